This is an optimization exercise on Yosys and OpenROAD, whose aim is small area, not a production implementation. In this exercise RTL edits were held to simulation tests only and were not proved equivalent to the original. Runs are listed by start time; runs that overlapped did not see each other's results, and the first one shown may already differ from the original design. The series may have gaps, and a smaller design here may also do less where the tests do not look. The flow treats the clock pin as an ideal source. Dropping or thinning the clock tree relies on that and would not hold on a real chip. Power and IR drop assume default switching activity.

**flow/constraint.sdc**
```tcl
create_clock -name core_clock -period 8.0 [get_ports {clk}]
set_input_delay 1.6000 -clock core_clock [delete_from_list [all_inputs] [get_ports {clk}]]
set_output_delay 1.6000 -clock core_clock [all_outputs]
set_load 0.01 [all_outputs]
```
**flow/run.sh**
```bash
#!/bin/bash
# synth_recipe.tcl (not shown) runs the flow's synth.tcl, then flattens the netlist and writes it again
# the make line also repeats each setting of config.mk as NAME=value (left out here)
make -C /OpenROAD-flow-scripts/flow DESIGN_CONFIG=/design/flow/config.mk WORK_HOME=/design/flow/orfs CLKGATE_MAP_FILE= SYNTH_SCRIPT=/design/flow/synth_recipe.tcl finish
```
**flow/config.mk**
```make
export PLATFORM = sky130hd
export DESIGN_NAME = design3
export DESIGN_NICKNAME = design3
export VERILOG_FILES = /design/flow/design.v
export SDC_FILE = /design/flow/constraint.sdc
export NUM_CORES = 4
export LEC_CHECK = 0
export CAP_MARGIN = 20
export CORE_MARGIN = 2
export CORE_UTILIZATION = 40
export SLEW_MARGIN = 20
```
**flow/design.v**
```verilog
module design3(clk, rst, fill, consume, error, height);
input clk, rst, fill, consume ;
output reg error;
output reg [7:0] height;
integer amount, only_activate;
always @(posedge clk)begin
if(rst)begin
  amount = 0;
  only_activate = 0;
  error = 1;
  height = 3'd000;
end
else begin
if(only_activate==0)begin
  if(amount<40)begin
  error=1;
  only_activate=1;
  amount = amount + 8;
  end
  else if(amount<=240 && amount>=40)begin
  error = 0;
  amount = amount + 8*fill - 4*consume; 
  only_activate = 0;
  end
  else if(amount>240)begin
  error = 1;
  amount = amount - 4; 
  only_activate = 1;
  end
  if(amount<=40) begin
  height = (amount/4)*3;
  end
  else if(amount<120 && amount>40) begin
  height = 30 + ((amount-40)/2);
  end
  else if(amount<248 && amount>=120)begin
  height = 30 + 40 + ((amount-120)/4);
   end
  end
else if(only_activate==1)begin
  if(amount<=40)begin
    if(amount>=40)begin
    error=0;
    end
  amount = amount + 8; 
  only_activate = 0;
  end
  else if(amount>=240)begin
    if(amount<=240)begin
    error=0;
    end
  amount = amount - 4; 
  only_activate = 0;
  end
  if(amount<=40) begin
  height = (amount/4)*3;
  end
  else if(amount<120 && amount>40) begin
  height = 30 + ((amount-40)/2);
  end
  else if(amount<248 && amount>=120)begin
  height = 30 + 40 + ((amount-120)/4);
   end
  end
 if(height<30||height>100)begin
  error=1;
  end
  else begin
  error=0;
  end
end
end
endmodule
```
==> results.yml, run 1 <==
finish:
  layout.cells.most_common_list: "147 x sky130_fd_sc_hd__ha_1, 117 x sky130_fd_sc_hd__nor2_1, 96 x sky130_fd_sc_hd__nand2_1"
  drive_above_1_share_pct: 7.77
  syn_to_final_growth_pct: 6.96
  layout.cells.most_common: "sky130_fd_sc_hd__ha_1"
  n_antenna_cell: 0
  final_nets: 1478
global_route:
  grt_antenna_before_repair: 0
  first_pass_grt_wire_length_mm: 59.8
  grt_util_all_layers_pct: 29.7
  globalRouteOverflowTotal: 0
  grt_start_max_net_pins: 43
  grt_pass1_vias: 10000
die:
  floorplan.initialDensity_pct: 41.0
  chipWidth_um: 160
  die-area_um2: 25500
  fp.coreArea_um2: 23600
  fp-row-count: 56
  die_y_um: 160
  num_io_pins: 13
worst_setup_path:
  critPathLaunchType: "primary input"
  crit_reg_reg_startpoint: "amount[24]$_SDFF_PP0_"
  critical_path.max_fanout: 7
  worst-endpoint-arrival_ns: 7.59
  worst_ep_required_time_ns: 8.19
  reg2reg_slack_ns: 0.81
  critical_path_class: "in -> reg"
  reg2reg_depth: 21
  r2r_end: "error$_SDFF_PP1_"
  worst_setup_path_end_kind: "register"
outcome:
  outcome: "timing/DRC/antenna clean"
clocking:
  hold_buffers: 0
  cts_tree: "yes"
  postCtsSetupBuffers: 0
  numCtsBuffers: 5
  cts.root.buffer_cell: "sky130_fd_sc_hd__clkbuf_16"
  cts.clk_slew.worst_paths_ns: 0.06
  postCtsResizedCells: 0
  cts.sink_count: 40
  max_clock_buf_depth: 2
  cts_htree_levels: 2
  worst_skew_pair.late_latency_ns: 0.31
drt:
  via_count: 10700
  detailedRoute.firstIterationViolations: 1463
  post-route-drc-count: 0
  met1_wl_mm: 17.2
  maxUsedRoutingLayer: "met4"
  met2_length_mm: 16.5
  final_routed_wirelength_mm: 39.0
  drtPass1Iterations: 6
  postRouteAntennaNets: 0
  met3_wirelength_mm: 4.01
  detail_route.wl_per_cell_um: 23.7
  routed_via_density: 6.50
synth:
  synth-edff-count: 0
  syn_inst: 1319
  ys_async_sr_fraction_pct: 0
  yosysWarningCount: 1
  synth_seq_cells: 40
  synthFlopType: "sky130_fd_sc_hd__dfxtp_1"
  yosys.cell_types.count: 105
  mappedNetlistArea_um2: 9690
  syn_nets: 1473
  syn_area_per_cell_um2: 7.35
  synth.yosys.seq_area_share_pct: 8.26
placed_design:
  place.port_buffers: 12
  pre_cts_ws_ns: 0.535
  place_hpwl_mm: 29.8
  place.gp.congestion: 0.969
timing:
  maxSlewViolCount: 0
  worst-slew-pin-transition_ns: 0.976
  setup-tns-final_ns: 0
  achievable-frequency_mhz: 135
  fin_worst_hold_slack_ns: 0.794
  min_period_over_period_pct: 92.4
  setup_viol: 0
  slew_headroom_pct: 34.9
  clock_skew_ns: 0.00969
  final-hold-violation-count: 0
  rsz0062_at_grt: "false"
  finalCriticalPeriod_ns: 7.40
  setup_slack_ns: 0.604
hold_path:
  hold_path.class: "reg -> reg"
  worst_hold_path.num_cells: 4
  hold_end: "height[2]$_SDFF_PP0_"
  hold_path_startpoint: "height[2]$_SDFF_PP0_"
flow_run:
  cap_viol_max_count: 0
worst max path at each step:
stage / depth (start not counted) / slack [ns] / end / start
finish: 22 / 0.60 / error$_SDFF_PP1_ / fill
global route: 22 / 0.34 / error$_SDFF_PP1_ / fill
CTS: 22 / 0.86 / error$_SDFF_PP1_ / fill
detailed placement: 22 / 0.54 / error$_SDFF_PP1_ / fill
global placement: 19 / 0.59 / error$_SDFF_PP1_ / fill
floorplan: 20 / 1.64 / error$_SDFF_PP1_ / fill
synthesized netlist by cell type (6+ instances only):
library cell,n,area (um2)
sky130_fd_sc_hd__buf_6,7,78.8
sky130_fd_sc_hd__o21ai_1,6,30.0
sky130_fd_sc_hd__o21ai_0,60,300
sky130_fd_sc_hd__a21o_1,18,135
sky130_fd_sc_hd__nor2b_1,14,87.6
sky130_fd_sc_hd__nand4_1,23,144
sky130_fd_sc_hd__or3_1,8,50.1
sky130_fd_sc_hd__nand3_1,52,260
sky130_fd_sc_hd__nor3b_1,7,52.6
sky130_fd_sc_hd__buf_2,9,45.0
sky130_fd_sc_hd__and3_1,19,119
sky130_fd_sc_hd__a21oi_1,92,460
sky130_fd_sc_hd__a21boi_0,11,82.6
sky130_fd_sc_hd__o211ai_1,17,128
sky130_fd_sc_hd__a31oi_1,17,106
sky130_fd_sc_hd__xor2_1,15,131
sky130_fd_sc_hd__inv_1,91,342
sky130_fd_sc_hd__a211oi_1,25,188
sky130_fd_sc_hd__ha_1,147,1840
sky130_fd_sc_hd__nor2_1,117,439
sky130_fd_sc_hd__a22oi_1,7,52.6
sky130_fd_sc_hd__o31ai_1,11,82.6
sky130_fd_sc_hd__dfxtp_1,40,801
sky130_fd_sc_hd__nor4_1,19,119
sky130_fd_sc_hd__a221oi_1,12,105
sky130_fd_sc_hd__o22ai_1,15,93.8
sky130_fd_sc_hd__o221ai_1,12,105
sky130_fd_sc_hd__clkbuf_1,28,105
sky130_fd_sc_hd__xnor2_1,70,613
sky130_fd_sc_hd__a2111oi_0,8,70.1
sky130_fd_sc_hd__or2_2,7,43.8
sky130_fd_sc_hd__nor3_1,49,245
sky130_fd_sc_hd__o21a_1,7,52.6
sky130_fd_sc_hd__nand2_1,96,360
sky130_fd_sc_hd__mux2i_1,14,140
sky130_fd_sc_hd__and2_1,14,87.6
flip-flops by register name, summed over array words and instances (netlist names):
name / cells
amount: 30
height: 8
only_activate: 1
error: 1
routing by layer:
metal	vias up	track usage, %
met4	0	10.3
met1	5030	41.7
met3	105	5.53
li1	4929	-
met2	618	45.3
met5	-	0
metrics by stage:
| step | util (%) | cells | instance area [um2] |
|---|---|---|---|
| after global placement | 43.3 | 1636 | 10200 |
| final | 43.9 | 1644 | 10400 |
| after CTS | 43.9 | 1644 | 10400 |
| after detailed placement | 43.3 | 1636 | 10200 |
| after floorplan | - | 1319 | 9690 |
| after global routing | 43.9 | 1644 | 10400 |
critical path, stage by stage:
cell	delay, ns
sky130_fd_sc_hd__clkdlybuf4s50_1	0.45
sky130_fd_sc_hd__inv_1	0.04
sky130_fd_sc_hd__ha_1	0.26
sky130_fd_sc_hd__inv_1	0.06
sky130_fd_sc_hd__ha_1	0.32
sky130_fd_sc_hd__ha_1	0.20
sky130_fd_sc_hd__or2_2	0.27
sky130_fd_sc_hd__a221oi_1	0.25
sky130_fd_sc_hd__buf_4	0.18
sky130_fd_sc_hd__o21ai_0	0.23
sky130_fd_sc_hd__o21ai_0	0.27
sky130_fd_sc_hd__nand3_1	0.10
sky130_fd_sc_hd__a31oi_1	0.28
sky130_fd_sc_hd__a21boi_0	0.58
sky130_fd_sc_hd__nand4_1	0.25
sky130_fd_sc_hd__nor4_4	0.47
sky130_fd_sc_hd__nand4_2	0.36
sky130_fd_sc_hd__mux2i_1	0.26
sky130_fd_sc_hd__nor2b_1	0.07
sky130_fd_sc_hd__a2111oi_1	0.57
sky130_fd_sc_hd__o211ai_1	0.18
sky130_fd_sc_hd__a221o_1	0.33
kinds of logic after synthesis:
kind of cell / Yosys count / synth area share [%]
AOI/OAI and AO/OA: 407 / 29.6
and+or+nand+nor: 475 / 25.7
adders and majority gates: 150 / 19.6
DFF: 40 / 8.26
muxes: 20 / 2.30
xor gates and xnor gates: 88 / 8.38
buffers and inverters: 139 / 6.12
layout make-up:
| class | instances | area [um2] |
|---|---|---|
| Fill cell | 2447 | 13200 |
| Multi-Input combinational cell | 1140 | 8300 |
| Sequential cell | 40 | 801 |
| Tap cell | 319 | 399 |
| Timing Repair Buffer | 45 | 368 |
| Inverter | 92 | 345 |
| Clock buffer | 6 | 139 |
| Clock inverter | 2 | 10.0 |
Power of run 1 is left out: the tool's default activity adds up to more than one toggle a clock period on the data nets, which glitch-free logic cannot reach.
==> run 2: changes to the inputs <==
==> flow/design.v (replaced) <==
module design3(clk, rst, fill, consume, error, height);
input clk, rst, fill, consume;
output error;
output [7:0] height;
reg [6:0] s;
wire [6:0] ns;
wire new_n26, new_n27, new_n28, new_n29, new_n30, new_n31, new_n32, new_n33, new_n34, new_n35, new_n36, new_n37, new_n38, new_n39, new_n40, new_n41, new_n42, new_n43, new_n44, new_n45, new_n46, new_n47, new_n48, new_n49, new_n50, new_n51, new_n52, new_n53, new_n54, new_n55, new_n56, new_n57, new_n58, new_n59, new_n60, new_n61, new_n62, new_n63, new_n66, new_n67, new_n69, new_n70, new_n71, new_n72, new_n73, new_n74, new_n76, new_n77, new_n78, new_n79, new_n80, new_n81, new_n82, new_n83, new_n84, new_n85, new_n86, new_n87, new_n88, new_n90, new_n92, new_n93, new_n94, new_n95, new_n96, new_n98, new_n99, new_n100, new_n102, new_n103, new_n104, new_n106, new_n108, new_n110, new_n111, new_n112, new_n113, new_n115;
  g_clkinv u0 (.A(s[5]), .Y(new_n26));
  g_clkinv u1 (.A(s[2]), .Y(new_n27));
  g_clkinv u2 (.A(s[3]), .Y(new_n28));
  g_clkinv u3 (.A(s[4]), .Y(new_n29));
  g_nor2 u4 (.A(new_n28), .B(new_n29), .Y(new_n30));
  g_clkinv u5 (.A(new_n30), .Y(new_n31));
  g_nor2 u6 (.A(new_n27), .B(new_n31), .Y(new_n32));
  g_clkinv u7 (.A(new_n32), .Y(new_n33));
  g_nor2 u8 (.A(new_n26), .B(new_n33), .Y(new_n34));
  g_clkinv u9 (.A(new_n34), .Y(new_n35));
  g_nor2 u10 (.A(s[3]), .B(s[4]), .Y(new_n36));
  g_nor3 u11 (.A(s[1]), .B(s[2]), .C(s[4]), .Y(new_n37));
  g_nor2 u12 (.A(new_n36), .B(new_n37), .Y(new_n38));
  g_clkinv u13 (.A(s[0]), .Y(new_n39));
  g_a21oi u14 (.A1(new_n34), .A2(s[1]), .B1(new_n39), .Y(new_n40));
  g_clkinv u15 (.A(new_n40), .Y(new_n41));
  g_nand2 u16 (.A(new_n28), .B(s[5]), .Y(new_n42));
  g_nand2 u17 (.A(new_n26), .B(s[3]), .Y(new_n43));
  g_a21oi u18 (.A1(s[0]), .A2(s[1]), .B1(s[5]), .Y(new_n44));
  g_nand2 u19 (.A(new_n44), .B(new_n27), .Y(new_n45));
  g_clkinv u20 (.A(new_n45), .Y(new_n46));
  g_a21oi u21 (.A1(new_n42), .A2(new_n43), .B1(new_n46), .Y(new_n47));
  g_nor2 u22 (.A(s[4]), .B(new_n28), .Y(new_n48));
  g_clkinv u23 (.A(new_n48), .Y(new_n49));
  g_nor2 u24 (.A(s[3]), .B(new_n45), .Y(new_n50));
  g_nor2 u25 (.A(s[2]), .B(new_n44), .Y(new_n51));
  g_nand2 u26 (.A(new_n51), .B(new_n36), .Y(new_n52));
  g_o211ai u27 (.A1(new_n45), .A2(new_n36), .B1(new_n42), .C1(new_n52), .Y(new_n53));
  g_clkinv u28 (.A(new_n36), .Y(new_n54));
  g_a21oi u29 (.A1(s[1]), .A2(s[2]), .B1(new_n54), .Y(new_n55));
  g_clkinv u30 (.A(s[1]), .Y(new_n56));
  g_nor2 u31 (.A(s[3]), .B(new_n29), .Y(new_n57));
  g_nor2 u32 (.A(new_n48), .B(new_n57), .Y(new_n58));
  g_nor4 u33 (.A(new_n39), .B(new_n56), .C(s[5]), .D(new_n58), .Y(new_n59));
  g_o21ai u34 (.A1(new_n55), .A2(new_n59), .B1(s[2]), .Y(new_n60));
  g_clkinv u35 (.A(new_n60), .Y(new_n61));
  g_nor2 u36 (.A(new_n53), .B(new_n61), .Y(new_n62));
  g_a211oi u37 (.A1(new_n62), .A2(new_n28), .B1(new_n46), .C1(new_n57), .Y(new_n63));
  g_o22ai u38 (.A1(new_n26), .A2(new_n49), .B1(new_n50), .B2(new_n63), .Y(height[4]));
  g_o22ai u39 (.A1(new_n29), .A2(new_n47), .B1(new_n49), .B2(height[4]), .Y(height[5]));
  g_nor3 u40 (.A(s[5]), .B(new_n30), .C(height[5]), .Y(new_n66));
  g_clkinv u41 (.A(new_n66), .Y(new_n67));
  g_a22oi u42 (.A1(new_n38), .A2(new_n41), .B1(new_n67), .B2(new_n35), .Y(error));
  g_a211oi u43 (.A1(s[1]), .A2(new_n34), .B1(s[6]), .C1(error), .Y(new_n69));
  g_nor2 u44 (.A(s[6]), .B(error), .Y(new_n70));
  g_nand2 u45 (.A(new_n70), .B(consume), .Y(new_n71));
  g_o21ai u46 (.A1(new_n35), .A2(new_n69), .B1(new_n71), .Y(new_n72));
  g_clkinv u47 (.A(rst), .Y(new_n73));
  g_o21ai u48 (.A1(s[0]), .A2(new_n72), .B1(new_n73), .Y(new_n74));
  g_a21oi u49 (.A1(s[0]), .A2(new_n72), .B1(new_n74), .Y(ns[0]));
  g_clkinv u50 (.A(fill), .Y(new_n76));
  g_nand4 u51 (.A(new_n70), .B(new_n39), .C(new_n76), .D(consume), .Y(new_n77));
  g_nand2 u52 (.A(new_n70), .B(new_n76), .Y(new_n78));
  g_o221ai u53 (.A1(new_n66), .A2(new_n70), .B1(s[0]), .B2(new_n71), .C1(new_n78), .Y(new_n79));
  g_or2 u54 (.A(new_n34), .B(new_n79), .X(new_n80));
  g_o211ai u55 (.A1(s[0]), .A2(new_n35), .B1(new_n77), .C1(new_n80), .Y(new_n81));
  g_o21ai u56 (.A1(new_n34), .A2(new_n66), .B1(s[6]), .Y(new_n82));
  g_nand2 u57 (.A(new_n79), .B(new_n56), .Y(new_n83));
  g_a21oi u58 (.A1(new_n77), .A2(new_n82), .B1(new_n83), .Y(new_n84));
  g_clkinv u59 (.A(new_n84), .Y(new_n85));
  g_o21ai u60 (.A1(new_n56), .A2(new_n80), .B1(new_n85), .Y(new_n86));
  g_nand2 u61 (.A(new_n86), .B(new_n81), .Y(new_n87));
  g_clkinv u62 (.A(new_n83), .Y(new_n88));
  g_a221oi u63 (.A1(s[1]), .A2(new_n81), .B1(new_n87), .B2(new_n88), .C1(rst), .Y(ns[1]));
  g_a21oi u64 (.A1(new_n87), .A2(new_n27), .B1(rst), .Y(new_n90));
  g_o21a u65 (.A1(new_n27), .A2(new_n87), .B1(new_n90), .X(ns[2]));
  g_nand3 u66 (.A(new_n86), .B(s[1]), .C(s[2]), .Y(new_n92));
  g_o21ai u67 (.A1(s[2]), .A2(new_n85), .B1(new_n92), .Y(new_n93));
  g_nor2 u68 (.A(new_n28), .B(new_n93), .Y(new_n94));
  g_clkinv u69 (.A(new_n94), .Y(new_n95));
  g_nand2 u70 (.A(new_n93), .B(new_n28), .Y(new_n96));
  g_a21oi u71 (.A1(new_n95), .A2(new_n96), .B1(rst), .Y(ns[3]));
  g_nor2 u72 (.A(s[2]), .B(new_n85), .Y(new_n98));
  g_nor2 u73 (.A(new_n98), .B(new_n94), .Y(new_n99));
  g_o21ai u74 (.A1(new_n58), .A2(new_n99), .B1(new_n73), .Y(new_n100));
  g_a21oi u75 (.A1(new_n58), .A2(new_n99), .B1(new_n100), .Y(ns[4]));
  g_a21oi u76 (.A1(new_n98), .A2(new_n36), .B1(new_n26), .Y(new_n102));
  g_nor2 u77 (.A(new_n31), .B(new_n92), .Y(new_n103));
  g_nor2 u78 (.A(new_n102), .B(new_n103), .Y(new_n104));
  g_nor2 u79 (.A(rst), .B(new_n104), .Y(ns[5]));
  g_nand2 u80 (.A(new_n82), .B(new_n73), .Y(new_n106));
  g_nor2 u81 (.A(new_n106), .B(new_n69), .Y(ns[6]));
  g_a21oi u82 (.A1(new_n32), .A2(s[1]), .B1(s[5]), .Y(new_n108));
  g_a21oi u83 (.A1(new_n67), .A2(new_n108), .B1(new_n41), .Y(height[0]));
  g_nor3 u84 (.A(new_n39), .B(s[5]), .C(new_n32), .Y(new_n110));
  g_nor2 u85 (.A(s[0]), .B(s[5]), .Y(new_n111));
  g_nand2 u86 (.A(new_n38), .B(new_n111), .Y(new_n112));
  g_nand2 u87 (.A(height[0]), .B(new_n44), .Y(new_n113));
  g_o311ai u88 (.A1(new_n56), .A2(new_n34), .A3(new_n110), .B1(new_n112), .C1(new_n113), .Y(height[1]));
  g_a21oi u89 (.A1(s[1]), .A2(new_n54), .B1(new_n55), .Y(new_n115));
  g_a2111oi u90 (.A1(new_n115), .A2(new_n111), .B1(new_n51), .C1(new_n37), .D1(new_n59), .Y(height[2]));
  g_clkinv u91 (.A(new_n62), .Y(height[3]));
  g_a21oi u92 (.A1(new_n31), .A2(new_n26), .B1(new_n46), .Y(height[6]));
assign height[7] = 1'b0;
always @(posedge clk) s <= ns;
endmodule
module g_a2111oi(A1, A2, B1, C1, D1, Y);
  input A1, A2, B1, C1, D1;
  output Y;
  assign Y = (~(A1)&~(B1)&~(C1)&~(D1)) | (~(A2)&~(B1)&~(C1)&~(D1));
endmodule
module g_a211oi(A1, A2, B1, C1, Y);
  input A1, A2, B1, C1;
  output Y;
  assign Y = (~(A1)&~(B1)&~(C1)) | (~(A2)&~(B1)&~(C1));
endmodule
module g_a21oi(A1, A2, B1, Y);
  input A1, A2, B1;
  output Y;
  assign Y = (~(A1)&~(B1)) | (~(A2)&~(B1));
endmodule
module g_a221oi(A1, A2, B1, B2, C1, Y);
  input A1, A2, B1, B2, C1;
  output Y;
  assign Y = (~(A1)&~(B1)&~(C1)) | (~(A1)&~(B2)&~(C1)) | (~(A2)&~(B1)&~(C1)) | (~(A2)&~(B2)&~(C1));
endmodule
module g_a22oi(A1, A2, B1, B2, Y);
  input A1, A2, B1, B2;
  output Y;
  assign Y = (~(A1)&~(B1)) | (~(A1)&~(B2)) | (~(A2)&~(B1)) | (~(A2)&~(B2));
endmodule
module g_clkinv(A, Y);
  input A;
  output Y;
  assign Y = (~(A));
endmodule
module g_nand2(A, B, Y);
  input A, B;
  output Y;
  assign Y = (~(A)) | (~(B));
endmodule
module g_nand3(A, B, C, Y);
  input A, B, C;
  output Y;
  assign Y = (~(A)) | (~(B)) | (~(C));
endmodule
module g_nand4(A, B, C, D, Y);
  input A, B, C, D;
  output Y;
  assign Y = (~(A)) | (~(B)) | (~(C)) | (~(D));
endmodule
module g_nor2(A, B, Y);
  input A, B;
  output Y;
  assign Y = (~(A)&~(B));
endmodule
module g_nor3(A, B, C, Y);
  input A, B, C;
  output Y;
  assign Y = (~(A)&~(B)&~(C));
endmodule
module g_nor4(A, B, C, D, Y);
  input A, B, C, D;
  output Y;
  assign Y = (~(A)&~(B)&~(C)&~(D));
endmodule
module g_o211ai(A1, A2, B1, C1, Y);
  input A1, A2, B1, C1;
  output Y;
  assign Y = (~(A1)&~(A2)) | (~(B1)) | (~(C1));
endmodule
module g_o21a(A1, A2, B1, X);
  input A1, A2, B1;
  output X;
  assign X = ((A1)&(B1)) | ((A2)&(B1));
endmodule
module g_o21ai(A1, A2, B1, Y);
  input A1, A2, B1;
  output Y;
  assign Y = (~(A1)&~(A2)) | (~(B1));
endmodule
module g_o221ai(A1, A2, B1, B2, C1, Y);
  input A1, A2, B1, B2, C1;
  output Y;
  assign Y = (~(B1)&~(B2)) | (~(A1)&~(A2)) | (~(C1));
endmodule
module g_o22ai(A1, A2, B1, B2, Y);
  input A1, A2, B1, B2;
  output Y;
  assign Y = (~(B1)&~(B2)) | (~(A1)&~(A2));
endmodule
module g_o311ai(A1, A2, A3, B1, C1, Y);
  input A1, A2, A3, B1, C1;
  output Y;
  assign Y = (~(A1)&~(A2)&~(A3)) | (~(B1)) | (~(C1));
endmodule
module g_or2(A, B, X);
  input A, B;
  output X;
  assign X = ((A)) | ((B));
endmodule
--- a/flow/config.mk
+++ b/flow/config.mk
@@ -8,4 +8,8 @@
 export CAP_MARGIN = 20
 export CORE_MARGIN = 2
 export CORE_UTILIZATION = 40
+export CTS_BUF_LIST = sky130_fd_sc_hd__clkbuf_4
+export CTS_CLUSTER_SIZE = 30
 export SLEW_MARGIN = 20
+export SYNTH_HIERARCHICAL = 1
+export SYNTH_MINIMUM_KEEP_SIZE = 0
==> results.yml, run 2 <==
power_and_ir_drop:
  power.net_switching_uw: 162
  total_power_uw: 339
  part_of_the_power_in_the_clock_network_pct: 10.1
  p_seq_share_pct: 20.4
  combinational_share_of_power_pct: 69.5
  sw_frac_of_total_pct: 47.9
  worst_ir_drop_vdd_mv: 0.194
  static-leakage-power_uw: 0.000315
  power_report.internal_total_uw: 176
  power.density_cell_area_nw_per_um2: 395
worst_setup_path:
  worst_setup_path_end_kind: "output port"
  crit_family: "buffers and inverters"
  worst-endpoint-arrival_ns: 3.27
  crit_reg_reg_startpoint: "s[1]$_DFF_P_"
  critical_path_class: "reg -> out"
  reg2reg_depth: 24
  slowest_stage: "sky130_fd_sc_hd__clkdlybuf4s50_1"
  worst_ep_required_time_ns: 6.40
  r2r_end: "s[4]$_DFF_P_"
  reg2reg_slack_ns: 3.87
  critPathLaunchType: "register"
  critical-path-max-stage-delay_ns: 0.58
  cp_num_buf_inv: 4
  timing.critical_path.cells: "inv_1, nor2_1, nor2_1, nor4_2, o21ai_1, inv_1, nor2_1, a211oi_2, o22ai_1, o22ai_1, nor3_2, inv_1, a21oi_2, nand2_1, o311ai_1, clkdlybuf4s50_1"
  critical_path.max_fanout: 6
timing:
  final-hold-violation-count: 0
  worst-slew-pin-transition_ns: 0.501
  rsz0062_at_grt: "false"
  clock_skew_ns: 0.00267
  maxSlewViolCount: 0
  setup-tns-final_ns: 0
  finalCriticalPeriod_ns: 4.87
  min_period_over_period_pct: 60.9
  achievable-frequency_mhz: 205
  slew_headroom_pct: 66.5
  setup_viol: 0
flow_run:
  cap_viol_max_count: 0
finish:
  drive_above_1_share_pct: 25.9
  final_nets: 121
  largest_register_ffs: 7
  max_flop_register: "s"
  filler_cell_count: 191
  layout.cells.most_common_list: "21 x sky130_fd_sc_hd__inv_1, 20 x sky130_fd_sc_hd__nor2_1, 14 x sky130_fd_sc_hd__a21oi_2"
  n_antenna_cell: 0
  syn_to_final_growth_pct: 21.8
  layout.cells.most_common: "sky130_fd_sc_hd__inv_1"
synth:
  ys_async_sr_fraction_pct: 0
  syn_inst: 102
  synth_top_area_share_pct: 19.9
  post_synth_top_area_cell: "sky130_fd_sc_hd__dfxtp_1"
  yosys.cell_types.count: 22
  synth-edff-count: 0
  synth_seq_cells: 7
  synth.most_common_cell: "sky130_fd_sc_hd__inv_1"
  synth_common_cells: "21 x sky130_fd_sc_hd__inv_1, 20 x sky130_fd_sc_hd__nor2_1, 14 x sky130_fd_sc_hd__a21oi_2"
  yosysWarningCount: 7
  synth.yosys.seq_area_share_pct: 19.9
  syn_area_per_cell_um2: 6.91
  synthFlopType: "sky130_fd_sc_hd__dfxtp_1"
  synth_area_leaders: "sky130_fd_sc_hd__dfxtp_1 20%, sky130_fd_sc_hd__a21oi_2 17%, sky130_fd_sc_hd__inv_1 11%"
  mappedNetlistArea_um2: 704
  syn_nets: 106
drt:
  drtPass1Iterations: 3
  via_count: 696
  final_routed_wirelength_mm: 1.55
  post-route-drc-count: 0
  routed_via_density: 5.23
  detailedRoute.firstIterationViolations: 16
  postRouteAntennaNets: 0
  detail_route.wl_per_cell_um: 11.7
global_route:
  grt_pass1_vias: 631
  globalRouteOverflowTotal: 0
  first_pass_grt_wire_length_mm: 2.57
  grt_util_all_layers_pct: 17.4
  grt_antenna_before_repair: 0
  grt_start_max_net_pins: 11
clocking:
  cts_tree: "yes"
  postCtsResizedCells: 0
  cts.sink_count: 7
  cts.root.buffer_cell: "sky130_fd_sc_hd__clkbuf_4"
  numCtsBuffers: 3
  cts_htree_levels: 1
  max_clock_buf_depth: 2
  cts.clk_slew.worst_paths_ns: 0.05
  postCtsSetupBuffers: 0
  hold_buffers: 0
  worst_skew_pair.late_latency_ns: 0.24
outcome:
  outcome: "timing/DRC/antenna clean"
placed_design:
  place_hpwl_mm: 1.29
  place.gp.congestion: 0.808
  place.port_buffers: 11
die:
  chipWidth_um: 46.0
  die-area_um2: 2110
  floorplan.initialDensity_pct: 41.7
  fp.coreArea_um2: 1690
  num_io_pins: 13
  die_y_um: 46.0
  fp-row-count: 15
hold_path:
  worst_hold_path.num_cells: 2
  hold_end: "s[6]$_DFF_P_"
  hold_path.class: "reg -> reg"
  hold_path_startpoint: "s[6]$_DFF_P_"
-- run 2: cell types whose count changed after synthesis, moves of 22 or more --
cell                       previous run  this run
sky130_fd_sc_hd__a211oi_1            25         0
sky130_fd_sc_hd__a21oi_1             92         0
sky130_fd_sc_hd__clkbuf_1            28         0
sky130_fd_sc_hd__dfxtp_1             40         7
sky130_fd_sc_hd__ha_1               147         0
sky130_fd_sc_hd__inv_1               91        21
sky130_fd_sc_hd__nand2_1             96        12
sky130_fd_sc_hd__nand3_1             52         1
sky130_fd_sc_hd__nand4_1             23         1
sky130_fd_sc_hd__nor2_1             117        20
sky130_fd_sc_hd__nor3_1              49         0
sky130_fd_sc_hd__o21ai_0             60         0
sky130_fd_sc_hd__xnor2_1             70         0
-- run 2: routing by layer --
layer  wire (um)  global-route usage (%)
met3          25                    1.19
met2         715                    27.8
met5           0                       0
met4          18                    12.0
met1         791                    21.9
-- run 2: power groups by stage --
stage	sequential [uW]	clock [uW]	combinational [uW]
floorplan	65.1	0	166
global placement	69.7	0	234
detailed placement	69.9	0	236
CTS	69.1	36.4	236
global route	72.0	38.5	259
finish	69.3	34.2	235
-- run 2: final cells by class --
type                    count  area (um2)  share of cell area [%]
multi-input cells          73         478                    55.7
inverters                  21        78.8                    9.18
repair buffers             11         110                    12.8
flip-flops and latches      7         140                    16.3
well taps                  17        21.3                    2.48
clock buffers               4        30.0                    3.50
-- run 2: through the flow --
step | area (um2) | cells | hold WS (ns) | setup WS [ns] | util, %
2_1_floorplan | 704 | 102 | 0.491 | 3.99 | -
3_3_place_gp | 828 | 129 | 0.518 | 3.48 | 49.0
3_5_place_dp | 828 | 129 | 0.532 | 3.42 | 49.0
4_1_cts | 858 | 133 | 0.546 | 3.15 | 50.8
5_1_grt | 858 | 133 | 0.598 | 2.85 | 50.8
6_report | 858 | 133 | 0.545 | 3.13 | 50.8
-- run 2: worst min-delay path: stages (launching register included) --
cell and delay, ns:
sky130_fd_sc_hd__dfxtp_1 0.36, sky130_fd_sc_hd__a211oi_2 0.05, sky130_fd_sc_hd__nor2_1 0.10
-- run 2: modules after synthesis, one instance, submodules excluded, excerpt --
module   area [um2]  flip-flops and latches
g_nand2        3.75                       0
g_or2          6.26                       0
g_a21oi        8.76                       0
design3         151                       7
g_a22oi        12.5                       0
g_nor3         10.0                       0
-- run 2: logic make-up after synthesis --
kind of cell	count (synthesis)	synth area share [%]
AND/OR/NAND/NOR	39	25.6
AO/OA/AOI/OAI	33	41.7
buffers and inverters	22	12.3
flip-flops	7	19.9
other	1	0.532
-- run 2: worst max-delay path by stage --
stage	from	end	slack, ns	depth (start not counted)
global route	s[3]$_DFF_P_	height[1]	2.85	16
finish	s[3]$_DFF_P_	height[1]	3.13	16
detailed placement	s[3]$_DFF_P_	height[1]	3.42	16
CTS	s[3]$_DFF_P_	height[1]	3.15	16
global placement	s[3]$_DFF_P_	height[1]	3.48	16
floorplan	s[1]$_DFF_P_	height[1]	3.99	13
==> run 3: changes to the inputs <==
--- a/flow/config.mk
+++ b/flow/config.mk
@@ -6,10 +6,10 @@
 export NUM_CORES = 4
 export LEC_CHECK = 0
 export CAP_MARGIN = 20
-export CORE_MARGIN = 2
-export CORE_UTILIZATION = 40
+export CORE_AREA = 2.5 2.5 62.5 62.5
 export CTS_BUF_LIST = sky130_fd_sc_hd__clkbuf_4
 export CTS_CLUSTER_SIZE = 30
+export DIE_AREA = 0 0 65 65
 export SLEW_MARGIN = 20
 export SYNTH_HIERARCHICAL = 1
 export SYNTH_MINIMUM_KEEP_SIZE = 0
==> results.yml, run 3 <==
outcome:
  outcome: "timing/DRC/antenna clean"
finish:
  layout.cells.most_common_list: "21 x sky130_fd_sc_hd__inv_1, 20 x sky130_fd_sc_hd__nor2_1, 14 x sky130_fd_sc_hd__a21oi_2"
  max_flop_register: "s"
  n_antenna_cell: 0
  largest_register_ffs: 7
  syn_to_final_growth_pct: 27.0
  drive_above_1_share_pct: 25.9
  final_nets: 121
  layout.cells.most_common: "sky130_fd_sc_hd__inv_1"
synth:
  synth_area_leaders: "sky130_fd_sc_hd__dfxtp_1 20%, sky130_fd_sc_hd__a21oi_2 17%, sky130_fd_sc_hd__inv_1 11%"
  synth.yosys.seq_area_share_pct: 19.9
  syn_inst: 102
  synth_seq_cells: 7
  synth.most_common_cell: "sky130_fd_sc_hd__inv_1"
  syn_nets: 106
  synth_common_cells: "21 x sky130_fd_sc_hd__inv_1, 20 x sky130_fd_sc_hd__nor2_1, 14 x sky130_fd_sc_hd__a21oi_2"
  syn_area_per_cell_um2: 6.91
  post_synth_top_area_cell: "sky130_fd_sc_hd__dfxtp_1"
  yosys.cell_types.count: 22
  synth-edff-count: 0
  mappedNetlistArea_um2: 704
  synth_top_area_share_pct: 19.9
  yosysWarningCount: 7
  ys_async_sr_fraction_pct: 0
  synthFlopType: "sky130_fd_sc_hd__dfxtp_1"
worst_setup_path:
  worst_setup_path_end_kind: "output port"
  critPathLaunchType: "register"
  critical_path_class: "reg -> out"
  worst-endpoint-arrival_ns: 3.25
  critical_path.max_fanout: 6
  crit_reg_reg_startpoint: "s[1]$_DFF_P_"
  worst_ep_required_time_ns: 6.40
  worstSetupStartpoint: "s[3]$_DFF_P_"
power_and_ir_drop:
  total_power_uw: 338
  static-leakage-power_uw: 0.000315
  power.density_cell_area_nw_per_um2: 378
  worst_ir_drop_vdd_mv: 0.0923
global_route:
  grt_pass1_vias: 671
  first_pass_grt_wire_length_mm: 2.73
  grt_antenna_before_repair: 0
  grt_util_all_layers_pct: 8.20
  grt_start_max_net_pins: 11
  globalRouteOverflowTotal: 0
drt:
  routed_via_density: 4.32
  via_count: 700
  post-route-drc-count: 0
  drtPass1Iterations: 4
  final_routed_wirelength_mm: 1.56
  detailedRoute.firstIterationViolations: 10
  detail_route.wl_per_cell_um: 9.62
  postRouteAntennaNets: 0
clocking:
  max_clock_buf_depth: 2
  cts.sink_count: 7
  postCtsSetupBuffers: 0
  cts_tree: "yes"
  hold_buffers: 0
  postCtsResizedCells: 0
  cts_htree_levels: 1
  cts.clk_slew.worst_paths_ns: 0.05
  numCtsBuffers: 3
  cts.root.buffer_cell: "sky130_fd_sc_hd__clkbuf_4"
  worst_skew_pair.late_latency_ns: 0.24
die:
  chipWidth_um: 65
  die-area_um2: 4230
  floorplan.initialDensity_pct: 20.8
  fp-row-count: 21
  fp.coreArea_um2: 3390
  num_io_pins: 13
  die_y_um: 65
timing:
  final-hold-violation-count: 0
  slew_headroom_pct: 66.3
  maxSlewViolCount: 0
  rsz0062_at_grt: "false"
  worst-slew-pin-transition_ns: 0.505
  fin_worst_hold_slack_ns: 0.532
  finalCriticalPeriod_ns: 4.85
  min_period_over_period_pct: 60.6
  clock_skew_ns: 0.000227
  achievable-frequency_mhz: 206
  setup_viol: 0
  setup-tns-final_ns: 0
flow_run:
  cap_viol_max_count: 0
placed_design:
  place.port_buffers: 11
  place.gp.congestion: 0.862
  place_hpwl_mm: 1.33
hold_path:
  hold_path.class: "reg -> reg"
  hold_path_startpoint: "s[6]$_DFF_P_"
[run 3: cell counts after synthesis]
Identical to the previous run, type by type.
[run 3: through the flow]
stage	util, %	std cells	setup slack, ns	cell area [um2]
2_1_floorplan	-	102	3.99	704
3_3_place_gp	25.5	158	3.42	865
3_5_place_dp	25.5	158	3.40	865
4_1_cts	26.4	162	3.11	895
5_1_grt	26.4	162	2.83	895
6_report	26.4	162	3.15	895
[run 3: power breakdown]
| group | internal [uW] | total [uW] | leakage [uW] | switching, uW |
|---|---|---|---|---|
| Clock | 22.3 | 34.3 | 0.0000184 | 11.9 |
| Combinational | 108 | 235 | 0.000240 | 127 |
| Sequential | 46.5 | 69.3 | 0.0000575 | 22.8 |
[run 3: final cells by class]
class                           count  area [um2]
Clock buffer                        4        30.0
Sequential cell                     7         140
Fill cell                         374        2490
Multi-Input combinational cell     73         478
Tap cell                           46        57.6
Inverter                           21        78.8
Timing Repair Buffer               11         110
[run 3: worst max-delay path, stage by stage (launching register included)]
cell,delay (ns)
sky130_fd_sc_hd__dfxtp_1,0.34
sky130_fd_sc_hd__inv_1,0.17
sky130_fd_sc_hd__nor2_1,0.09
sky130_fd_sc_hd__nor2_1,0.26
sky130_fd_sc_hd__nor4_2,0.11
sky130_fd_sc_hd__o21ai_1,0.14
sky130_fd_sc_hd__inv_1,0.05
sky130_fd_sc_hd__nor2_1,0.16
sky130_fd_sc_hd__a211oi_2,0.09
sky130_fd_sc_hd__o22ai_1,0.22
sky130_fd_sc_hd__o22ai_1,0.16
sky130_fd_sc_hd__nor3_2,0.23
sky130_fd_sc_hd__inv_1,0.12
sky130_fd_sc_hd__a21oi_2,0.15
sky130_fd_sc_hd__nand2_1,0.06
sky130_fd_sc_hd__o311ai_1,0.08
sky130_fd_sc_hd__clkdlybuf4s50_1,0.58
[run 3: path summary, 6_finish.rpt]
kind | to | slack [ns] | depth (start not counted)
worst min register to register | s[6]$_DFF_P_ | 0.53 | 2
worst max register to register | s[4]$_DFF_P_ | 3.87 | 24
worst max-delay path | height[1] | 3.15 | 16
worst min-delay path | s[6]$_DFF_P_ | 0.53 | 2
[run 3: logic make-up (layout without fill, tap and decap cells)]
kind of cell | count (synthesis) | after routing | synth area share [%]
compound gates | 33 | 33 | 41.7
flops | 7 | 7 | 19.9
simple gates | 39 | 39 | 25.6
buf+inv | 22 | 36 | 12.3
other cells | 1 | 1 | 0.532
[run 3: modules after synthesis (local to each module, per instance), a selection]
module / flip-flops and latches / times used / cell area [um2]
g_a2111oi: 0 / 1 / 15.0
g_o311ai: 0 / 1 / 8.76
g_nand4: 0 / 1 / 6.26
g_o22ai: 0 / 2 / 6.26
g_o21ai: 0 / 7 / 5.00
g_nor2: 0 / 20 / 3.75
g_o21a: 0 / 1 / 7.51
g_nor4: 0 / 1 / 12.5
g_o211ai: 0 / 2 / 12.5
g_or2: 0 / 1 / 6.26
g_a22oi: 0 / 1 / 12.5
g_nand3: 0 / 1 / 5.00
g_a211oi: 0 / 2 / 12.5
[run 3: routing by layer]
layer	GRT usage, %	vias up	part of all wire, %
met3	1.22	2	3.7
met4	4.79	0	1.1
li1	-	371	-
met5	0	-	0
met2	14.0	11	49
met1	9.63	316	47
==> run 4: changes to the inputs <==
==> flow/flow/run.sh (new file) <==
#!/bin/bash
# Own layout flow: the standard synthesis and layout steps, with
#  - port buffers of the smallest buffer cell (every port still gets one),
#  - combinational cells swapped to their smallest drive strength after the resizer,
#  - a minimal clock tree (no dummy load cells).
# Each tool's output goes to a log file in the work folder.
set -uo pipefail
W=$PWD
export BUFFER_PORTS_ARGS="-buffer_cell sky130_fd_sc_hd__buf_1"
export POST_RESIZE_TCL=$W/flow/downsize.tcl
export CTS_ARGS="-sink_clustering_enable -repair_clock_nets -dont_use_dummy_load -sink_clustering_size 30 -buf_list sky130_fd_sc_hd__clkbuf_4 -root_buf sky130_fd_sc_hd__clkbuf_4"
bash standard.sh synth > $W/synth.log 2>&1 || { tail -50 $W/synth.log; exit 1; }
bash standard.sh > $W/layout.log 2>&1 || { tail -50 $W/layout.log; exit 1; }
==> flow/flow/downsize.tcl (new file) <==
# Swap each combinational cell to the smallest-area cell of the same family
# (same function and pins, e.g. a21oi_2 -> a21oi_1). Registers, clock cells,
# port buffers and tie cells are left as they are.
set lib_cells {}
foreach lc [get_lib_cells */*] { lappend lib_cells [get_name $lc] }
proc family { name } {
  if { [regexp {^(sky130_fd_sc_hd__[a-z0-9]+)_([0-9]+)$} $name -> base drive] } { return $base }
  return ""
}
array set best {}
foreach lc [get_lib_cells */*] {
  set n [get_name $lc]
  if { [regexp {lpflow|probe} $n] } { continue }
  set fam [family $n]
  if { $fam == "" } { continue }
  set a [get_property $lc area]
  if { ![info exists best($fam)] || $a < [lindex $best($fam) 1] } { set best($fam) [list $n $a] }
}
set count 0
foreach inst [[ord::get_db_block] getInsts] {
  set m [[$inst getMaster] getName]
  if { ![regexp {^sky130_fd_sc_hd__(a|o|nand|nor|inv|and|or|xor|xnor|mux|maj|clkinv)} $m] } { continue }
  if { [regexp {^sky130_fd_sc_hd__(dfx|dfr|clkbuf|buf|conb)} $m] } { continue }
  set fam [family $m]
  if { $fam == "" || ![info exists best($fam)] } { continue }
  set to [lindex $best($fam) 0]
  if { $to != $m } {
    replace_cell [$inst getName] $to
    incr count
  }
}
puts "downsize: swapped $count cells"
==> flow/standard.sh (new file) <==
#!/bin/bash
# synth_recipe.tcl (not shown) runs the flow's synth.tcl, then flattens the netlist and writes it again
# the make line also repeats each setting of config.mk as NAME=value (left out here)
make -C /OpenROAD-flow-scripts/flow DESIGN_CONFIG=/design/flow/config.mk WORK_HOME=/design/flow/orfs CLKGATE_MAP_FILE= SYNTH_SCRIPT=/design/flow/synth_recipe.tcl "${@:-finish}"
--- a/flow/config.mk
+++ b/flow/config.mk
@@ -7,8 +7,6 @@
 export LEC_CHECK = 0
 export CAP_MARGIN = 20
 export CORE_AREA = 2.5 2.5 62.5 62.5
-export CTS_BUF_LIST = sky130_fd_sc_hd__clkbuf_4
-export CTS_CLUSTER_SIZE = 30
 export DIE_AREA = 0 0 65 65
 export SLEW_MARGIN = 20
 export SYNTH_HIERARCHICAL = 1
removed: flow/run.sh
==> results.yml, run 4 <==
drt:
  drtPass1Iterations: 4
  routed_via_density: 4.24
  postRouteAntennaNets: 0
  detailedRoute.firstIterationViolations: 16
  via_count: 682
  final_routed_wirelength_mm: 1.49
  post-route-drc-count: 0
  detail_route.wl_per_cell_um: 9.22
worst_setup_path:
  worstSetupStartpoint: "s[3]$_DFF_P_"
  reg2reg_slack_ns: 4.00
  worst-endpoint-arrival_ns: 2.85
  reg2reg_depth: 24
  critPathCapture: "height[1]"
  critPathLaunchType: "register"
  critical_path_class: "reg -> out"
  worst_ep_required_time_ns: 6.40
  critical_path.max_fanout: 6
  r2r_end: "s[4]$_DFF_P_"
  worst_setup_path_end_kind: "output port"
  crit_reg_reg_startpoint: "s[3]$_DFF_P_"
placed_design:
  place.port_buffers: 11
  place.gp.congestion: 0.778
  place_hpwl_mm: 1.26
synth:
  synth_common_cells: "21 x sky130_fd_sc_hd__inv_1, 20 x sky130_fd_sc_hd__nor2_1, 14 x sky130_fd_sc_hd__a21oi_2"
  mappedNetlistArea_um2: 704
  synth-edff-count: 0
  synth.most_common_cell: "sky130_fd_sc_hd__inv_1"
  synth.yosys.seq_area_share_pct: 19.9
  synth-simple-area-share_pct: 25.6
  yosys.cell_types.count: 22
  post_synth_top_area_cell: "sky130_fd_sc_hd__dfxtp_1"
  yosys-mux-area-fraction_pct: 0
  yosysWarningCount: 7
  ys_async_sr_fraction_pct: 0
  synth_compound_gate_area_share_pct: 41.7
  syn_area_per_cell_um2: 6.91
  syn_inst: 102
  syn_nets: 106
  synth_adder_area_share_pct: 0
  synth_area_leaders: "sky130_fd_sc_hd__dfxtp_1 20%, sky130_fd_sc_hd__a21oi_2 17%, sky130_fd_sc_hd__inv_1 11%"
  synth_xor_area_share_pct: 0
  synthFlopType: "sky130_fd_sc_hd__dfxtp_1"
  synth_seq_cells: 7
  synth_top_area_share_pct: 19.9
  synth_top_family_by_area: "compound AO/OA/AOI/OAI gates"
die:
  die_y_um: 65
  fp-row-count: 21
  num_io_pins: 13
  die-area_um2: 4230
  floorplan.initialDensity_pct: 20.8
  chipWidth_um: 65
  fp.coreArea_um2: 3390
global_route:
  first_pass_grt_wire_length_mm: 2.62
  globalRouteOverflowTotal: 0
  grt_pass1_vias: 638
  grt_util_all_layers_pct: 7.56
  grt_antenna_before_repair: 0
  grt_start_max_net_pins: 11
timing:
  finalCriticalPeriod_ns: 4.45
  setup-tns-final_ns: 0
  fin_worst_hold_slack_ns: 0.532
  clock_skew_ns: 0.00963
  achievable-frequency_mhz: 225
  min_period_over_period_pct: 55.6
  setup_viol: 0
  maxSlewViolCount: 0
  final-hold-violation-count: 0
  rsz0062_at_grt: "false"
clocking:
  postCtsSetupBuffers: 0
  cts.sink_count: 7
  max_clock_buf_depth: 2
  hold_buffers: 0
  numCtsBuffers: 3
  worst_skew_pair.late_latency_ns: 0.24
  cts.root.buffer_cell: "sky130_fd_sc_hd__clkbuf_4"
  cts_htree_levels: 1
  cts_tree: "yes"
  cts.clk_slew.worst_paths_ns: 0.05
  postCtsResizedCells: 0
hold_path:
  worst_hold_path.num_cells: 2
  hold_path.class: "reg -> reg"
finish:
  final_nets: 121
  layout.cells.most_common_list: "21 x sky130_fd_sc_hd__inv_1, 20 x sky130_fd_sc_hd__nor2_1, 14 x sky130_fd_sc_hd__a21oi_1"
  largest_register_ffs: 7
  layout.cells.most_common: "sky130_fd_sc_hd__inv_1"
  syn_to_final_growth_pct: -0.533
  max_flop_register: "s"
  n_antenna_cell: 0
  drive_above_1_share_pct: 2.61
power_and_ir_drop:
  total_power_uw: 252
  power.density_cell_area_nw_per_um2: 359
  worst_ir_drop_vdd_mv: 0.0708
  static-leakage-power_uw: 0.000261
flow_run:
  cap_viol_max_count: 0
outcome:
  outcome: "timing/DRC/antenna clean"
run 4: changes by cell type in the layout (fill, tap and decap cells not counted), moves of 7 or more:
cell and delta:
sky130_fd_sc_hd__o21ai_0 +7, sky130_fd_sc_hd__a21oi_1 +14, sky130_fd_sc_hd__clkdlybuf4s50_1 -11, sky130_fd_sc_hd__buf_1 +11, sky130_fd_sc_hd__o21ai_1 -7, sky130_fd_sc_hd__a21oi_2 -14
run 4: layout make-up:
cell class                      count  area [um2]
Tap cell                           46        57.6
Clock buffer                        3        22.5
Multi-Input combinational cell     73         360
Timing Repair Buffer               11        41.3
Fill cell                         398        2690
Inverter                           21        78.8
Sequential cell                     7         140
run 4: metal layers:
layer,vias up,track usage (%),share of wire [%]
met3,0,1.56,2.7
met4,0,1.60,0
met2,14,12.6,51
met1,299,9.97,46
li1,369,-,-
met5,-,0,0
run 4: modules after synthesis (local to each module, per instance), a selection:
module | area, um2 | cells
g_o22ai | 6.26 | 1
design3 | 151 | 9
g_clkinv | 3.75 | 1
g_a21oi | 8.76 | 1
g_o311ai | 8.76 | 1
g_o211ai | 12.5 | 1
run 4: logic make-up (layout without fill, tap and decap cells):
family / after synthesis / in the layout
simple gates: 39 / 39
compound gates: 33 / 33
buf+inv: 22 / 35
flops: 7 / 7
other cells: 1 / 1
run 4: worst min-delay path by stage:
stage	start	endpoint	slack (ns)
2_1_floorplan	s[6]$_DFF_P_	s[6]$_DFF_P_	0.49
3_3_place_gp	s[6]$_DFF_P_	s[6]$_DFF_P_	0.52
3_5_place_dp	s[6]$_DFF_P_	s[6]$_DFF_P_	0.52
4_1_cts	s[6]$_DFF_P_	s[6]$_DFF_P_	0.54
5_1_grt	s[0]$_DFF_P_	s[0]$_DFF_P_	0.59
6_report	s[6]$_DFF_P_	s[6]$_DFF_P_	0.53
run 4: critical path, cell delays in order (launching register included):
cell                       delay [ns]
sky130_fd_sc_hd__dfxtp_1         0.34
sky130_fd_sc_hd__inv_1           0.15
sky130_fd_sc_hd__nor2_1          0.08
sky130_fd_sc_hd__nor2_1          0.17
sky130_fd_sc_hd__nor4_1          0.09
sky130_fd_sc_hd__o21ai_0         0.16
sky130_fd_sc_hd__inv_1           0.05
sky130_fd_sc_hd__nor2_1          0.14
sky130_fd_sc_hd__a211oi_1        0.09
sky130_fd_sc_hd__o22ai_1         0.22
sky130_fd_sc_hd__o22ai_1         0.15
sky130_fd_sc_hd__nor3_1          0.33
sky130_fd_sc_hd__inv_1           0.10
sky130_fd_sc_hd__a21oi_1         0.18
sky130_fd_sc_hd__nand2_1         0.06
sky130_fd_sc_hd__o311ai_0        0.11
sky130_fd_sc_hd__buf_1           0.19
run 4: where the power goes:
group / total (uW) / internal, uW / leakage (uW) / switching (uW)
Combinational: 160 / 56.7 / 0.000190 / 103
Clock: 28.1 / 17.0 / 0.0000138 / 11.1
Sequential: 63.6 / 46.6 / 0.0000575 / 17.1
run 4: metrics by stage:
stage	cells	instance area [um2]	worst slack, ns	utilization, %
2_1_floorplan	102	704	3.99	-
3_3_place_gp	158	796	3.78	23.5
3_5_place_dp	158	678	3.77	20.0
4_1_cts	161	701	3.50	20.7
5_1_grt	161	701	3.21	20.7
6_report	161	701	3.55	20.7
==> run 5: changes to the inputs <==
==> flow/flow/run.sh (replaced) <==
#!/bin/bash
# Own layout flow: the standard synthesis and layout steps, with
#  - port buffers of the smallest buffer cell (every port still gets one),
#  - combinational cells swapped to their smallest drive strength after the resizer,
#  - a clock tree of one buffer: after CTS the leaf buffers are removed and the
#    root buffer drives every register clock pin directly (no skew).
# Each tool's output goes to a log file in the work folder.
set -uo pipefail
W=$PWD
export BUFFER_PORTS_ARGS="-buffer_cell sky130_fd_sc_hd__buf_1"
export POST_RESIZE_TCL=$W/flow/downsize.tcl
export POST_CTS_TCL=$W/flow/oneclkbuf.tcl
export ONE_CLKBUF_CELL=sky130_fd_sc_hd__clkbuf_4
export CTS_ARGS="-sink_clustering_enable -repair_clock_nets -dont_use_dummy_load -sink_clustering_size 30 -buf_list sky130_fd_sc_hd__clkbuf_4 -root_buf sky130_fd_sc_hd__clkbuf_4"
bash standard.sh synth > $W/synth.log 2>&1 || { tail -50 $W/synth.log; exit 1; }
bash standard.sh > $W/layout.log 2>&1 || { tail -50 $W/layout.log; exit 1; }
==> flow/flow/oneclkbuf.tcl (new file) <==
# After CTS: collapse the clock tree to a single buffer. The clock port drives one
# buffer whose output drives every register's clock pin directly (no skew).
set block [ord::get_db_block]
set clkport_net ""
foreach bt [$block getBTerms] {
  if { [$bt getName] == "clk" } { set clkport_net [$bt getNet] }
}
set root ""
foreach it [$clkport_net getITerms] {
  if { [$it isInputSignal] } { set root [$it getInst] }
}
set rootout ""
foreach it [$root getITerms] { if { [$it isOutputSignal] } { set rootout [$it getNet] } }
set leaves {}
foreach it [$rootout getITerms] {
  set inst [$it getInst]
  if { [$it isInputSignal] && [string match "*clkbuf*" [[$inst getMaster] getName]] } { lappend leaves $inst }
}
foreach leaf $leaves {
  set lout ""
  foreach it [$leaf getITerms] { if { [$it isOutputSignal] } { set lout [$it getNet] } }
  foreach it [$lout getITerms] {
    if { [$it isInputSignal] } {
      $it disconnect
      $it connect $rootout
    }
  }
  odb::dbInst_destroy $leaf
  odb::dbNet_destroy $lout
}
replace_cell [$root getName] $::env(ONE_CLKBUF_CELL)
puts "oneclkbuf: removed [llength $leaves] leaf buffers, root [$root getName] is $::env(ONE_CLKBUF_CELL)"
==> results.yml, run 5 <==
synth:
  synth_common_cells: "21 x sky130_fd_sc_hd__inv_1, 20 x sky130_fd_sc_hd__nor2_1, 14 x sky130_fd_sc_hd__a21oi_2"
  synth.most_common_cell: "sky130_fd_sc_hd__inv_1"
  synth_seq_cells: 7
  synth_area_leaders: "sky130_fd_sc_hd__dfxtp_1 20%, sky130_fd_sc_hd__a21oi_2 17%, sky130_fd_sc_hd__inv_1 11%"
  synthFlopType: "sky130_fd_sc_hd__dfxtp_1"
  syn_inst: 102
  yosysWarningCount: 7
  ys_async_sr_fraction_pct: 0
  mappedNetlistArea_um2: 704
  post_synth_top_area_cell: "sky130_fd_sc_hd__dfxtp_1"
  syn_nets: 106
  yosys.cell_types.count: 22
  synth-edff-count: 0
  synth_top_area_share_pct: 19.9
  syn_area_per_cell_um2: 6.91
  synth.yosys.seq_area_share_pct: 19.9
drt:
  detail_route.wl_per_cell_um: 9.18
  postRouteAntennaNets: 0
  via_count: 683
  drtPass1Iterations: 4
  post-route-drc-count: 0
  detailedRoute.firstIterationViolations: 21
  routed_via_density: 4.30
  final_routed_wirelength_mm: 1.46
finish:
  final_nets: 119
  drive_above_1_share_pct: 0.885
  syn_to_final_growth_pct: -2.66
  max_flop_register: "s"
  layout.cells.most_common: "sky130_fd_sc_hd__inv_1"
  n_antenna_cell: 0
  final_core_utilization_pct: 20.2
  largest_register_ffs: 7
  filler_cell_count: 398
  layout.cells.most_common_list: "21 x sky130_fd_sc_hd__inv_1, 20 x sky130_fd_sc_hd__nor2_1, 14 x sky130_fd_sc_hd__a21oi_1"
  final_area_um2: 686
hold_path:
  hold_path.class: "reg -> reg"
  worst_hold_path.num_cells: 2
  hold_path_startpoint: "s[6]$_DFF_P_"
  hold_end: "s[6]$_DFF_P_"
die:
  fp-row-count: 21
  fp.coreArea_um2: 3390
  num_io_pins: 13
  chipWidth_um: 65
  floorplan.initialDensity_pct: 20.8
  die_y_um: 65
  die-area_um2: 4230
outcome:
  outcome: "timing/DRC/antenna clean"
worst_setup_path:
  critPathLaunchType: "register"
  worst-endpoint-arrival_ns: 2.77
  reg2reg_slack_ns: 3.99
  worst_ep_required_time_ns: 6.40
  crit_reg_reg_startpoint: "s[3]$_DFF_P_"
  reg2reg_depth: 24
  critical_path.max_fanout: 6
  worst_setup_path_end_kind: "output port"
  r2r_end: "s[4]$_DFF_P_"
  critical_path_class: "reg -> out"
placed_design:
  place.port_buffers: 11
  place.gp.congestion: 0.778
  detailed_place.area_um2: 678
  pre_cts_ws_ns: 3.77
  place_hpwl_mm: 1.26
power_and_ir_drop:
  static-leakage-power_uw: 0.000252
  worst_ir_drop_vdd_mv: 0.0704
  power.density_cell_area_nw_per_um2: 346
global_route:
  grt_pass1_vias: 617
  globalRouteOverflowTotal: 0
  grt_util_all_layers_pct: 8.10
  first_pass_grt_wire_length_mm: 2.60
  grt_antenna_before_repair: 0
  grt_start_max_net_pins: 11
timing:
  final-hold-violation-count: 0
  maxSlewViolCount: 0
  fin_worst_hold_slack_ns: 0.537
  setup_slack_ns: 3.63
  finalCriticalPeriod_ns: 4.37
  rsz0062_at_grt: "false"
  setup_viol: 0
  min_period_over_period_pct: 54.6
  clock_skew_ns: 0.000671
  setup-tns-final_ns: 0
  achievable-frequency_mhz: 229
clocking:
  cts.clk_slew.worst_paths_ns: 0.07
  cts.sink_count: 7
  worst_skew_pair.late_latency_ns: 0.14
flow_run:
  cap_viol_max_count: 0
run 5: final cells by class:
| cell class | count | area [um2] | area share, % |
|---|---|---|---|
| Timing Repair Buffer | 11 | 41.3 | 6.02 |
| Sequential cell | 7 | 140 | 20.4 |
| Clock buffer | 1 | 7.51 | 1.09 |
| Inverter | 21 | 78.8 | 11.5 |
| Tap cell | 46 | 57.6 | 8.39 |
| Multi-Input combinational cell | 73 | 360 | 52.6 |
run 5: cells by family after synthesis:
group,count (synthesis),synth area share [%]
other,1,0.532
buffers and inverters,22,12.3
AOI/OAI and AO/OA,33,41.7
DFF,7,19.9
and+or+nand+nor,39,25.6
run 5: power breakdown:
group / switching, uW / internal, uW
registers: 17.0 / 46.4
logic: 103 / 56.7
clock network: 8.21 / 5.96
total: 128 / 109
run 5: routing by layer:
| metal | wire length (um) | track usage [%] | vias up |
|---|---|---|---|
| li1 | - | - | 365 |
| met1 | 671 | 11.1 | 299 |
| met2 | 736 | 14.3 | 19 |
| met5 | 0 | 0 | - |
| met3 | 51 | 1.04 | 0 |
| met4 | 0 | 0 | 0 |
run 5: worst max-delay path: stages (launching register included):
cell                       delay (ns)
sky130_fd_sc_hd__dfxtp_1         0.35
sky130_fd_sc_hd__inv_1           0.15
sky130_fd_sc_hd__nor2_1          0.08
sky130_fd_sc_hd__nor2_1          0.17
sky130_fd_sc_hd__nor4_1          0.09
sky130_fd_sc_hd__o21ai_0         0.16
sky130_fd_sc_hd__inv_1           0.05
sky130_fd_sc_hd__nor2_1          0.14
sky130_fd_sc_hd__a211oi_1        0.09
sky130_fd_sc_hd__o22ai_1         0.22
sky130_fd_sc_hd__o22ai_1         0.15
sky130_fd_sc_hd__nor3_1          0.33
sky130_fd_sc_hd__inv_1           0.10
sky130_fd_sc_hd__a21oi_1         0.18
sky130_fd_sc_hd__nand2_1         0.06
sky130_fd_sc_hd__o311ai_0        0.11
sky130_fd_sc_hd__buf_1           0.19
run 5: per-stage QoR:
step | total power, uW | std cells
finish | 238 | 159
global placement | 277 | 158
floorplan | 232 | 102
global route | 271 | 159
detailed placement | 225 | 158
run 5: how the worst max path moves through the flow:
stage                       from  cells past startpoint         to  slack, ns
floorplan           s[1]$_DFF_P_                     13  height[1]       3.99
global placement    s[1]$_DFF_P_                     14  height[1]       3.78
detailed placement  s[3]$_DFF_P_                     16  height[1]       3.77
global route        s[3]$_DFF_P_                     16  height[1]       3.29
finish              s[3]$_DFF_P_                     16  height[1]       3.63
run 5: modules after synthesis, one instance, submodules excluded, a selection:
| module | copies in the design | area (um2) | cells inside | flops+latches |
|---|---|---|---|---|
| g_o311ai | 1 | 8.76 | 1 | 0 |
| g_or2 | 1 | 6.26 | 1 | 0 |
| g_nor3 | 3 | 10.0 | 1 | 0 |
| g_nand3 | 1 | 5.00 | 1 | 0 |
| g_clkinv | 21 | 3.75 | 1 | 0 |
| g_nor2 | 20 | 3.75 | 1 | 0 |
| g_nand4 | 1 | 6.26 | 1 | 0 |
| g_o211ai | 2 | 12.5 | 1 | 0 |
| g_a21oi | 14 | 8.76 | 1 | 0 |
| g_o221ai | 1 | 15.0 | 1 | 0 |
| g_a221oi | 1 | 15.0 | 1 | 0 |
==> run 6: changes to the inputs <==
==> flow/design.v (replaced) <==
module design3(clk, rst, fill, consume, error, height);
input clk, rst, fill, consume;
output error;
output [7:0] height;
reg [6:0] s;
wire [6:0] ns;
wire new_n26, new_n27, new_n28, new_n29, new_n30, new_n31, new_n32, new_n33, new_n34, new_n35, new_n36, new_n37, new_n38, new_n39, new_n40, new_n41, new_n42, new_n43, new_n45, new_n46, new_n47, new_n48, new_n49, new_n50, new_n51, new_n53, new_n54, new_n56, new_n57, new_n58, new_n60, new_n61, new_n62, new_n63, new_n64, new_n65, new_n66, new_n67, new_n68, new_n70, new_n71, new_n72, new_n73, new_n74, new_n76, new_n78, new_n79, new_n82, new_n83, new_n84, new_n85, new_n87, new_n88, new_n90, new_n92;
  g_clkinv u0 (.A(s[5]), .Y(new_n26));
  g_clkinv u1 (.A(s[3]), .Y(new_n27));
  g_clkinv u2 (.A(s[4]), .Y(new_n28));
  g_nor2 u3 (.A(new_n27), .B(new_n28), .Y(new_n29));
  g_clkinv u4 (.A(new_n29), .Y(new_n30));
  g_clkinv u5 (.A(s[2]), .Y(new_n31));
  g_nor3 u6 (.A(new_n26), .B(new_n30), .C(new_n31), .Y(new_n32));
  g_nor2 u7 (.A(s[0]), .B(s[1]), .Y(new_n33));
  g_clkinv u8 (.A(new_n33), .Y(new_n34));
  g_nand2 u9 (.A(new_n32), .B(new_n34), .Y(new_n35));
  g_nand2b u10 (.A_N(s[6]), .B(new_n35), .Y(new_n36));
  g_nor2 u11 (.A(s[1]), .B(s[2]), .Y(new_n37));
  g_o21ai u12 (.A1(new_n27), .A2(new_n37), .B1(new_n28), .Y(new_n38));
  g_nor2 u13 (.A(s[5]), .B(new_n38), .Y(new_n39));
  g_nor2 u14 (.A(new_n36), .B(new_n39), .Y(new_n40));
  g_a22oi u15 (.A1(s[5]), .A2(new_n36), .B1(consume), .B2(new_n40), .Y(new_n41));
  g_nor2 u16 (.A(s[0]), .B(new_n41), .Y(new_n42));
  g_a21oi u17 (.A1(s[0]), .A2(new_n41), .B1(new_n42), .Y(new_n43));
  g_nor2 u18 (.A(rst), .B(new_n43), .Y(ns[0]));
  g_clkinv u19 (.A(s[1]), .Y(new_n45));
  g_o21ai u20 (.A1(s[0]), .A2(s[5]), .B1(new_n36), .Y(new_n46));
  g_o31ai u21 (.A1(new_n36), .A2(new_n39), .A3(fill), .B1(new_n46), .Y(new_n47));
  g_and2 u22 (.A(new_n42), .B(new_n47), .X(new_n48));
  g_nor2 u23 (.A(new_n42), .B(new_n47), .Y(new_n49));
  g_nor2 u24 (.A(new_n48), .B(new_n49), .Y(new_n50));
  g_nor2 u25 (.A(new_n45), .B(new_n50), .Y(new_n51));
  g_a211oi u26 (.A1(new_n45), .A2(new_n50), .B1(rst), .C1(new_n51), .Y(ns[1]));
  g_o22ai u27 (.A1(s[1]), .A2(new_n48), .B1(new_n45), .B2(new_n49), .Y(new_n53));
  g_nor2 u28 (.A(new_n31), .B(new_n53), .Y(new_n54));
  g_a211oi u29 (.A1(new_n31), .A2(new_n53), .B1(rst), .C1(new_n54), .Y(ns[2]));
  g_a21oi u30 (.A1(s[1]), .A2(s[2]), .B1(new_n37), .Y(new_n56));
  g_nor2 u31 (.A(new_n53), .B(new_n56), .Y(new_n57));
  g_nor2 u32 (.A(s[3]), .B(new_n57), .Y(new_n58));
  g_a211oi u33 (.A1(s[3]), .A2(new_n57), .B1(rst), .C1(new_n58), .Y(ns[3]));
  g_clkinv u34 (.A(s[0]), .Y(new_n60));
  g_nor2 u35 (.A(new_n60), .B(new_n45), .Y(new_n61));
  g_nor2 u36 (.A(s[2]), .B(new_n61), .Y(new_n62));
  g_nor2 u37 (.A(new_n27), .B(new_n62), .Y(new_n63));
  g_clkinv u38 (.A(new_n63), .Y(new_n64));
  g_nand2 u39 (.A(new_n27), .B(new_n62), .Y(new_n65));
  g_nand2 u40 (.A(new_n64), .B(new_n65), .Y(new_n66));
  g_nand2 u41 (.A(new_n57), .B(new_n66), .Y(new_n67));
  g_nor2 u42 (.A(new_n28), .B(new_n67), .Y(new_n68));
  g_a211oi u43 (.A1(new_n28), .A2(new_n67), .B1(rst), .C1(new_n68), .Y(ns[4]));
  g_nor3 u44 (.A(new_n45), .B(new_n31), .C(new_n30), .Y(new_n70));
  g_nand2 u45 (.A(new_n49), .B(new_n70), .Y(new_n71));
  g_nor2 u46 (.A(s[3]), .B(s[4]), .Y(new_n72));
  g_clkinv u47 (.A(new_n72), .Y(new_n73));
  g_o21ai u48 (.A1(new_n73), .A2(new_n67), .B1(s[5]), .Y(new_n74));
  g_a21oi u49 (.A1(new_n71), .A2(new_n74), .B1(rst), .Y(ns[5]));
  g_a21oi u50 (.A1(s[0]), .A2(new_n26), .B1(new_n39), .Y(new_n76));
  g_a21oi u51 (.A1(s[6]), .A2(new_n76), .B1(new_n40), .Y(ns[6]));
  g_nor2 u52 (.A(new_n33), .B(new_n38), .Y(new_n78));
  g_nor3 u53 (.A(new_n70), .B(new_n78), .C(new_n76), .Y(new_n79));
  g_nor2 u54 (.A(new_n60), .B(new_n79), .Y(height[0]));
  g_a211oi u55 (.A1(new_n45), .A2(s[5]), .B1(new_n32), .C1(new_n79), .Y(height[1]));
  g_nor2 u56 (.A(s[5]), .B(new_n70), .Y(new_n82));
  g_nand2 u57 (.A(new_n72), .B(new_n56), .Y(new_n83));
  g_clkinv u58 (.A(new_n61), .Y(new_n84));
  g_nand3 u59 (.A(new_n34), .B(new_n84), .C(new_n38), .Y(new_n85));
  g_a32oi u60 (.A1(new_n82), .A2(new_n83), .A3(new_n85), .B1(new_n31), .B2(s[5]), .Y(height[2]));
  g_o21ai u61 (.A1(new_n72), .A2(new_n84), .B1(new_n83), .Y(new_n87));
  g_a22oi u62 (.A1(s[2]), .A2(new_n87), .B1(new_n73), .B2(new_n62), .Y(new_n88));
  g_o32ai u63 (.A1(s[5]), .A2(new_n70), .A3(new_n88), .B1(s[3]), .B2(new_n26), .Y(height[3]));
  g_nand2 u64 (.A(new_n82), .B(new_n83), .Y(new_n90));
  g_o32ai u65 (.A1(new_n26), .A2(new_n29), .A3(new_n72), .B1(new_n66), .B2(new_n90), .Y(height[4]));
  g_nor2 u66 (.A(s[4]), .B(new_n63), .Y(new_n92));
  g_o21ai u67 (.A1(new_n28), .A2(new_n64), .B1(new_n82), .Y(height[6]));
  g_o22ai u68 (.A1(new_n26), .A2(new_n30), .B1(new_n92), .B2(height[6]), .Y(height[5]));
  g_o22ai u69 (.A1(s[5]), .A2(new_n38), .B1(s[1]), .B2(new_n35), .Y(error));
assign height[7] = 1'b0;
always @(posedge clk) s <= ns;
endmodule
module g_a211oi(A1, A2, B1, C1, Y);
  input A1, A2, B1, C1;
  output Y;
  assign Y = (~(A1)&~(B1)&~(C1)) | (~(A2)&~(B1)&~(C1));
endmodule
module g_a21oi(A1, A2, B1, Y);
  input A1, A2, B1;
  output Y;
  assign Y = (~(A1)&~(B1)) | (~(A2)&~(B1));
endmodule
module g_a22oi(A1, A2, B1, B2, Y);
  input A1, A2, B1, B2;
  output Y;
  assign Y = (~(A1)&~(B1)) | (~(A1)&~(B2)) | (~(A2)&~(B1)) | (~(A2)&~(B2));
endmodule
module g_a32oi(A1, A2, A3, B1, B2, Y);
  input A1, A2, A3, B1, B2;
  output Y;
  assign Y = (~(A1)&~(B1)) | (~(A1)&~(B2)) | (~(A2)&~(B1)) | (~(A3)&~(B1)) | (~(A2)&~(B2)) | (~(A3)&~(B2));
endmodule
module g_and2(A, B, X);
  input A, B;
  output X;
  assign X = ((A)&(B));
endmodule
module g_clkinv(A, Y);
  input A;
  output Y;
  assign Y = (~(A));
endmodule
module g_nand2(A, B, Y);
  input A, B;
  output Y;
  assign Y = (~(A)) | (~(B));
endmodule
module g_nand2b(A_N, B, Y);
  input A_N, B;
  output Y;
  assign Y = ((A_N)) | (~(B));
endmodule
module g_nand3(A, B, C, Y);
  input A, B, C;
  output Y;
  assign Y = (~(A)) | (~(B)) | (~(C));
endmodule
module g_nor2(A, B, Y);
  input A, B;
  output Y;
  assign Y = (~(A)&~(B));
endmodule
module g_nor3(A, B, C, Y);
  input A, B, C;
  output Y;
  assign Y = (~(A)&~(B)&~(C));
endmodule
module g_o21ai(A1, A2, B1, Y);
  input A1, A2, B1;
  output Y;
  assign Y = (~(A1)&~(A2)) | (~(B1));
endmodule
module g_o22ai(A1, A2, B1, B2, Y);
  input A1, A2, B1, B2;
  output Y;
  assign Y = (~(B1)&~(B2)) | (~(A1)&~(A2));
endmodule
module g_o31ai(A1, A2, A3, B1, Y);
  input A1, A2, A3, B1;
  output Y;
  assign Y = (~(A1)&~(A2)&~(A3)) | (~(B1));
endmodule
module g_o32ai(A1, A2, A3, B1, B2, Y);
  input A1, A2, A3, B1, B2;
  output Y;
  assign Y = (~(A1)&~(A2)&~(A3)) | (~(B1)&~(B2));
endmodule
==> results.yml, run 6 <==
power_and_ir_drop:
  power_report.internal_total_uw: 72.8
  total_power_uw: 134
  combinational_share_of_power_pct: 54.3
  power.density_cell_area_nw_per_um2: 227
  p_seq_share_pct: 35.7
  power.net_switching_uw: 60.8
  part_of_the_power_in_the_clock_network_pct: 10.0
  static-leakage-power_uw: 0.000194
  sw_frac_of_total_pct: 45.5
  worst_ir_drop_vdd_mv: 0.0345
drt:
  detail_route.wl_per_cell_um: 8.76
  via_count: 566
  routed_via_density: 4.16
  postRouteAntennaNets: 0
  post-route-drc-count: 0
  detailedRoute.firstIterationViolations: 51
  drtPass1Iterations: 5
  final_routed_wirelength_mm: 1.19
timing:
  setup-tns-final_ns: 0
  setup_viol: 0
  achievable-frequency_mhz: 282
  final-hold-violation-count: 0
  worst-slew-pin-transition_ns: 0.499
  rsz0062_at_grt: "false"
  min_period_over_period_pct: 44.3
  maxSlewViolCount: 0
  finalCriticalPeriod_ns: 3.54
  setup_slack_ns: 4.46
  slew_headroom_pct: 66.4
  clock_skew_ns: 0.000318
worst_setup_path:
  critical_path.max_fanout: 6
  slowest_stage: "sky130_fd_sc_hd__o21ai_0"
  critical-path-max-stage-delay_ns: 0.43
  cp_num_buf_inv: 1
  crit_family: "compound AO/OA/AOI/OAI gates"
  worst-endpoint-arrival_ns: 1.94
  critPathLaunchType: "register"
  timing.critical_path.depth: 7
  critical-path-top-cell-by-count: "sky130_fd_sc_hd__nor2_1"
  worst_setup_path_end_kind: "output port"
  worst_ep_required_time_ns: 6.40
  critical_path_class: "reg -> out"
  timing.critical_path.cells: "nor2_1, o21ai_0, nor2_1, a21oi_1, nor3_1, a211oi_1, buf_1"
  reg2reg_depth: 13
synth:
  syn_inst: 79
  syn_area_per_cell_um2: 7.32
  post_synth_top_area_cell: "sky130_fd_sc_hd__dfxtp_1"
  synth_common_cells: "22 x sky130_fd_sc_hd__nor2_1, 11 x sky130_fd_sc_hd__inv_1, 7 x sky130_fd_sc_hd__dfxtp_1, 7 x sky130_fd_sc_hd__nand2_1"
  synth_seq_cells: 7
  mappedNetlistArea_um2: 578
  yosysWarningCount: 7
  ys_async_sr_fraction_pct: 0
  synth-edff-count: 0
  yosys.cell_types.count: 18
  synth_area_leaders: "sky130_fd_sc_hd__dfxtp_1 24%, sky130_fd_sc_hd__nor2_1 14%, sky130_fd_sc_hd__a211oi_2 11%"
  synth_top_area_share_pct: 24.2
  synth.most_common_cell: "sky130_fd_sc_hd__nor2_1"
  synth.yosys.seq_area_share_pct: 24.2
  synthFlopType: "sky130_fd_sc_hd__dfxtp_1"
  syn_nets: 83
global_route:
  globalRouteOverflowTotal: 0
  grt_start_max_net_pins: 11
  grt_pass1_vias: 472
  first_pass_grt_wire_length_mm: 2.00
  grt_util_all_layers_pct: 6.43
  grt_antenna_before_repair: 0
placed_design:
  place_hpwl_mm: 1.04
  place.port_buffers: 11
  place.gp.congestion: 0.877
  detailed_place.area_um2: 581
  pre_cts_ws_ns: 4.62
finish:
  syn_to_final_growth_pct: 1.73
  layout.cells.most_common_list: "22 x sky130_fd_sc_hd__nor2_1, 11 x sky130_fd_sc_hd__inv_1, 11 x sky130_fd_sc_hd__buf_1"
  final_area_um2: 588
  layout.cells.most_common: "sky130_fd_sc_hd__nor2_1"
  max_flop_register: "s"
  final_nets: 96
  n_antenna_cell: 0
  largest_register_ffs: 7
  drive_above_1_share_pct: 1.11
die:
  chipWidth_um: 65
  die_y_um: 65
  num_io_pins: 13
  fp-row-count: 21
  die-area_um2: 4230
  fp.coreArea_um2: 3390
  floorplan.initialDensity_pct: 17.1
flow_run:
  cap_viol_max_count: 0
outcome:
  outcome: "timing/DRC/antenna clean"
hold_path:
  worst_hold_path.num_cells: 1
  hold_path.class: "reg -> reg"
clocking:
  cts.sink_count: 7
  worst_skew_pair.late_latency_ns: 0.14
  cts.clk_slew.worst_paths_ns: 0.07
## run 6: per-stage QoR
stage | util (%) | hold WS [ns] | instances
2_1_floorplan | - | 0.408 | 79
3_3_place_gp | 19.7 | 0.429 | 135
3_5_place_dp | 17.1 | 0.423 | 135
5_1_grt | 17.3 | 0.446 | 136
6_report | 17.3 | 0.424 | 136
## run 6: power by group through the flow
stage	combinational (uW)	sequential (uW)	clock, uW
2_1_floorplan	70.2	48.7	0
3_3_place_gp	90.4	50.1	0
3_5_place_dp	72.3	48.5	0
5_1_grt	82.1	49.1	16.0
6_report	72.5	47.7	13.4
## run 6: worst paths after layout
path | from | end | slack [ns]
worst min-delay path | s[6]$_DFF_P_ | s[6]$_DFF_P_ | 0.42
worst max register to register | s[5]$_DFF_P_ | s[5]$_DFF_P_ | 5.40
worst max-delay path | s[1]$_DFF_P_ | height[1] | 4.46
worst min register to register | s[6]$_DFF_P_ | s[6]$_DFF_P_ | 0.42
## run 6: per-layer routing
metal	GRT usage, %	share of wire, %	up-vias
met5	0	0	-
met4	1.60	2.6	0
met3	2.43	7.9	4
met2	10.7	46	26
met1	7.77	43	240
li1	-	-	296
## run 6: cells by family (layout without fill, tap and decap cells)
group | count (synthesis) | in the layout | synth area share, %
buffers and inverters | 12 | 23 | 8.44
DFF | 7 | 7 | 24.2
and+or+nand+nor | 35 | 35 | 27.1
other | 1 | 1 | 0.649
AOI/OAI and AO/OA | 24 | 24 | 39.6
## run 6: per-module statistics from Yosys (local to each module, per instance), excerpt
module	times used	cells	cell area (um2)
design3	1	9	151
g_a21oi	5	1	8.76
g_a22oi	2	1	12.5
g_and2	1	1	6.26
g_clkinv	11	1	3.75
g_nand2	7	1	3.75
g_nand2b	1	1	6.26
g_nand3	1	1	5.00
g_nor2	22	1	3.75
g_nor3	3	1	10.0
g_o21ai	5	1	5.00
g_o22ai	3	1	6.26
g_o31ai	1	1	12.5
g_o32ai	2	1	16.3
## run 6: cell type report
type,instances,area (um2)
Clock buffer,1,7.51
Fill cell,393,2800
Inverter,11,41.3
Tap cell,46,57.6
Multi-Input combinational cell,60,300
Timing Repair Buffer,11,41.3
Sequential cell,7,140
==> run 7: changes to the inputs <==
==> flow/design.v (replaced) <==
module design3(clk, rst, fill, consume, error, height);
input clk, rst, fill, consume;
output error;
output [7:0] height;
reg [6:0] s;
wire [6:0] ns;
wire new_n26, new_n27, new_n28, new_n29, new_n30, new_n31, new_n32, new_n33, new_n35, new_n36, new_n37, new_n38, new_n39, new_n40, new_n41, new_n42, new_n43, new_n44, new_n45, new_n46, new_n47, new_n48, new_n49, new_n50, new_n51, new_n52, new_n54, new_n55, new_n56, new_n57, new_n59, new_n60, new_n62, new_n63, new_n64, new_n66, new_n67, new_n68, new_n70, new_n72, new_n73, new_n74, new_n78, new_n80, new_n82, new_n83, new_n84;
  g_nand3 u0 (.A(s[3]), .B(s[5]), .C(s[4]), .Y(new_n26));
  g_clkinv u1 (.A(s[0]), .Y(new_n27));
  g_clkinv u2 (.A(s[1]), .Y(new_n28));
  g_clkinv u3 (.A(s[2]), .Y(new_n29));
  g_o22ai u4 (.A1(new_n28), .A2(new_n29), .B1(s[1]), .B2(s[2]), .Y(new_n30));
  g_clkinv u5 (.A(s[4]), .Y(new_n31));
  g_o21ai u6 (.A1(new_n27), .A2(new_n28), .B1(new_n29), .Y(new_n32));
  g_nand2 u7 (.A(s[3]), .B(new_n32), .Y(new_n33));
  g_o21bai u8 (.A1(new_n31), .A2(new_n33), .B1_N(s[5]), .Y(height[6]));
  g_o21ai u9 (.A1(s[5]), .A2(new_n30), .B1(height[6]), .Y(new_n35));
  g_nor2 u10 (.A(s[2]), .B(new_n35), .Y(new_n36));
  g_a221oi u11 (.A1(s[0]), .A2(s[1]), .B1(new_n27), .B2(new_n28), .C1(new_n36), .Y(new_n37));
  g_clkinv u12 (.A(new_n37), .Y(new_n38));
  g_nor3 u13 (.A(new_n26), .B(new_n38), .C(new_n27), .Y(new_n39));
  g_or2 u14 (.A(rst), .B(new_n39), .X(new_n40));
  g_nor2 u15 (.A(new_n26), .B(new_n38), .Y(new_n41));
  g_nand2 u16 (.A(new_n31), .B(new_n33), .Y(new_n42));
  g_a211oi u17 (.A1(s[1]), .A2(s[3]), .B1(new_n42), .C1(s[5]), .Y(new_n43));
  g_or2 u18 (.A(s[6]), .B(new_n43), .X(new_n44));
  g_nor2 u19 (.A(new_n41), .B(new_n44), .Y(new_n45));
  g_and2 u20 (.A(consume), .B(new_n45), .X(new_n46));
  g_nor2 u21 (.A(s[0]), .B(new_n43), .Y(new_n47));
  g_nand2 u22 (.A(new_n26), .B(height[6]), .Y(new_n48));
  g_nand2 u23 (.A(new_n42), .B(new_n48), .Y(new_n49));
  g_nor2 u24 (.A(new_n45), .B(new_n49), .Y(new_n50));
  g_a21oi u25 (.A1(new_n46), .A2(new_n47), .B1(new_n50), .Y(new_n51));
  g_o21a u26 (.A1(new_n27), .A2(new_n46), .B1(new_n51), .X(new_n52));
  g_nor2 u27 (.A(new_n40), .B(new_n52), .Y(ns[0]));
  g_o21ai u28 (.A1(fill), .A2(new_n44), .B1(new_n51), .Y(new_n54));
  g_clkinv u29 (.A(fill), .Y(new_n55));
  g_o211ai u30 (.A1(new_n55), .A2(new_n50), .B1(new_n47), .C1(ns[0]), .Y(new_n56));
  g_a21oi u31 (.A1(new_n54), .A2(new_n56), .B1(new_n28), .Y(new_n57));
  g_a311oi u32 (.A1(new_n54), .A2(new_n56), .A3(new_n28), .B1(new_n57), .C1(new_n40), .Y(ns[1]));
  g_o22ai u33 (.A1(s[1]), .A2(new_n56), .B1(new_n28), .B2(new_n54), .Y(new_n59));
  g_nor2 u34 (.A(s[2]), .B(new_n59), .Y(new_n60));
  g_a211oi u35 (.A1(s[2]), .A2(new_n59), .B1(rst), .C1(new_n60), .Y(ns[2]));
  g_clkinv u36 (.A(s[3]), .Y(new_n62));
  g_nand2 u37 (.A(new_n30), .B(new_n59), .Y(new_n63));
  g_nor2 u38 (.A(new_n62), .B(new_n63), .Y(new_n64));
  g_a211oi u39 (.A1(new_n62), .A2(new_n63), .B1(rst), .C1(new_n64), .Y(ns[3]));
  g_o21ai u40 (.A1(s[3]), .A2(new_n32), .B1(new_n33), .Y(new_n66));
  g_nand3 u41 (.A(new_n30), .B(new_n59), .C(new_n66), .Y(new_n67));
  g_nor2 u42 (.A(new_n31), .B(new_n67), .Y(new_n68));
  g_a211oi u43 (.A1(new_n31), .A2(new_n67), .B1(rst), .C1(new_n68), .Y(ns[4]));
  g_o21ai u44 (.A1(s[3]), .A2(s[4]), .B1(s[5]), .Y(new_n70));
  g_a211oi u45 (.A1(ns[4]), .A2(new_n70), .B1(rst), .C1(new_n35), .Y(ns[5]));
  g_nor2 u46 (.A(new_n39), .B(new_n43), .Y(new_n72));
  g_o21ai u47 (.A1(new_n30), .A2(new_n72), .B1(new_n35), .Y(new_n73));
  g_clkinv u48 (.A(new_n73), .Y(new_n74));
  g_clkinv u49 (.A(new_n72), .Y(error));
  g_o22ai u50 (.A1(new_n36), .A2(new_n74), .B1(new_n38), .B2(error), .Y(height[2]));
  g_a21oi u51 (.A1(new_n44), .A2(height[2]), .B1(new_n45), .Y(ns[6]));
  g_a211oi u52 (.A1(new_n37), .A2(ns[6]), .B1(new_n73), .C1(new_n47), .Y(new_n78));
  g_nor2 u53 (.A(new_n27), .B(new_n78), .Y(height[0]));
  g_nor2 u54 (.A(s[1]), .B(new_n74), .Y(new_n80));
  g_nor3 u55 (.A(new_n41), .B(new_n78), .C(new_n80), .Y(height[1]));
  g_a211oi u56 (.A1(new_n62), .A2(new_n31), .B1(s[5]), .C1(new_n32), .Y(new_n82));
  g_clkinv u57 (.A(new_n80), .Y(new_n83));
  g_a21oi u58 (.A1(new_n35), .A2(new_n83), .B1(s[3]), .Y(new_n84));
  g_a311o u59 (.A1(s[1]), .A2(s[2]), .A3(new_n78), .B1(new_n82), .C1(new_n84), .X(height[3]));
  g_clkinv u60 (.A(new_n49), .Y(height[5]));
  g_o22ai u61 (.A1(new_n66), .A2(new_n73), .B1(height[5]), .B2(new_n70), .Y(height[4]));
assign height[7] = 1'b0;
always @(posedge clk) s <= ns;
endmodule
module g_a211oi(A1, A2, B1, C1, Y);
  input A1, A2, B1, C1;
  output Y;
  assign Y = (~(A1)&~(B1)&~(C1)) | (~(A2)&~(B1)&~(C1));
endmodule
module g_a21oi(A1, A2, B1, Y);
  input A1, A2, B1;
  output Y;
  assign Y = (~(A1)&~(B1)) | (~(A2)&~(B1));
endmodule
module g_a221oi(A1, A2, B1, B2, C1, Y);
  input A1, A2, B1, B2, C1;
  output Y;
  assign Y = (~(A1)&~(B1)&~(C1)) | (~(A1)&~(B2)&~(C1)) | (~(A2)&~(B1)&~(C1)) | (~(A2)&~(B2)&~(C1));
endmodule
module g_a311o(A1, A2, A3, B1, C1, X);
  input A1, A2, A3, B1, C1;
  output X;
  assign X = ((A1)&(A2)&(A3)) | ((B1)) | ((C1));
endmodule
module g_a311oi(A1, A2, A3, B1, C1, Y);
  input A1, A2, A3, B1, C1;
  output Y;
  assign Y = (~(A1)&~(B1)&~(C1)) | (~(A2)&~(B1)&~(C1)) | (~(A3)&~(B1)&~(C1));
endmodule
module g_and2(A, B, X);
  input A, B;
  output X;
  assign X = ((A)&(B));
endmodule
module g_clkinv(A, Y);
  input A;
  output Y;
  assign Y = (~(A));
endmodule
module g_nand2(A, B, Y);
  input A, B;
  output Y;
  assign Y = (~(A)) | (~(B));
endmodule
module g_nand3(A, B, C, Y);
  input A, B, C;
  output Y;
  assign Y = (~(A)) | (~(B)) | (~(C));
endmodule
module g_nor2(A, B, Y);
  input A, B;
  output Y;
  assign Y = (~(A)&~(B));
endmodule
module g_nor3(A, B, C, Y);
  input A, B, C;
  output Y;
  assign Y = (~(A)&~(B)&~(C));
endmodule
module g_o211ai(A1, A2, B1, C1, Y);
  input A1, A2, B1, C1;
  output Y;
  assign Y = (~(A1)&~(A2)) | (~(B1)) | (~(C1));
endmodule
module g_o21a(A1, A2, B1, X);
  input A1, A2, B1;
  output X;
  assign X = ((A1)&(B1)) | ((A2)&(B1));
endmodule
module g_o21ai(A1, A2, B1, Y);
  input A1, A2, B1;
  output Y;
  assign Y = (~(A1)&~(A2)) | (~(B1));
endmodule
module g_o21bai(A1, A2, B1_N, Y);
  input A1, A2, B1_N;
  output Y;
  assign Y = (~(A1)&~(A2)) | ((B1_N));
endmodule
module g_o22ai(A1, A2, B1, B2, Y);
  input A1, A2, B1, B2;
  output Y;
  assign Y = (~(B1)&~(B2)) | (~(A1)&~(A2));
endmodule
module g_or2(A, B, X);
  input A, B;
  output X;
  assign X = ((A)) | ((B));
endmodule
==> results.yml, run 7 <==
finish:
  filler_cell_count: 390
  final_core_utilization_pct: 16.9
  drive_above_1_share_pct: 1.22
  layout.cells.most_common: "sky130_fd_sc_hd__nor2_1"
  final_nets: 88
  max_flop_register: "s"
  multi_input_area_um2: 284
  register_area_um2: 140
  layout.cells.non_filler: 128
  largest_register_ffs: 7
  layout.cells.most_common_list: "12 x sky130_fd_sc_hd__nor2_1, 11 x sky130_fd_sc_hd__inv_1, 11 x sky130_fd_sc_hd__buf_1"
  syn_to_final_growth_pct: 5.06
  n_antenna_cell: 0
  final_area_um2: 572
worst_setup_path:
  timing.critical_path.cells: "inv_1, o21ai_0, nand2_1, o21bai_1, o21ai_0, nor2_1, a221oi_1, inv_1, nor3_1, nor2_1, o21ai_0, inv_1, o22ai_1, a21oi_1, a211oi_1, a311o_1, buf_1"
  crit_family: "compound AO/OA/AOI/OAI gates"
  critPathLaunchType: "register"
  crit_reg_reg_startpoint: "s[1]$_DFF_P_"
  reg2reg_slack_ns: 4.19
  critical_path_class: "reg -> out"
  critical_path.max_fanout: 7
  slowest_stage: "sky130_fd_sc_hd__dfxtp_1"
  reg2reg_depth: 19
  worst-endpoint-arrival_ns: 3.79
  worst_setup_path_end_kind: "output port"
  r2r_end: "s[5]$_DFF_P_"
  critical-path-max-stage-delay_ns: 0.38
  worst_ep_required_time_ns: 6.40
  cp_num_buf_inv: 4
die:
  chipWidth_um: 65
  fp.coreArea_um2: 3390
  fp-row-count: 21
  num_io_pins: 13
  die-area_um2: 4230
  floorplan.initialDensity_pct: 16.1
  die_y_um: 65
hold_path:
  hold_path_startpoint: "s[2]$_DFF_P_"
  worst_hold_path.num_cells: 2
  hold_path.class: "reg -> reg"
  hold_end: "s[2]$_DFF_P_"
global_route:
  globalRouteOverflowTotal: 0
  grt_pass1_vias: 426
  grt_util_all_layers_pct: 7.08
  grt_antenna_before_repair: 0
  first_pass_grt_wire_length_mm: 2.03
  grt_start_max_net_pins: 8
synth:
  synthFlopType: "sky130_fd_sc_hd__dfxtp_1"
  synth-edff-count: 0
  yosys-mux-area-fraction_pct: 0
  synth_adder_area_share_pct: 0
  post_synth_top_area_cell: "sky130_fd_sc_hd__dfxtp_1"
  yosys.cell_types.count: 20
  yosysWarningCount: 7
  synth_area_leaders: "sky130_fd_sc_hd__dfxtp_1 26%, sky130_fd_sc_hd__a211oi_2 16%, sky130_fd_sc_hd__nor2_1 8.3%"
  synth_xor_area_share_pct: 0
  mappedNetlistArea_um2: 544
  synth_compound_gate_area_share_pct: 43.9
  synth_seq_cells: 7
  synth_top_area_share_pct: 25.7
  synth_common_cells: "12 x sky130_fd_sc_hd__nor2_1, 11 x sky130_fd_sc_hd__inv_1, 7 x sky130_fd_sc_hd__a211oi_2, 7 x sky130_fd_sc_hd__dfxtp_1, 6 x sky130_fd_sc_hd__o21ai_1"
  ys_async_sr_fraction_pct: 0
  synth-simple-area-share_pct: 20.7
  syn_area_per_cell_um2: 7.67
  synth.most_common_cell: "sky130_fd_sc_hd__nor2_1"
  synth_top_family_by_area: "compound AO/OA/AOI/OAI gates"
  synth.yosys.seq_area_share_pct: 25.7
  syn_inst: 71
  syn_nets: 75
drt:
  post-route-drc-count: 0
  routed_via_density: 4.15
  postRouteAntennaNets: 0
  via_count: 531
  detailedRoute.firstIterationViolations: 18
  detail_route.wl_per_cell_um: 9.77
  drtPass1Iterations: 4
  final_routed_wirelength_mm: 1.25
timing:
  finalCriticalPeriod_ns: 5.39
  setup_viol: 0
  setup-tns-final_ns: 0
  achievable-frequency_mhz: 186
  final-hold-violation-count: 0
  maxSlewViolCount: 0
  rsz0062_at_grt: "false"
  clock_skew_ns: 0.000404
  min_period_over_period_pct: 67.3
outcome:
  outcome: "timing/DRC/antenna clean"
clocking:
  worst_skew_pair.late_latency_ns: 0.15
  cts.sink_count: 7
  cts.clk_slew.worst_paths_ns: 0.08
placed_design:
  detailed_place.area_um2: 564
  placed_cells_incl_taps: 127
  place.port_buffers: 11
  place_hpwl_mm: 1.04
  place.gp.congestion: 0.827
flow_run:
  cap_viol_max_count: 0
==> run 7: changes by cell type in the layout (fill, tap and decap cells not counted), sizes merged, moves of 2 or more <==
cell / previous run / this run
nand2: 7 / 5
or2: 0 / 2
a22oi: 2 / 0
a211oi: 5 / 7
nor2: 22 / 12
o32ai: 2 / 0
==> run 7: layout make-up <==
cell class	instances	share of cell area [%]
Timing Repair Buffer	11	7.22
Multi-Input combinational cell	52	49.7
Clock buffer	1	1.31
Sequential cell	7	24.5
Inverter	11	7.22
Tap cell	46	10.1
==> run 7: worst reg2reg max path, cell delays in order (launching register included) <==
cell and delay, ns:
sky130_fd_sc_hd__dfxtp_1 0.45, sky130_fd_sc_hd__inv_1 0.15, sky130_fd_sc_hd__o21ai_0 0.32, sky130_fd_sc_hd__nand2_1 0.15, sky130_fd_sc_hd__o21bai_1 0.24, sky130_fd_sc_hd__o21ai_0 0.24, sky130_fd_sc_hd__nor2_1 0.19, sky130_fd_sc_hd__a221oi_1 0.08
sky130_fd_sc_hd__inv_1 0.10, sky130_fd_sc_hd__nor2_1 0.07, sky130_fd_sc_hd__nor2_1 0.17, sky130_fd_sc_hd__and2_0 0.18, sky130_fd_sc_hd__a21oi_1 0.08, sky130_fd_sc_hd__o21a_1 0.11, sky130_fd_sc_hd__nor2_1 0.13, sky130_fd_sc_hd__o211ai_1 0.15
sky130_fd_sc_hd__o22ai_1 0.30, sky130_fd_sc_hd__nand3_1 0.14, sky130_fd_sc_hd__a211oi_1 0.32, sky130_fd_sc_hd__a211oi_1 0.11
==> run 7: routing by layer <==
| metal | track usage, % | vias up | routed length [um] |
|---|---|---|---|
| met5 | 0 | - | 0 |
| met4 | 3.19 | 0 | 27 |
| met3 | 2.08 | 2 | 94 |
| met2 | 10.2 | 20 | 550 |
| met1 | 9.65 | 231 | 577 |
| li1 | - | 278 | - |
==> run 7: kinds of logic (layout without fill, tap and decap cells) <==
group           Yosys count  in the layout
other cells               1              1
simple gates             24             24
flops                     7              7
compound gates           27             27
buf+inv                  12             23
==> run 7: how the worst max path moves through the flow <==
stage	slack, ns	end	cells after the start	from
floorplan	3.36	height[3]	16	s[1]$_DFF_P_
global placement	2.95	height[3]	17	s[1]$_DFF_P_
detailed placement	2.83	height[3]	17	s[1]$_DFF_P_
global route	2.21	height[3]	17	s[1]$_DFF_P_
finish	2.61	height[3]	17	s[1]$_DFF_P_
==> run 7: Yosys stat by module (local to each module, per instance), excerpt <==
module    cells  cell area [um2]  flip-flops and latches  copies in the design
g_a221oi      1             15.0                       0                     1
g_a211oi      1             12.5                       0                     7
g_o21bai      1             7.51                       0                     1
g_nor3        1             10.0                       0                     2
g_o211ai      1             12.5                       0                     1
g_a311oi      1             8.76                       0                     1
g_and2        1             6.26                       0                     1
g_a21oi       1             8.76                       0                     4
g_o22ai       1             6.26                       0                     4
==> run 7: through the flow <==
step                setup slack [ns]  hold WS (ns)
floorplan                       3.36         0.505
global route                    2.21         0.598
detailed placement              2.83         0.549
global placement                2.95         0.564
finish                          2.61         0.576
Power of run 7 is not shown: the default activity estimate is doubtful for this run.
==> run 8: changes to the inputs <==
==> flow/design.v (replaced) <==
module design3(clk, rst, fill, consume, error, height);
input clk, rst, fill, consume;
output error;
output [7:0] height;
reg [6:0] s;
wire [6:0] ns;
wire new_n26, new_n27, new_n28, new_n29, new_n30, new_n31, new_n32, new_n34, new_n35, new_n36, new_n37, new_n38, new_n39, new_n40, new_n41, new_n42, new_n43, new_n44, new_n45, new_n46, new_n47, new_n49, new_n50, new_n51, new_n52, new_n53, new_n55, new_n56, new_n57, new_n59, new_n60, new_n61, new_n62, new_n63, new_n65, new_n66, new_n68, new_n69, new_n70, new_n73, new_n74, new_n75, new_n76, new_n77, new_n78, new_n80, new_n82, new_n85, new_n87;
  g_nand2 u0 (.A(s[3]), .B(s[4]), .Y(new_n26));
  g_clkinv u1 (.A(s[0]), .Y(new_n27));
  g_clkinv u2 (.A(s[1]), .Y(new_n28));
  g_clkinv u3 (.A(s[2]), .Y(new_n29));
  g_o21ai u4 (.A1(new_n27), .A2(new_n28), .B1(new_n29), .Y(new_n30));
  g_clkinv u5 (.A(new_n30), .Y(new_n31));
  g_clkinv u6 (.A(s[5]), .Y(new_n32));
  g_o21ai u7 (.A1(new_n26), .A2(new_n31), .B1(new_n32), .Y(height[6]));
  g_clkinv u8 (.A(s[6]), .Y(new_n34));
  g_o21bai u9 (.A1(s[3]), .A2(s[4]), .B1_N(height[6]), .Y(new_n35));
  g_nor2 u10 (.A(new_n30), .B(new_n35), .Y(new_n36));
  g_nand2 u11 (.A(s[1]), .B(new_n36), .Y(new_n37));
  g_clkinv u12 (.A(s[3]), .Y(new_n38));
  g_nor2 u13 (.A(new_n38), .B(new_n31), .Y(new_n39));
  g_nor3 u14 (.A(s[4]), .B(height[6]), .C(new_n39), .Y(new_n40));
  g_nor2 u15 (.A(s[0]), .B(s[1]), .Y(new_n41));
  g_a2111oi u16 (.A1(new_n34), .A2(new_n41), .B1(new_n32), .C1(new_n29), .D1(new_n26), .Y(new_n42));
  g_a21oi u17 (.A1(new_n37), .A2(new_n40), .B1(new_n42), .Y(new_n43));
  g_o41a u18 (.A1(s[4]), .A2(height[6]), .A3(s[2]), .A4(new_n34), .B1(new_n43), .X(new_n44));
  g_a21oi u19 (.A1(consume), .A2(new_n44), .B1(new_n42), .Y(new_n45));
  g_nor2 u20 (.A(s[0]), .B(new_n45), .Y(new_n46));
  g_a21oi u21 (.A1(s[0]), .A2(new_n45), .B1(new_n46), .Y(new_n47));
  g_nor2 u22 (.A(rst), .B(new_n47), .Y(ns[0]));
  g_nand2 u23 (.A(fill), .B(new_n44), .Y(new_n49));
  g_o21ai u24 (.A1(new_n39), .A2(new_n44), .B1(new_n49), .Y(new_n50));
  g_nor2 u25 (.A(s[1]), .B(new_n50), .Y(new_n51));
  g_a21oi u26 (.A1(s[1]), .A2(new_n50), .B1(new_n51), .Y(new_n52));
  g_nor2 u27 (.A(new_n46), .B(new_n52), .Y(new_n53));
  g_a211oi u28 (.A1(new_n46), .A2(new_n52), .B1(rst), .C1(new_n53), .Y(ns[1]));
  g_nor2 u29 (.A(s[2]), .B(new_n53), .Y(new_n55));
  g_a21oi u30 (.A1(s[2]), .A2(new_n53), .B1(new_n55), .Y(new_n56));
  g_nor2 u31 (.A(new_n51), .B(new_n56), .Y(new_n57));
  g_a211oi u32 (.A1(new_n51), .A2(new_n56), .B1(rst), .C1(new_n57), .Y(ns[2]));
  g_clkinv u33 (.A(ns[2]), .Y(new_n59));
  g_nor3 u34 (.A(s[2]), .B(new_n53), .C(new_n59), .Y(new_n60));
  g_a31oi u35 (.A1(s[2]), .A2(new_n53), .A3(new_n59), .B1(new_n60), .Y(new_n61));
  g_a21oi u36 (.A1(s[3]), .A2(new_n61), .B1(new_n60), .Y(new_n62));
  g_nor2 u37 (.A(new_n38), .B(new_n61), .Y(new_n63));
  g_a211oi u38 (.A1(new_n61), .A2(new_n62), .B1(rst), .C1(new_n63), .Y(ns[3]));
  g_o21ai u39 (.A1(s[3]), .A2(s[4]), .B1(new_n26), .Y(new_n65));
  g_nor2 u40 (.A(new_n65), .B(new_n62), .Y(new_n66));
  g_a211oi u41 (.A1(new_n65), .A2(new_n62), .B1(rst), .C1(new_n66), .Y(ns[4]));
  g_o21ai u42 (.A1(s[3]), .A2(s[4]), .B1(s[5]), .Y(new_n68));
  g_clkinv u43 (.A(new_n26), .Y(new_n69));
  g_a31oi u44 (.A1(s[2]), .A2(new_n69), .A3(s[1]), .B1(s[5]), .Y(new_n70));
  g_a211oi u45 (.A1(new_n68), .A2(ns[4]), .B1(rst), .C1(new_n70), .Y(ns[5]));
  g_nor2 u46 (.A(new_n43), .B(new_n46), .Y(error));
  g_clkinv u47 (.A(error), .Y(new_n73));
  g_o21ai u48 (.A1(new_n57), .A2(new_n73), .B1(new_n70), .Y(new_n74));
  g_o21ai u49 (.A1(new_n27), .A2(new_n28), .B1(new_n73), .Y(new_n75));
  g_nor2 u50 (.A(new_n41), .B(new_n75), .Y(new_n76));
  g_nor2 u51 (.A(new_n74), .B(new_n76), .Y(new_n77));
  g_nor2 u52 (.A(s[1]), .B(new_n77), .Y(new_n78));
  g_a21oi u53 (.A1(s[6]), .A2(new_n78), .B1(new_n44), .Y(ns[6]));
  g_o21ai u54 (.A1(new_n41), .A2(new_n73), .B1(new_n70), .Y(new_n80));
  g_nor2b u55 (.A(new_n27), .B_N(new_n80), .Y(height[0]));
  g_nor2b u56 (.A(new_n80), .B_N(new_n75), .Y(new_n82));
  g_nor3 u57 (.A(new_n42), .B(new_n78), .C(new_n82), .Y(height[1]));
  g_a21oi u58 (.A1(new_n29), .A2(s[5]), .B1(new_n77), .Y(height[2]));
  g_a21oi u59 (.A1(s[2]), .A2(new_n82), .B1(new_n36), .Y(new_n85));
  g_o21ai u60 (.A1(s[3]), .A2(new_n70), .B1(new_n85), .Y(height[3]));
  g_nor2 u61 (.A(new_n69), .B(new_n30), .Y(new_n87));
  g_o22ai u62 (.A1(new_n32), .A2(new_n26), .B1(new_n35), .B2(new_n40), .Y(height[5]));
  g_o32ai u63 (.A1(new_n39), .A2(new_n87), .A3(new_n74), .B1(new_n65), .B2(height[5]), .Y(height[4]));
assign height[7] = 1'b0;
always @(posedge clk) s <= ns;
endmodule
module g_a2111oi(A1, A2, B1, C1, D1, Y);
  input A1, A2, B1, C1, D1;
  output Y;
  assign Y = (~(A1)&~(B1)&~(C1)&~(D1)) | (~(A2)&~(B1)&~(C1)&~(D1));
endmodule
module g_a211oi(A1, A2, B1, C1, Y);
  input A1, A2, B1, C1;
  output Y;
  assign Y = (~(A1)&~(B1)&~(C1)) | (~(A2)&~(B1)&~(C1));
endmodule
module g_a21oi(A1, A2, B1, Y);
  input A1, A2, B1;
  output Y;
  assign Y = (~(A1)&~(B1)) | (~(A2)&~(B1));
endmodule
module g_a31oi(A1, A2, A3, B1, Y);
  input A1, A2, A3, B1;
  output Y;
  assign Y = (~(A1)&~(B1)) | (~(A2)&~(B1)) | (~(A3)&~(B1));
endmodule
module g_clkinv(A, Y);
  input A;
  output Y;
  assign Y = (~(A));
endmodule
module g_nand2(A, B, Y);
  input A, B;
  output Y;
  assign Y = (~(A)) | (~(B));
endmodule
module g_nor2(A, B, Y);
  input A, B;
  output Y;
  assign Y = (~(A)&~(B));
endmodule
module g_nor2b(A, B_N, Y);
  input A, B_N;
  output Y;
  assign Y = (~(A)&(B_N));
endmodule
module g_nor3(A, B, C, Y);
  input A, B, C;
  output Y;
  assign Y = (~(A)&~(B)&~(C));
endmodule
module g_o21ai(A1, A2, B1, Y);
  input A1, A2, B1;
  output Y;
  assign Y = (~(A1)&~(A2)) | (~(B1));
endmodule
module g_o21bai(A1, A2, B1_N, Y);
  input A1, A2, B1_N;
  output Y;
  assign Y = (~(A1)&~(A2)) | ((B1_N));
endmodule
module g_o22ai(A1, A2, B1, B2, Y);
  input A1, A2, B1, B2;
  output Y;
  assign Y = (~(B1)&~(B2)) | (~(A1)&~(A2));
endmodule
module g_o32ai(A1, A2, A3, B1, B2, Y);
  input A1, A2, A3, B1, B2;
  output Y;
  assign Y = (~(A1)&~(A2)&~(A3)) | (~(B1)&~(B2));
endmodule
module g_o41a(A1, A2, A3, A4, B1, X);
  input A1, A2, A3, A4, B1;
  output X;
  assign X = ((A1)&(B1)) | ((A2)&(B1)) | ((A3)&(B1)) | ((A4)&(B1));
endmodule
==> results.yml, run 8 <==
drt:
  final_routed_wirelength_mm: 1.28
  via_count: 523
  detailedRoute.firstIterationViolations: 29
  post-route-drc-count: 0
  postRouteAntennaNets: 0
  routed_via_density: 4.02
  drtPass1Iterations: 5
  detail_route.wl_per_cell_um: 9.82
worst_setup_path:
  critical_path_class: "reg -> out"
  worst_ep_required_time_ns: 6.40
  r2r_end: "s[5]$_DFF_P_"
  reg2reg_slack_ns: 3.33
  critical_path.max_fanout: 7
  crit_reg_reg_startpoint: "s[1]$_DFF_P_"
  worstSetupStartpoint: "s[1]$_DFF_P_"
  worst-endpoint-arrival_ns: 4.07
  worst_setup_path_end_kind: "output port"
  critPathLaunchType: "register"
  reg2reg_depth: 25
  critPathCapture: "height[1]"
timing:
  slew_headroom_pct: 43.2
  maxSlewViolCount: 0
  clock_skew_ns: 0.000522
  setup_viol: 0
  rsz0062_at_grt: "false"
  finalCriticalPeriod_ns: 5.67
  worst-slew-pin-transition_ns: 0.830
  setup-tns-final_ns: 0
  fin_worst_hold_slack_ns: 0.438
  final-hold-violation-count: 0
  achievable-frequency_mhz: 176
  min_period_over_period_pct: 70.9
synth:
  synthFlopType: "sky130_fd_sc_hd__dfxtp_1"
  ys_async_sr_fraction_pct: 0
  synth_common_cells: "16 x sky130_fd_sc_hd__nor2_1, 10 x sky130_fd_sc_hd__inv_1, 9 x sky130_fd_sc_hd__a21oi_2, 9 x sky130_fd_sc_hd__o21ai_1, 7 x sky130_fd_sc_hd__dfxtp_1"
  synth_top_area_share_pct: 24.5
  synth_seq_cells: 7
  post_synth_top_area_cell: "sky130_fd_sc_hd__dfxtp_1"
  syn_inst: 73
  mappedNetlistArea_um2: 573
  yosysWarningCount: 7
  synth.yosys.seq_area_share_pct: 24.5
  syn_area_per_cell_um2: 7.85
  synth.most_common_cell: "sky130_fd_sc_hd__nor2_1"
  yosys.cell_types.count: 17
  syn_nets: 77
  synth_area_leaders: "sky130_fd_sc_hd__dfxtp_1 24%, sky130_fd_sc_hd__a21oi_2 14%, sky130_fd_sc_hd__a211oi_2 11%"
  synth-edff-count: 0
placed_design:
  place.port_buffers: 11
  place_hpwl_mm: 1.01
  place.gp.congestion: 0.825
power_and_ir_drop:
  power.net_switching_uw: 155
  p_seq_share_pct: 23.5
  part_of_the_power_in_the_clock_network_pct: 5.5
  power_report.internal_total_uw: 124
  power.density_cell_area_nw_per_um2: 490
  static-leakage-power_uw: 0.000192
  combinational_share_of_power_pct: 71.0
  sw_frac_of_total_pct: 55.7
  worst_ir_drop_vdd_mv: 0.0688
die:
  num_io_pins: 13
  floorplan.initialDensity_pct: 16.9
  fp-row-count: 21
  die_y_um: 65
  die-area_um2: 4230
  chipWidth_um: 65
  fp.coreArea_um2: 3390
finish:
  max_flop_register: "s"
  drive_above_1_share_pct: 1.19
  layout.cells.most_common: "sky130_fd_sc_hd__nor2_1"
  n_antenna_cell: 0
  final_nets: 90
  filler_cell_count: 393
  layout.cells.most_common_list: "16 x sky130_fd_sc_hd__nor2_1, 11 x sky130_fd_sc_hd__buf_1, 10 x sky130_fd_sc_hd__inv_1"
  syn_to_final_growth_pct: -0.655
  largest_register_ffs: 7
clocking:
  cts.clk_slew.worst_paths_ns: 0.08
  worst_skew_pair.late_latency_ns: 0.15
  cts.sink_count: 7
outcome:
  outcome: "timing/DRC/antenna clean"
global_route:
  grt_pass1_vias: 445
  first_pass_grt_wire_length_mm: 1.98
  globalRouteOverflowTotal: 0
  grt_antenna_before_repair: 0
  grt_start_max_net_pins: 9
  grt_util_all_layers_pct: 6.64
flow_run:
  cap_viol_max_count: 0
hold_path:
  hold_path.class: "reg -> reg"
-- run 8: changes by cell type after synthesis, moves of 3 or more --
cell,change
sky130_fd_sc_hd__nor2_1,+4
sky130_fd_sc_hd__o21ai_1,+3
sky130_fd_sc_hd__o22ai_1,-3
sky130_fd_sc_hd__a21oi_2,+5
-- run 8: cell families (layout without fill, tap and decap cells) --
| family | Yosys count | count (layout) | synth area share, % |
|---|---|---|---|
| DFF | 7 | 7 | 24.5 |
| buffers and inverters | 11 | 22 | 7.86 |
| other | 1 | 1 | 0.654 |
| AOI/OAI and AO/OA | 30 | 30 | 44.5 |
| and+or+nand+nor | 24 | 24 | 22.5 |
-- run 8: final cells by class --
class | count | area, um2 | area share [%]
Clock buffer | 1 | 7.51 | 1.32
Sequential cell | 7 | 140 | 24.6
Inverter | 10 | 37.5 | 6.59
Timing Repair Buffer | 11 | 41.3 | 7.25
Multi-Input combinational cell | 55 | 285 | 50.1
Tap cell | 46 | 57.6 | 10.1
-- run 8: power groups by stage --
stage | Clock (uW) | Sequential, uW | Combinational (uW)
2_1_floorplan | 0 | 64.6 | 214
3_5_place_dp | 0 | 65.8 | 197
5_1_grt | 17.4 | 68.0 | 226
6_report | 15.2 | 65.7 | 198
3_3_place_gp | 0 | 70.3 | 264
-- run 8: worst min-delay path by stage --
stage	to	cells past startpoint	startpoint
floorplan	s[6]$_DFF_P_	1	s[6]$_DFF_P_
global placement	s[6]$_DFF_P_	1	s[6]$_DFF_P_
detailed placement	s[6]$_DFF_P_	1	s[6]$_DFF_P_
global route	s[6]$_DFF_P_	1	s[6]$_DFF_P_
finish	s[6]$_DFF_P_	1	s[6]$_DFF_P_
-- run 8: critical path, stage by stage (launching register included) --
cell and delay (ns):
sky130_fd_sc_hd__dfxtp_1 0.46, sky130_fd_sc_hd__inv_1 0.08, sky130_fd_sc_hd__o21ai_0 0.37, sky130_fd_sc_hd__inv_1 0.10, sky130_fd_sc_hd__o21ai_0 0.46, sky130_fd_sc_hd__o21bai_1 0.21, sky130_fd_sc_hd__nor2_1 0.08, sky130_fd_sc_hd__nand2_1 0.07
sky130_fd_sc_hd__a21oi_1 0.08, sky130_fd_sc_hd__o41a_1 0.21, sky130_fd_sc_hd__nand2_1 0.07, sky130_fd_sc_hd__o21ai_0 0.09, sky130_fd_sc_hd__nor2_1 0.19, sky130_fd_sc_hd__a21oi_1 0.08, sky130_fd_sc_hd__nor2_1 0.27, sky130_fd_sc_hd__nor2_1 0.08
sky130_fd_sc_hd__a21oi_1 0.16, sky130_fd_sc_hd__nor2_1 0.08, sky130_fd_sc_hd__o21ai_0 0.28, sky130_fd_sc_hd__nor2_1 0.10, sky130_fd_sc_hd__nor2_1 0.15, sky130_fd_sc_hd__nor3_1 0.08, sky130_fd_sc_hd__buf_1 0.16
-- run 8: per-layer routing --
metal  track usage (%)  vias to the layer above  routed length [um]
li1                  -                      279                   -
met1              8.90                      230                 619
met2              10.4                       12                 549
met3              2.43                        2                  98
met4             0.798                        0                  10
met5                 0                        -                   0
-- run 8: per-stage QoR --
stage | total power [uW] | instance area, um2 | setup slack (ns) | instances | utilization (%)
after floorplan | 278 | 573 | 3.11 | 73 | -
final | 279 | 569 | 2.33 | 130 | 16.8
after global placement | 334 | 664 | 2.62 | 129 | 19.6
after detailed placement | 263 | 562 | 2.66 | 129 | 16.6
after global routing | 311 | 569 | 1.96 | 130 | 16.8
-- run 8: Yosys stat by module (local to each module, per instance), a selection --
module     area, um2  cells  flip-flops and latches
design3          151      9                       7
g_a2111oi       15.0      1                       0
g_a21oi         8.76      1                       0
g_a31oi         6.26      1                       0
g_clkinv        3.75      1                       0
g_nand2         3.75      1                       0
g_nor2          3.75      1                       0
g_nor2b         13.8      1                       0
g_nor3          10.0      1                       0
g_o21bai        7.51      1                       0
g_o22ai         6.26      1                       0
g_o32ai         16.3      1                       0
==> run 9: changes to the inputs <==
==> flow/run.sh (new file) <==
#!/bin/bash
# synth_recipe.tcl (not shown) runs the flow's synth.tcl, then flattens the netlist and writes it again
# the make line also repeats each setting of config.mk as NAME=value (left out here)
make -C /OpenROAD-flow-scripts/flow DESIGN_CONFIG=/design/flow/config.mk WORK_HOME=/design/flow/orfs CLKGATE_MAP_FILE= SYNTH_SCRIPT=/design/flow/synth_recipe.tcl finish
--- a/flow/config.mk
+++ b/flow/config.mk
@@ -7,6 +7,8 @@
 export LEC_CHECK = 0
 export CAP_MARGIN = 20
 export CORE_AREA = 2.5 2.5 62.5 62.5
+export CTS_BUF_LIST = sky130_fd_sc_hd__clkbuf_4
+export CTS_CLUSTER_SIZE = 30
 export DIE_AREA = 0 0 65 65
 export SLEW_MARGIN = 20
 export SYNTH_HIERARCHICAL = 1
removed: flow/flow/run.sh
removed: flow/flow/downsize.tcl
removed: flow/flow/oneclkbuf.tcl
removed: flow/standard.sh
==> results.yml, run 9 <==
outcome:
  outcome: "timing/DRC/antenna clean"
synth:
  synthFlopType: "sky130_fd_sc_hd__dfxtp_1"
  synth-edff-count: 0
  yosys.cell_types.count: 17
  synth_top_area_share_pct: 24.5
  synth.most_common_cell: "sky130_fd_sc_hd__nor2_1"
  ys_async_sr_fraction_pct: 0
  synth_common_cells: "16 x sky130_fd_sc_hd__nor2_1, 10 x sky130_fd_sc_hd__inv_1, 9 x sky130_fd_sc_hd__a21oi_2, 9 x sky130_fd_sc_hd__o21ai_1, 7 x sky130_fd_sc_hd__dfxtp_1"
  post_synth_top_area_cell: "sky130_fd_sc_hd__dfxtp_1"
  syn_inst: 73
  synth_area_leaders: "sky130_fd_sc_hd__dfxtp_1 24%, sky130_fd_sc_hd__a21oi_2 14%, sky130_fd_sc_hd__a211oi_2 11%"
  mappedNetlistArea_um2: 573
  synth.yosys.seq_area_share_pct: 24.5
  syn_area_per_cell_um2: 7.85
  yosysWarningCount: 7
  synth_seq_cells: 7
  syn_nets: 77
timing:
  rsz0062_at_grt: "false"
  achievable-frequency_mhz: 165
  worst-slew-pin-transition_ns: 0.602
  finalCriticalPeriod_ns: 6.05
  setup_viol: 0
  slew_headroom_pct: 59.8
  maxSlewViolCount: 0
  final-hold-violation-count: 0
  setup-tns-final_ns: 0
  min_period_over_period_pct: 75.6
  fin_worst_hold_slack_ns: 0.442
  clock_skew_ns: 0.00382
clocking:
  numCtsBuffers: 3
  postCtsResizedCells: 0
  cts_htree_levels: 1
  cts.root.buffer_cell: "sky130_fd_sc_hd__clkbuf_4"
  hold_buffers: 0
  cts.clk_slew.worst_paths_ns: 0.05
  max_clock_buf_depth: 2
  cts_tree: "yes"
  worst_skew_pair.late_latency_ns: 0.25
  cts.sink_count: 7
  postCtsSetupBuffers: 0
finish:
  layout.cells.most_common_list: "16 x sky130_fd_sc_hd__nor2_1, 11 x sky130_fd_sc_hd__clkdlybuf4s50_1, 10 x sky130_fd_sc_hd__inv_1"
  max_flop_register: "s"
  final_area_um2: 763
  final_nets: 92
  syn_to_final_growth_pct: 33.2
  drive_above_1_share_pct: 28.7
  layout.cells.most_common: "sky130_fd_sc_hd__nor2_1"
  largest_register_ffs: 7
  n_antenna_cell: 0
placed_design:
  place.port_buffers: 11
  place_hpwl_mm: 1.16
  place.gp.congestion: 0.850
  detailed_place.area_um2: 733
worst_setup_path:
  critical_path_class: "reg -> out"
  critical_path.max_fanout: 8
  worst_ep_required_time_ns: 6.40
  worst-endpoint-arrival_ns: 4.45
  slowest_stage: "sky130_fd_sc_hd__dfxtp_1"
  reg2reg_slack_ns: 3.43
  critPathLaunchType: "register"
  critical-path-top-cell-by-count: "sky130_fd_sc_hd__nor2_1"
  timing.critical_path.cells: "inv_1, o21ai_1, inv_1, o21ai_1, o21bai_1, nor2_1, nand2_1, a21oi_2, o41a_1, nand2_1, o21ai_1, nor2_1, a21oi_2, nor2_1, nor2_1, a21oi_2, nor2_1, o21ai_1, nor2_1, nor2_1, nor3_2, clkdlybuf4s50_1"
  critical-path-max-stage-delay_ns: 0.51
  worst_setup_path_end_kind: "output port"
die:
  num_io_pins: 13
  die_y_um: 65
  chipWidth_um: 65
  floorplan.initialDensity_pct: 16.9
  fp.coreArea_um2: 3390
  fp-row-count: 21
  die-area_um2: 4230
global_route:
  first_pass_grt_wire_length_mm: 2.33
  grt_pass1_vias: 564
  grt_start_max_net_pins: 9
  grt_util_all_layers_pct: 7.23
  grt_antenna_before_repair: 0
  globalRouteOverflowTotal: 0
drt:
  met2_length_um: 654
  final_routed_wirelength_mm: 1.38
  drtPass1Iterations: 5
  postRouteAntennaNets: 0
  via_count: 574
  met1_wl_um: 576
  met3_wirelength_um: 98
  detail_route.wl_per_cell_um: 10.4
  detailedRoute.firstIterationViolations: 24
  post-route-drc-count: 0
  maxUsedRoutingLayer: "met4"
  routed_via_density: 4.32
flow_run:
  cap_viol_max_count: 0
hold_path:
  hold_path.class: "reg -> reg"
## run 9: cell counts after synthesis
No cell type changed its count.
## run 9: path summary, 6_finish.rpt
path | start | end | cells past startpoint
worst min register to register | s[6]$_DFF_P_ | s[6]$_DFF_P_ | 1
worst min-delay path | s[6]$_DFF_P_ | s[6]$_DFF_P_ | 1
worst max register to register | s[2]$_DFF_P_ | s[5]$_DFF_P_ | 25
worst max-delay path | s[2]$_DFF_P_ | height[1] | 22
## run 9: layer usage
| layer | global-route usage, % | up-vias |
|---|---|---|
| li1 | - | 288 |
| met1 | 7.97 | 254 |
| met2 | 11.1 | 26 |
| met3 | 2.60 | 6 |
| met4 | 5.85 | 0 |
| met5 | 0 | - |
## run 9: Yosys stat by module, one instance, submodules excluded, excerpt
module	flip-flops and latches	copies in the design	area, um2	cells
g_o21bai	0	1	7.51	1
g_o22ai	0	1	6.26	1
g_nand2	0	3	3.75	1
g_a21oi	0	9	8.76	1
g_nor3	0	3	10.0	1
g_a211oi	0	5	12.5	1
g_clkinv	0	10	3.75	1
## run 9: final cells by class
class                           count  area (um2)
Inverter                           10        37.5
Multi-Input combinational cell     55         388
Fill cell                         381        2630
Timing Repair Buffer               11         110
Tap cell                           46        57.6
Clock buffer                        4        30.0
Sequential cell                     7         140
## run 9: per-stage QoR
| step | std cells | setup WS, ns | utilization [%] |
|---|---|---|---|
| final | 133 | 1.95 | 22.5 |
| after floorplan | 73 | 3.11 | - |
| after CTS | 133 | 2.00 | 22.5 |
| after detailed placement | 129 | 2.11 | 21.6 |
| after global routing | 133 | 1.48 | 22.5 |
| after global placement | 129 | 2.17 | 21.6 |
## run 9: logic make-up after synthesis
kind of cell | count (synthesis) | share of synthesized area (%)
buffers and inverters | 11 | 7.86
other | 1 | 0.654
flip-flops | 7 | 24.5
AND/OR/NAND/NOR | 24 | 22.5
AO/OA/AOI/OAI | 30 | 44.5
## run 9: worst max-delay path: cells and delay by family (launching register included)
kind	cells	cell delay (ns)
buffers and inverters	3	0.74
AO/OA/AOI/OAI	9	1.48
AND/OR/NAND/NOR	10	1.47
flip-flops	1	0.51
Power of run 9 is not shown: the default activity estimate is doubtful for this run.

## port drivers added, routing unchanged
The flow's constraints put no driver on any port. The routed layouts listed below were extracted and timed again, unchanged, in two steps. Step 1, drivers: a clkbuf_16 drives clk and a buf_2 each remaining input, both assumed. Step 2 moves the port delays by t, midway between the first and last clock arrival at a register: inputs arrive t later, outputs are due t later. That takes back most of the time a late clock gives input paths. Three values: no drivers, after step 1, after step 2; two values: the first two.
| run | t (ns) | slack for setup (ns) | worst setup path after step 2 | worst slew at a driven data input, ns |
|---|---|---|---|---|
| run 1 | 0.350 | 0.604 / 0.629 / 0.278 | input to register | 0.03 |
| run 2 | 0.260 | 3.131 / 3.114 / 3.374 | register to output | 0.03 |
| run 3 | 0.261 | 3.151 / 3.133 / 3.394 | register to output | 0.03 |
| run 4 | 0.256 | 3.548 / 3.532 / 3.788 | register to output | 0.03 |
| run 5 | 0.157 | 3.631 / 3.615 / 3.771 | register to output | 0.03 |
| run 6 | 0.155 | 4.456 / 4.437 / 4.592 | register to output | 0.03 |
| run 7 | 0.169 | 2.614 / 2.593 / 2.761 | register to output | 0.03 |
| run 8 | 0.166 | 2.330 / 2.309 / 2.475 | register to output | 0.03 |
| run 9 | 0.264 | 1.948 / 1.929 / 2.096 | input to output | 0.03 |
After both steps every run listed still meets setup and hold. The setup slack of run 1, which loses most, moves by +0.025 ns with the drivers and by -0.326 ns with both steps.
